Background: an optimization exercise with open tools, aiming at small area, a short achievable clock period and few clock cycles per item. Do not read the settings as production practice.
RTL that was checked went through simulation tests only; none was proved equivalent to the original.
Order is by start time. A run may have started before the one above it ended, and the first run may already hold edits.
Not every run is shown, and edits may drop behaviour that the tests do not exercise.
Function not checked in runs 2 to 6 and 8 to 10: the RTL went through the layout flow alone.

===== design/flow/config.mk =====
export PLATFORM = sky130hd
export DESIGN_NAME = ascon128_top
export DESIGN_NICKNAME = ascon128_top
export VERILOG_FILES = /design/flow/design.v
export SDC_FILE = /design/flow/constraint.sdc
export NUM_CORES = 8
export LEC_CHECK = 0
export CAP_MARGIN = 20
export CORE_MARGIN = 2
export CORE_UTILIZATION = 40
export SLEW_MARGIN = 20

===== design/flow/constraint.sdc =====
create_clock -name core_clock -period 8.0 [get_ports {CLK}]
set_input_delay 1.6000 -clock core_clock [delete_from_list [all_inputs] [get_ports {CLK}]]
set_output_delay 1.6000 -clock core_clock [all_outputs]
set_load 0.01 [all_outputs]

===== design/flow/design.v =====
module ascon_round (
    input  [63:0] x0, x1, x2, x3, x4,
    input  [63:0] m0, m1, m2, m3, m4,
    output [63:0] y0, y1, y2, y3, y4
);
    wire [63:0] a0 = x0 ^ x4;
    wire [63:0] a4 = x4 ^ x3;
    wire [63:0] a2 = x2 ^ x1;
    wire [63:0] b0 = a0 ^ (~x1 & a2);
    wire [63:0] b1 = x1 ^ (~a2 & x3);
    wire [63:0] b2 = a2 ^ (~x3 & a4);
    wire [63:0] b3 = x3 ^ (~a4 & a0);
    wire [63:0] b4 = a4 ^ (~a0 & x1);
    wire [63:0] s0 = b0 ^ b4;
    wire [63:0] s1 = b1 ^ b0;
    wire [63:0] s2 = ~b2;
    wire [63:0] s3 = b3 ^ b2;
    wire [63:0] s4 = b4;
    assign y0 = s0 ^ {s0[18:0], s0[63:19]} ^ {s0[27:0], s0[63:28]} ^ m0;
    assign y1 = s1 ^ {s1[60:0], s1[63:61]} ^ {s1[38:0], s1[63:39]} ^ m1;
    assign y2 = s2 ^ {s2[0],    s2[63:1]}  ^ {s2[5:0],  s2[63:6]}  ^ m2;
    assign y3 = s3 ^ {s3[9:0],  s3[63:10]} ^ {s3[16:0], s3[63:17]} ^ m3;
    assign y4 = s4 ^ {s4[6:0],  s4[63:7]}  ^ {s4[40:0], s4[63:41]} ^ m4;
endmodule
module ascon128_top(CLK, RST, START, SK, N, A, P, DONE, C, T);
    input CLK;
    input RST;
    input START;
    input [127:0] SK, N;
    input [63:0] A;
    input [63:0] P;
    output reg DONE;
    output [63:0] C;
    output [127:0] T;
    reg [63:0] x0, x1, x2, x3, x4;
    reg [127:0] k;
    reg [63:0] a_r, c_r;
    reg busy;
    reg [1:0] ph;      
    reg [3:0] rd;      
    wire last_rd = (rd == 4'd11);
    wire e_a = last_rd & (ph == 2'd0);
    wire e_p = last_rd & (ph == 2'd1);
    wire e_k = last_rd & (ph == 2'd2);
    wire e_t = last_rd & (ph == 2'd3);
    wire [3:0] rd_n = last_rd ? ((ph == 2'd2) ? 4'd0 : 4'd6) : rd + 4'd1;
    wire [7:0] rc_n = e_t ? 8'h00 : {~rd_n, rd_n};
    wire [63:0] m0 = ({64{e_a}} & a_r) | ({64{e_p}} & c_r);
    wire [63:0] m1 = {64{e_k}} & k[127:64];
    wire [63:0] m2 = ({64{e_k}} & k[63:0]) ^ {56'd0, rc_n};
    wire [63:0] m3 = {64{e_a | e_t}} & k[127:64];
    wire [63:0] m4 = ({64{e_a | e_t}} & k[63:0]) ^ {63'd0, e_p};
    wire [63:0] y0, y1, y2, y3, y4;
    ascon_round u_round (
        .x0(x0), .x1(x1), .x2(x2), .x3(x3), .x4(x4),
        .m0(m0), .m1(m1), .m2(m2), .m3(m3), .m4(m4),
        .y0(y0), .y1(y1), .y2(y2), .y3(y3), .y4(y4));
    always @(posedge CLK) begin
        if (!busy) begin
            x0  <= 64'h80400c0600000000;
            x1  <= SK[127:64];
            x2  <= SK[63:0] ^ 64'hf0;
            x3  <= N[127:64];
            x4  <= N[63:0];
            k   <= SK;
            a_r <= A;
            c_r <= P;
        end else begin
            x0 <= y0;
            x1 <= y1;
            x2 <= y2;
            x3 <= y3;
            x4 <= y4;
            if (e_p) c_r <= y0;
        end
    end
    always @(posedge CLK) begin
        if (RST) begin
            busy <= 1'b0;
            DONE <= 1'b0;
            ph   <= 2'd0;
            rd   <= 4'd0;
        end else begin
            DONE <= busy & e_t;
            if (!busy) begin
                busy <= START;
                ph   <= 2'd0;
                rd   <= 4'd0;
            end else begin
                busy <= ~e_t;
                rd   <= rd_n;
                if (last_rd) ph <= ph + 2'd1;
            end
        end
    end
    assign C = c_r;
    assign T = {x3, x4};
endmodule

===== design/flow/run.sh =====
#!/bin/bash
# synth_recipe.tcl (not shown) runs the flow's synth.tcl, then flattens the netlist and writes it again
# the make line also repeats each setting of config.mk as NAME=value (left out here)
make -C /OpenROAD-flow-scripts/flow DESIGN_CONFIG=/design/flow/config.mk WORK_HOME=/design/flow/orfs CLKGATE_MAP_FILE= SYNTH_SCRIPT=/design/flow/synth_recipe.tcl finish

==> results of run 1 <==
Yosys cell counts (all sizes together):
library cell    n  area share (%)
a211o           1           0.020
a211oi          2           0.035
a21boi          3           0.052
a21oi         146             1.7
a22oi          64             1.1
a311oi          1           0.020
a31oi           1           0.015
and2          101             1.5
and3            2           0.029
and3b           2           0.041
and4b           1           0.023
buf            56            0.72
clkbuf         90            0.78
clkinv          1          0.0087
dfxtp         328              15
edfxtp        256              18
ha            133             3.9
inv           159             1.4
maj3           22            0.51
mux2          196             5.1
mux2i           4           0.093
nand2         331             2.9
nand2b          2           0.029
nand3           3           0.035
nand3b          2           0.035
nor2          228             2.0
nor2b           3           0.044
nor3            3           0.035
nor3b         127             2.5
o211a           2           0.046
o211ai          1           0.017
o21ai          95             1.1
o31ai           1           0.017
or2             5           0.073
or3             1           0.015
xnor2         513              11
xnor3         392              20
xor2          175             3.6
xor3          118             6.5
worst max-delay path: stages, from the launching register on:
cell	delay (ns)
dfxtp_1	0.41
inv_1	0.09
ha_2	0.21
buf_12	0.17
nor2_4	0.57
buf_4	0.55
buf_4	0.64
nor3b_2	0.13
xnor3_1	0.37
xnor3_1	0.18
mux2_2	0.26
per-layer routing:
metal	up-vias	track usage (%)	part of all wire [%]	wire length, um
met5	-	0	0.028	57
met4	8	20.9	6.7	13600
met3	394	9.40	11	22600
met2	1999	54.1	44	88400
met1	15700	45.9	38	77000
li1	13400	-	-	-
sequential cells by signal, indices dropped and copies added, names as in the netlist:
signal  count
busy        1
x4         64
c_r        64
a_r        64
x1         64
DONE        1
ph          2
x3         64
x0         64
k         128
x2         64
rd          4
stage by stage:
step                utilization, %  instances
floorplan                        -       3571
finish                        50.1       5649
global route                  50.1       5638
CTS                           50.1       5638
detailed placement            47.7       5500
global placement              47.7       5500
how the worst max path moves through the flow:
stage	startpoint	endpoint	slack (ns)
after floorplan	busy	a_r[0]	1.45
after global placement	ph[0]	x4[33]	4.24
after detailed placement	ph[0]	x4[33]	4.18
after CTS	ph[0]	x4[33]	4.17
after global routing	ph[0]	x3[59]	4.05
final	ph[0]	x4[33]	4.12
final cells by class:
type | instances | area (um^2)
Sequential cell | 584 | 14300
Multi-Input combinational cell | 2681 | 27800
Clock inverter | 39 | 383
Fill cell | 9756 | 53300
Timing Repair Buffer | 672 | 6570
Antenna cell | 11 | 27.5
Tap cell | 1403 | 1760
Clock buffer | 99 | 2170
Inverter | 160 | 608
cell families (layout without fill, tap and decap cells):
kind of cell    Yosys count  after routing
xor+xnor               1198           1198
simple gates            811            811
flops                   584            584
compound gates          317            317
buf+inv                 306            970
mux                     200            200
fa+ha+maj               155            155
other cells               0             11
==> reports/metrics.yaml, run 1 <==
crit_path_end_kind: "flip-flop"
gp_congestion: 1.05
worst_pin_slew_ns: 1.38
clock_skew_ns: 0.0315
setup_ws_ns: 4.12
die_w_um: 332
synth_area_per_cell_um2: 12.1
layout-drive-gt1-share_pct: 11.4
rr_startpoint: "ph[0]"
r2r_slack_ns: 4.12
cts_buffers: 75
status: "no timing/DRC/antenna violations"
rr_worst_depth: 10
rsz0062_at_grt: "false"
cts_tree: "built"
crit_arrival_ns: 4.42
drc: 0
muxShareOfSynthArea_pct: 5.21
hold_viol: 0
root_buffer: "clkbuf_16"
grt_pass1_vias: 30100
num_vias: 31500
grt-ovfl-total: 0
place_worst_setup_slack_ns: 4.18
dr.first_iter.drc_count: 4191
htree_levels: 3
drv_slew: 0
hold_depth: 2
grt_max_degree: 148
synthAdderAreaFrac_pct: 4.37
die_area_um2: 110000
hp-start: "ph[1]"
dp_hpwl_um: 166000
crit_required_ns: 8.54
worstSkewPairLatency_ns: 0.67
synth-compound-area-share_pct: 4.14
hold_path_end: "ph[1]"
relSlewSlack_pct: 6.94
die_y_um: 332
synth-seq-area-share_pct: 33.1
dr.pass1.iters: 6
r2r_end: "x4[33]"
synth_nets: 4091
hold_class: "flip-flop to flip-flop"
post-route-period-util_pct: 48.5
core_um2: 107000
maxCapViolCount: 0
synth_xor_area_share_pct: 41.1
whs_ns: 0.506
post_cts_buffers: 0
ant_nets: 0
synth-seq-cells: 584
grt_pass1_wl_um: 263000
viasPerCell: 5.58
syn_inst: 3571
pin_count: 580
synth_simple_gate_area_share_pct: 9.20
nNetsFinal: 4694
path_clk_slew_ns: 0.06
wl_per_cell_um: 35.7
startpoint_type: "flip-flop"
synthToLayoutAreaGrowth_pct: 24.4
cts-resized-gates: 0
drt-total-wl_um: 202000
tns_ns: 0
cts_buffer_depth: 3
port_buffers: 579
initial_utilization_pct: 40.3
fmax_ghz: 0.258
clock-sinks: 584
synth_area_um2: 43100
grtUsageTotal_pct: 35.7
postCtsHoldBufs: 0
critPathKind: "flip-flop to flip-flop"
final_area_um2: 53600
dpl_cell_area_um2: 51000
synth_cell_type_count: 47
antenna_found_initial: 26
yosys_warnings: 1
crit_fanout: 66
fin_crit_ns: 3.88
final_cell_mix: "clkdlybuf4s50_1, xnor2_1, xnor3_1"
setup_viol: 0
synth_top_family_by_area: "XOR/XNOR gates"
layout_commonest_cell: "clkdlybuf4s50_1"
rows: 120
Testbench counts, summed over its fixed seeds: cycles 29,608, items 800.
Power of run 1 is not shown: default switching activity piles up to over one toggle a cycle in this logic, so the estimate is an artifact.
==> run 2: changes to the inputs <==
--- a/design/flow/design.v
+++ b/design/flow/design.v
@@ -39,14 +39,14 @@
     reg [1:0] ph;      
     reg [3:0] rd;      
-    wire last_rd = (rd == 4'd11);
-    wire e_a = last_rd & (ph == 2'd0);
-    wire e_p = last_rd & (ph == 2'd1);
-    wire e_k = last_rd & (ph == 2'd2);
-    wire e_t = last_rd & (ph == 2'd3);
+    reg e_a, e_p, e_k, e_t;
+    reg [7:0] rc;      
+    wire last_rd = e_a | e_p | e_k | e_t;
     wire [3:0] rd_n = last_rd ? ((ph == 2'd2) ? 4'd0 : 4'd6) : rd + 4'd1;
-    wire [7:0] rc_n = e_t ? 8'h00 : {~rd_n, rd_n};
+    wire [1:0] ph_n = last_rd ? ph + 2'd1 : ph;
+    wire [3:0] rd_nn = (rd_n == 4'd11) ? ((ph_n == 2'd2) ? 4'd0 : 4'd6) : rd_n + 4'd1;
+    wire last_n = (rd_n == 4'd11);
     wire [63:0] m0 = ({64{e_a}} & a_r) | ({64{e_p}} & c_r);
     wire [63:0] m1 = {64{e_k}} & k[127:64];
-    wire [63:0] m2 = ({64{e_k}} & k[63:0]) ^ {56'd0, rc_n};
+    wire [63:0] m2 = ({64{e_k}} & k[63:0]) ^ {56'd0, rc};
     wire [63:0] m3 = {64{e_a | e_t}} & k[127:64];
     wire [63:0] m4 = ({64{e_a | e_t}} & k[63:0]) ^ {63'd0, e_p};
@@ -81,14 +81,29 @@
             ph   <= 2'd0;
             rd   <= 4'd0;
+            rc   <= 8'he1;
+            e_a  <= 1'b0;
+            e_p  <= 1'b0;
+            e_k  <= 1'b0;
+            e_t  <= 1'b0;
         end else begin
-            DONE <= busy & e_t;
+            DONE <= e_t;
             if (!busy) begin
                 busy <= START;
                 ph   <= 2'd0;
                 rd   <= 4'd0;
+                rc   <= 8'he1;
+                e_a  <= 1'b0;
+                e_p  <= 1'b0;
+                e_k  <= 1'b0;
+                e_t  <= 1'b0;
             end else begin
                 busy <= ~e_t;
                 rd   <= rd_n;
-                if (last_rd) ph <= ph + 2'd1;
+                ph   <= ph_n;
+                rc   <= {~rd_nn, rd_nn};
+                e_a  <= last_n & (ph_n == 2'd0);
+                e_p  <= last_n & (ph_n == 2'd1);
+                e_k  <= last_n & (ph_n == 2'd2);
+                e_t  <= last_n & (ph_n == 2'd3);
             end
         end
--- a/design/flow/config.mk
+++ b/design/flow/config.mk
@@ -6,6 +6,8 @@
 export NUM_CORES = 8
 export LEC_CHECK = 0
+export ABC_CLOCK_PERIOD_IN_PS = 2800
 export CAP_MARGIN = 20
 export CORE_MARGIN = 2
 export CORE_UTILIZATION = 40
+export SETUP_SLACK_MARGIN = 5
 export SLEW_MARGIN = 20
==> reports/metrics.yaml, run 2 <==
critPathKind: "flip-flop to flip-flop"
crit_path_end_kind: "flip-flop"
synth-seq-cells: 596  # +2.1%
dp_cells: 5426  # -1.3%
fin_crit_ns: 3.16  # -0.717 ns
die_area_um2: 111000  # +0.12%
grt_pass1_vias: 29700  # -1.6%
crit_fanout: 3  # -95%
async_flop_share_pct: 0  # unchanged
hold_viol: 0  # unchanged
grt-ovfl-total: 0  # unchanged
synth_common_cells: "nand2_1, xnor2_1, xnor3_1, dfxtp_1, edfxtp_1"
viasPerCell: 5.52  # -1.1%
core_um2: 107000  # +0.14%
tns_ns: 0  # unchanged
largest_register_ffs: 128  # unchanged
layout-drive-gt1-share_pct: 16.7  # +5.3 points
synth_cell_type_count: 41  # -13%
synthTopCellsByArea: "xnor3_1, edfxtp_1, dfxtp_1"
clock-sinks: 596  # +2.1%
gp_congestion: 1.05  # unchanged
drt-total-wl_um: 199000  # -1.1%
grtUsageTotal_pct: 35.4  # -0.25 points
yosysMostFrequentCell: "nand2_1"
crit_arrival_ns: 3.63  # -0.79 ns
pin_count: 580  # unchanged
rsz0062_at_grt: "false"
largest_register: "k"
root_buffer: "clkbuf_16"
antenna_found_initial: 23  # -12%
dpl_cell_area_um2: 50900  # -0.27%
layout_commonest_cell: "nand2_1"
maxCapViolCount: 0  # unchanged
ant_nets: 0  # unchanged
grt_pass1_wl_um: 261000  # -1.1%
dr.pass1.iters: 5  # -1
drv_slew: 0  # unchanged
setup_viol: 0  # unchanged
relSlewSlack_pct: 8.21  # +1.3 points
synth_area_per_cell_um2: 12.3  # +1.8%
postCtsHoldBufs: 0  # unchanged
htree_levels: 3  # unchanged
crit_required_ns: 8.47  # -0.07 ns
finish.utilization_pct: 50.0  # -0.17 points
worstSkewPairLatency_ns: 0.68  # about the same
synth_nets: 4030  # -1.5%
port_buffers: 579  # unchanged
die_y_um: 332  # about the same
grt_max_degree: 132  # -11%
stdcell_count: 5582  # -1.2%
cts_buffers: 75  # unchanged
hold_class: "flip-flop to flip-flop"
drc: 0  # unchanged
startpoint_type: "flip-flop"
worst_pin_slew_ns: 1.37  # -0.00912 ns
synth_top_area_cell: "xnor3_1"
synth-seq-area-share_pct: 33.6  # +0.52 points
ys.flop_type: "dfxtp_1"
fmax_ghz: 0.316  # +23%
synthToLayoutAreaGrowth_pct: 24.0
initial_utilization_pct: 40.3  # about the same
synth_edf_count: 256  # unchanged
post-route-period-util_pct: 39.5  # -9.0 points
synth_area_um2: 43200  # +0.12%
path_clk_slew_ns: 0.06  # about the same
nNetsFinal: 4624  # -1.5%
rows: 120  # unchanged
num_vias: 30800  # -2.3%
cts_buffer_depth: 3  # unchanged
dr.first_iter.drc_count: 4114  # -1.8%
cts_tree: "built"
syn_inst: 3512  # -1.7%
final_area_um2: 53500  # -0.20%
netlist.area_leader.share_pct: 18.8  # -1.6 points
yosys_warnings: 1  # unchanged
wl_per_cell_um: 35.7  # +0.14%
clock_skew_ns: 0.0333  # +0.00182 ns
dp_hpwl_um: 164000  # -1.5%
status: "no timing/DRC/antenna violations"
final_cell_mix: "nand2_1, xnor2_1, clkdlybuf4s50_1"
die_w_um: 332  # about the same
-- run 2: changes by cell type after synthesis, moves of 18 or more --
cell | previous run | this run
xor3_1 | 118 | 151
nor3b_1 | 103 | 1
xor2_1 | 175 | 132
nand2_1 | 331 | 502
a21oi_1 | 146 | 83
mux2_2 | 196 | 178
nor2_1 | 227 | 180
and2_1 | 95 | 70
o21ai_1 | 3 | 27
xnor3_1 | 392 | 361
xnor2_2 | 8 | 109
o21ai_0 | 92 | 146
xnor2_1 | 505 | 433
nor3b_2 | 24 | 0
-- run 2: cell families (layout without fill, tap and decap cells) --
logic type | Yosys count | in the layout | share of synthesized area [%]
and+or+nand+nor | 777 | 777 | 7.34
xor gates and xnor gates | 1203 | 1203 | 43.4
adders and majority gates | 148 | 148 | 4.20
muxes | 184 | 184 | 4.80
DFF | 596 | 596 | 33.6
AOI/OAI and AO/OA | 324 | 324 | 4.16
buffers and inverters | 280 | 937 | 2.55
other | 0 | 10 | 0
-- run 2: path summary, 6_finish.rpt --
check / cells after the start / endpoint / from / slack, ns
max: 6 / x0[10] / x4[29] / 4.84
min: 2 / e_t / ph[0] / 0.48
max reg2reg: 6 / x0[10] / x4[29] / 4.84
min reg2reg: 2 / e_t / ph[0] / 0.48
-- run 2: cell type report --
cell class	instances	area (um^2)
Multi-Input combinational cell	2636	27800
Sequential cell	596	14700
Fill cell	9625	53600
Tap cell	1403	1760
Clock buffer	121	2300
Inverter	150	571
Antenna cell	10	25.0
Timing Repair Buffer	647	6190
Clock inverter	19	130
-- run 2: per-layer routing --
metal | up-vias | global-route usage (%) | wire length (um)
met2 | 1920 | 53.5 | 87500
met4 | 16 | 18.9 | 12300
met1 | 15400 | 45.3 | 75800
met5 | - | 0 | 103
li1 | 13100 | - | -
met3 | 361 | 11.3 | 23800
-- run 2: repair_timing --
action,in CTS,in global routing
pin swaps,0,0
hold endpoints to repair,0,0
setup endpoints to repair,214,61
resized for setup,480,62
buffers inserted,2,3
-- run 2: worst max-delay path, stage by stage (launching register included) --
cell	delay, ns
dfxtp_4	0.39
buf_12	0.15
ha_1	0.35
xor2_1	0.64
xnor3_1	0.54
xnor3_1	0.26
nor2_1	0.64
-- run 2: stage by stage --
| step | hold slack [ns] | setup WS [ns] |
|---|---|---|
| 4_1_cts | 0.481 | 4.96 |
| 2_1_floorplan | 0.443 | 5.04 |
| 5_1_grt | 0.525 | 5.00 |
| 6_report | 0.477 | 4.84 |
| 3_5_place_dp | 0.474 | 4.57 |
| 3_3_place_gp | 0.475 | 4.56 |
Power of run 2 is left out for the same reason.
==> run 3: changes to the inputs <==
--- a/design/flow/design.v
+++ b/design/flow/design.v
@@ -40,18 +40,25 @@
     reg [3:0] rd;      
     reg e_a, e_p, e_k, e_t;
-    reg [7:0] rc;      
+    reg [7:0] rc2;     
+    reg [7:0] rc3;     
     wire last_rd = e_a | e_p | e_k | e_t;
-    wire [3:0] rd_n = last_rd ? ((ph == 2'd2) ? 4'd0 : 4'd6) : rd + 4'd1;
+    wire [3:0] rd_n = last_rd ? ((ph == 2'd2) ? 4'd0 : 4'd6) : rd + 4'd2;
     wire [1:0] ph_n = last_rd ? ph + 2'd1 : ph;
-    wire [3:0] rd_nn = (rd_n == 4'd11) ? ((ph_n == 2'd2) ? 4'd0 : 4'd6) : rd_n + 4'd1;
-    wire last_n = (rd_n == 4'd11);
+    wire last_n = (rd_n == 4'd10);
+    wire [3:0] rd_nn = last_n ? ((ph_n == 2'd2) ? 4'd0 : 4'd6) : rd_n + 4'd2;
+    wire [3:0] rd_n1 = rd_n + 4'd1;
     wire [63:0] m0 = ({64{e_a}} & a_r) | ({64{e_p}} & c_r);
     wire [63:0] m1 = {64{e_k}} & k[127:64];
-    wire [63:0] m2 = ({64{e_k}} & k[63:0]) ^ {56'd0, rc};
+    wire [63:0] m2 = ({64{e_k}} & k[63:0]) ^ {56'd0, rc3};
     wire [63:0] m3 = {64{e_a | e_t}} & k[127:64];
     wire [63:0] m4 = ({64{e_a | e_t}} & k[63:0]) ^ {63'd0, e_p};
+    wire [63:0] h0, h1, h2, h3, h4;
     wire [63:0] y0, y1, y2, y3, y4;
-    ascon_round u_round (
+    ascon_round u_round1 (
         .x0(x0), .x1(x1), .x2(x2), .x3(x3), .x4(x4),
+        .m0(64'd0), .m1(64'd0), .m2({56'd0, rc2}), .m3(64'd0), .m4(64'd0),
+        .y0(h0), .y1(h1), .y2(h2), .y3(h3), .y4(h4));
+    ascon_round u_round2 (
+        .x0(h0), .x1(h1), .x2(h2), .x3(h3), .x4(h4),
         .m0(m0), .m1(m1), .m2(m2), .m3(m3), .m4(m4),
         .y0(y0), .y1(y1), .y2(y2), .y3(y3), .y4(y4));
@@ -81,5 +88,6 @@
             ph   <= 2'd0;
             rd   <= 4'd0;
-            rc   <= 8'he1;
+            rc2  <= 8'he1;
+            rc3  <= 8'hd2;
             e_a  <= 1'b0;
             e_p  <= 1'b0;
@@ -92,5 +100,6 @@
                 ph   <= 2'd0;
                 rd   <= 4'd0;
-                rc   <= 8'he1;
+                rc2  <= 8'he1;
+                rc3  <= 8'hd2;
                 e_a  <= 1'b0;
                 e_p  <= 1'b0;
@@ -101,5 +110,6 @@
                 rd   <= rd_n;
                 ph   <= ph_n;
-                rc   <= {~rd_nn, rd_nn};
+                rc2  <= {~rd_n1, rd_n1};
+                rc3  <= {~rd_nn, rd_nn};
                 e_a  <= last_n & (ph_n == 2'd0);
                 e_p  <= last_n & (ph_n == 2'd1);
--- a/design/flow/config.mk
+++ b/design/flow/config.mk
@@ -6,5 +6,5 @@
 export NUM_CORES = 8
 export LEC_CHECK = 0
-export ABC_CLOCK_PERIOD_IN_PS = 2800
+export ABC_CLOCK_PERIOD_IN_PS = 3000
 export CAP_MARGIN = 20
 export CORE_MARGIN = 2
==> reports/metrics.yaml, run 3 <==
crit_arrival_ns: 5.10  # +1.47 ns
crit_path_end_kind: "flip-flop"
pin_count: 580  # unchanged
netlist.area_leader.share_pct: 19.6  # +0.72 points
tns_ns: 0  # unchanged
yosysMostFrequentCell: "xnor2_1"
initial_utilization_pct: 40.4  # +0.049 points
check.faults: "capacitance limit, slew limit"
grt-ovfl-total: 0  # unchanged
largest_register_ffs: 128  # unchanged
path_clk_slew_ns: 0.06  # about the same
rows: 138  # +15%
fin_crit_ns: 4.60  # +1.44 ns
grt_pass1_vias: 54200  # +83%
cts_buffers: 77  # +2.7%
fmax_ghz: 0.217  # -31%
layout-drive-gt1-share_pct: 68.5  # +52 points
core_um2: 142000  # +32%
wl_per_cell_um: 46.1  # +29%
synthTopCellsByArea: "xnor3_1, xnor2_1, edfxtp_1"
drv_slew: 2  # +2
synth_area_per_cell_um2: 11.2  # -8.6%
dpl_cell_area_um2: 70900  # +39%
place_worst_setup_slack_ns: 2.33  # -2.24 ns
clock-sinks: 601  # +0.84%
port_buffers: 579  # unchanged
synth_top_area_cell: "xnor3_1"
synth_nets: 5741  # +42%
synth_edf_count: 256  # unchanged
hold_depth: 1  # -1
die_w_um: 382  # +15%
yosys_warnings: 1  # unchanged
htree_levels: 3  # unchanged
async_flop_share_pct: 0  # unchanged
viasPerCell: 6.26  # +13%
synth_common_cells: "xnor2_1, xnor3_1, nand2_1, xor2_1, dfxtp_1"
hold_viol: 0  # unchanged
grt_pass1_wl_um: 514000  # +97%
worstSkewPairLatency_ns: 0.76  # +0.08 ns
nNetsFinal: 8181  # +77%
final_area_um2: 114000  # +110%
synth-seq-cells: 601  # +0.84%
postCtsHoldBufs: 0  # unchanged
crit_required_ns: 8.50  # +0.03 ns
die_area_um2: 146000  # +32%
synth-seq-area-share_pct: 25.5  # -8.1 points
nFillCells: 6811  # -29%
cts_tree: "built"
die_y_um: 382  # +15%
startpoint_type: "flip-flop"
relSlewSlack_pct: -65.0  # -73 points
clock_skew_ns: 0.0393  # +0.00600 ns
syn_inst: 5093  # +45%
hp-start: "e_t"
dr.first_iter.drc_count: 8963  # +120%
crit_fanout: 53  # +50
rr_startpoint: "e_a"
gp_congestion: 1.17  # +11%
synth_area_um2: 57200  # +33%
startpoint: "e_a"
ant_nets: 0  # unchanged
synthToLayoutAreaGrowth_pct: 99.3
dr.pass1.iters: 8  # +3
status: "failed layout checks"
root_buffer: "clkbuf_16"
grt_max_degree: 168  # +27%
drc: 0  # unchanged
final_cell_mix: "buf_4, xnor2_4, buf_6"
ys.flop_type: "dfxtp_1"
synth_cell_type_count: 45  # +9.8%
grtUsageTotal_pct: 54.1  # +19 points
worst_pin_slew_ns: 2.47  # +1.10 ns
largest_register: "k"
hold_class: "flip-flop to flip-flop"
num_vias: 59700  # +94%
setup_ws_ns: 3.40  # -1.44 ns
setup_viol: 0  # unchanged
cts_buffer_depth: 3  # unchanged
antenna_found_initial: 46  # +100%
post-route-period-util_pct: 57.5  # +18 points
dp_hpwl_um: 307000  # +87%
layout_commonest_cell: "buf_4"
drt-total-wl_um: 440000  # +120%
critPathKind: "flip-flop to flip-flop"
rr_worst_depth: 5  # -1
maxCapViolCount: 1  # +1
rsz0062_at_grt: "true"
==> run 3: cell types whose count changed after synthesis, moves of 110 or more <==
cell | previous run | this run
xnor2_1 | 433 | 1012
xor2_1 | 132 | 449
inv_1 | 150 | 319
nor2_1 | 180 | 340
xnor3_1 | 361 | 497
ha_1 | 131 | 261
a21oi_1 | 83 | 193
==> run 3: cell type report <==
| class | count | area [um^2] | area share (%) |
|---|---|---|---|
| flip-flops and latches | 601 | 15400 | 13.5 |
| diodes | 46 | 115 | 0.101 |
| clock buffers | 113 | 2290 | 2.01 |
| multi-input cells | 4051 | 64700 | 56.8 |
| repair buffers | 2478 | 27600 | 24.2 |
| inverters | 324 | 1310 | 1.15 |
| well taps | 1890 | 2360 | 2.07 |
| clock inverters | 29 | 279 | 0.245 |
==> run 3: logic make-up (layout without fill, tap and decap cells) <==
| kind of cell | Yosys count | after routing | synth area share [%] |
|---|---|---|---|
| AOI/OAI and AO/OA | 341 | 341 | 3.29 |
| xor gates and xnor gates | 2214 | 2214 | 50.3 |
| adders and majority gates | 344 | 344 | 7.20 |
| buffers and inverters | 441 | 2944 | 2.90 |
| DFF | 601 | 601 | 25.5 |
| muxes | 222 | 222 | 4.21 |
| other | 0 | 46 | 0 |
| and+or+nand+nor | 930 | 930 | 6.59 |
==> run 3: metrics by stage <==
stage | util, % | instances | hold slack, ns
after global routing | 80.4 | 9492 | 0.565
after CTS | 74.0 | 9022 | 0.499
final | 80.4 | 9532 | 0.560
after global placement | 49.9 | 7565 | 0.485
after floorplan | - | 5093 | 0.452
after detailed placement | 50.0 | 7569 | 0.506
==> run 3: worst max-delay path: stages, from the launching register on <==
cell and delay (ns):
dfxtp_2 0.47, buf_4 0.39, a22oi_1 1.94, xnor3_2 0.82, xnor3_2 0.36, mux2_2 0.31
==> run 3: worst paths after layout <==
| path | end | slack (ns) |
|---|---|---|
| worst max-delay path | c_r[58] | 3.40 |
| worst min-delay path | DONE | 0.56 |
| worst max register to register | c_r[58] | 3.40 |
| worst min register to register | DONE | 0.56 |
==> run 3: routing by layer <==
layer | global-route usage (%) | part of all wire (%) | vias to the layer above
met5 | 0 | 0.33 | -
met4 | 51.4 | 14 | 34
met3 | 22.6 | 16 | 2435
met2 | 75.3 | 39 | 6196
met1 | 62.3 | 31 | 29400
li1 | - | - | 21600
==> run 3: timing repair <==
action | in CTS | in global routing
pin swaps | 1401 | 921
endpoints found under the setup margin | 652 | 425
setup buffers | 1311 | 464
resized for setup | 3708 | 975
gates cloned | 0 | 0
Power of run 3 is left out for the same reason.
==> run 4: changes to the inputs <==
--- a/design/flow/design.v
+++ b/design/flow/design.v
@@ -40,25 +40,18 @@
     reg [3:0] rd;      
     reg e_a, e_p, e_k, e_t;
-    reg [7:0] rc2;     
-    reg [7:0] rc3;     
+    reg [7:0] rc;      
     wire last_rd = e_a | e_p | e_k | e_t;
-    wire [3:0] rd_n = last_rd ? ((ph == 2'd2) ? 4'd0 : 4'd6) : rd + 4'd2;
+    wire [3:0] rd_n = last_rd ? ((ph == 2'd2) ? 4'd0 : 4'd6) : rd + 4'd1;
     wire [1:0] ph_n = last_rd ? ph + 2'd1 : ph;
-    wire last_n = (rd_n == 4'd10);
-    wire [3:0] rd_nn = last_n ? ((ph_n == 2'd2) ? 4'd0 : 4'd6) : rd_n + 4'd2;
-    wire [3:0] rd_n1 = rd_n + 4'd1;
+    wire [3:0] rd_nn = (rd_n == 4'd11) ? ((ph_n == 2'd2) ? 4'd0 : 4'd6) : rd_n + 4'd1;
+    wire last_n = (rd_n == 4'd11);
     wire [63:0] m0 = ({64{e_a}} & a_r) | ({64{e_p}} & c_r);
     wire [63:0] m1 = {64{e_k}} & k[127:64];
-    wire [63:0] m2 = ({64{e_k}} & k[63:0]) ^ {56'd0, rc3};
+    wire [63:0] m2 = ({64{e_k}} & k[63:0]) ^ {56'd0, rc};
     wire [63:0] m3 = {64{e_a | e_t}} & k[127:64];
     wire [63:0] m4 = ({64{e_a | e_t}} & k[63:0]) ^ {63'd0, e_p};
-    wire [63:0] h0, h1, h2, h3, h4;
     wire [63:0] y0, y1, y2, y3, y4;
-    ascon_round u_round1 (
+    ascon_round u_round (
         .x0(x0), .x1(x1), .x2(x2), .x3(x3), .x4(x4),
-        .m0(64'd0), .m1(64'd0), .m2({56'd0, rc2}), .m3(64'd0), .m4(64'd0),
-        .y0(h0), .y1(h1), .y2(h2), .y3(h3), .y4(h4));
-    ascon_round u_round2 (
-        .x0(h0), .x1(h1), .x2(h2), .x3(h3), .x4(h4),
         .m0(m0), .m1(m1), .m2(m2), .m3(m3), .m4(m4),
         .y0(y0), .y1(y1), .y2(y2), .y3(y3), .y4(y4));
@@ -88,6 +81,5 @@
             ph   <= 2'd0;
             rd   <= 4'd0;
-            rc2  <= 8'he1;
-            rc3  <= 8'hd2;
+            rc   <= 8'he1;
             e_a  <= 1'b0;
             e_p  <= 1'b0;
@@ -100,6 +92,5 @@
                 ph   <= 2'd0;
                 rd   <= 4'd0;
-                rc2  <= 8'he1;
-                rc3  <= 8'hd2;
+                rc   <= 8'he1;
                 e_a  <= 1'b0;
                 e_p  <= 1'b0;
@@ -110,6 +101,5 @@
                 rd   <= rd_n;
                 ph   <= ph_n;
-                rc2  <= {~rd_n1, rd_n1};
-                rc3  <= {~rd_nn, rd_nn};
+                rc   <= {~rd_nn, rd_nn};
                 e_a  <= last_n & (ph_n == 2'd0);
                 e_p  <= last_n & (ph_n == 2'd1);
==> design/flow/flow/run.sh (new file) <==
#!/bin/bash
# Layout flow: the standard synthesis unchanged, then the standard ORFS
# steps with a tighter timing-repair target, plain buffers on the ports and a
# clock tree built from smaller buffers. Each tool's output goes to its own log.
set -euo pipefail
here=$(cd "$(dirname "$0")" && pwd)
source "$here/params.sh"
bash standard.sh synth > synth.log 2>&1
bash standard.sh \
  SETUP_SLACK_MARGIN="$SETUP_MARGIN" \
  TNS_END_PERCENT="$TNS_END" \
  BUFFER_PORTS_ARGS="-buffer_cell $PORT_BUF" \
  CTS_ARGS="$CTS_ARGS" \
  finish > layout.log 2>&1
==> design/flow/flow/params.sh (new file) <==
SETUP_MARGIN=5.6
TNS_END=100
PORT_BUF=sky130_fd_sc_hd__buf_2
CTS_ARGS="-sink_clustering_enable -repair_clock_nets -dont_use_dummy_load"
==> design/flow/standard.sh (new file) <==
#!/bin/bash
# synth_recipe.tcl (not shown) runs the flow's synth.tcl, then flattens the netlist and writes it again
# the make line also repeats each setting of config.mk as NAME=value (left out here)
make -C /OpenROAD-flow-scripts/flow DESIGN_CONFIG=/design/flow/config.mk WORK_HOME=/design/flow/orfs CLKGATE_MAP_FILE= SYNTH_SCRIPT=/design/flow/synth_recipe.tcl "${@:-finish}"
--- a/design/flow/config.mk
+++ b/design/flow/config.mk
@@ -6,8 +6,7 @@
 export NUM_CORES = 8
 export LEC_CHECK = 0
-export ABC_CLOCK_PERIOD_IN_PS = 3000
+export ABC_CLOCK_PERIOD_IN_PS = 2500
 export CAP_MARGIN = 20
 export CORE_MARGIN = 2
 export CORE_UTILIZATION = 40
-export SETUP_SLACK_MARGIN = 5
 export SLEW_MARGIN = 20
removed: design/flow/run.sh
==> reports/metrics.yaml, run 4 <==
status: "no timing/DRC/antenna violations"
fin_crit_ns: 2.92  # -1.68 ns
path_clk_slew_ns: 0.05  # about the same
path_depth: 1  # -4
crit_path_end_kind: "output pin"
cp_slowest_cell: "edfxtp_1"
async_flop_share_pct: 0  # unchanged
grt_max_degree: 98  # -42%
wl_per_cell_um: 36.1  # -22%
synth_edf_count: 256  # unchanged
tns_ns: 0  # unchanged
drt-total-wl_um: 212000  # -52%
stdcell_count: 5882  # -38%
hold_class: "flip-flop to flip-flop"
layout-drive-gt1-share_pct: 42.7  # -26 points
cts_buffer_depth: 3  # unchanged
netlist.area_leader.share_pct: 18.8  # -0.72 points
port_buffers: 579  # unchanged
synth_nets: 4030  # -30%
crit_required_ns: 6.40  # -2.10 ns
hold_viol: 0  # unchanged
rr_worst_depth: 6  # +1
clock-sinks: 596  # -0.83%
cts_buffers: 78  # +1.3%
grtUsageTotal_pct: 37.2  # -17 points
grt_pass1_vias: 31400  # -42%
startpoint_type: "flip-flop"
critPathMaxStageDelay_ns: 0.48  # -1.46 ns
hold_depth: 2  # +1
synthTopCellsByArea: "xnor3_1, edfxtp_1, dfxtp_1"
grt_pass1_wl_um: 274000  # -47%
critPathTopFamily: "flip-flops"
final_cell_mix: "nand2_1, buf_2, buf_4"
synth_area_per_cell_um2: 12.3  # +9.4%
synth_area_um2: 43200  # -25%
setup_viol: 0  # unchanged
syn_inst: 3512  # -31%
dr.first_iter.drc_count: 4491  # -50%
crit_fanout: 2  # -96%
crit_arrival_ns: 1.32  # -3.78 ns
met1_usage_pct: 47.9  # -14 points
initial_utilization_pct: 40.3  # -0.049 points
synth_common_cells: "nand2_1, xnor2_1, xnor3_1, dfxtp_1, edfxtp_1"
largest_register_ffs: 128  # unchanged
fmax_ghz: 0.342  # +57%
postCtsHoldBufs: 0  # unchanged
relSlewSlack_pct: 40.1  # +110 points
yosys_warnings: 1  # unchanged
nNetsFinal: 4991  # -39%
clock_skew_ns: 0.0698  # +0.0305 ns
largest_register: "k"
worstPathCellList: "buf_2"
ys.flop_type: "dfxtp_1"
ant_nets: 0  # unchanged
synth-seq-area-share_pct: 33.6  # +8.1 points
synth-seq-cells: 596  # -0.83%
drc: 0  # unchanged
drv_slew: 0  # -2
layout_commonest_cell: "nand2_1"
pin_count: 580  # unchanged
path_buf_inv: 1  # unchanged
synthToLayoutAreaGrowth_pct: 36.2
viasPerCell: 5.67  # -9.5%
die_w_um: 332  # -13%
critPathKind: "flip-flop to output pin"
dr.pass1.iters: 5  # -3
grt-ovfl-total: 0  # unchanged
synth_cell_type_count: 41  # -8.9%
use_met3_pct: 10.6  # -12 points
cts_tree: "built"
dp_hpwl_um: 166000  # -46%
post-route-period-util_pct: 36.5  # -21 points
htree_levels: 3  # unchanged
gp_congestion: 1.04  # -11%
worst_pin_slew_ns: 0.889  # -1.59 ns
num_vias: 33300  # -44%
yosysMostFrequentCell: "nand2_1"
rsz0062_at_grt: "true"
antenna_found_initial: 24  # -48%
die_y_um: 332  # -13%
die_area_um2: 111000  # -24%
busiest_layer: "met2"
grt_use_met2_pct: 56.7  # -19 points
synth_top_area_cell: "xnor3_1"
rows: 120  # -13%
core_um2: 107000  # -24%
dp_cells: 5429  # -28%
maxCapViolCount: 0  # -1
worstSkewPairLatency_ns: 0.68  # -0.08 ns
root_buffer: "clkbuf_16"
==> run 4: logic make-up (layout without fill, tap and decap cells) <==
kind of cell | after synthesis | in the layout | synth area share [%]
muxes | 184 | 184 | 4.80
other | 0 | 8 | 0
AOI/OAI and AO/OA | 324 | 324 | 4.16
xor gates and xnor gates | 1203 | 1203 | 43.4
adders and majority gates | 148 | 148 | 4.20
buffers and inverters | 280 | 1237 | 2.55
DFF | 596 | 596 | 33.6
and+or+nand+nor | 777 | 779 | 7.34
==> run 4: cell type report <==
cell class	instances	area, um^2
flip-flops and latches	596	15000
clock buffers	78	1950
inverters	150	573
repair buffers	1009	8000
multi-input cells	2638	31500
diodes	8	20.0
fillers	8952	48300
well taps	1403	1760
==> run 4: stage by stage <==
step                hold slack [ns]  utilization, %  area (um^2)  setup WS, ns
floorplan                     0.443               -        43200          5.62
global placement              0.459            44.8        47900          4.45
detailed placement            0.463            44.8        48000          4.47
CTS                           0.447            52.4        56100          5.05
global route                  0.482            54.9        58800          5.06
finish                        0.444            54.9        58800          5.08
==> run 4: timing repair <==
action                                  4_1_cts  5_1_grt
endpoints found under the setup margin      536      342
cloned                                        8        2
pin swaps                                    69      101
setup buffers                               208      149
endpoints found under the hold margin         0        0
resized for setup                           850      226
==> run 4: layer usage <==
metal	routed length (um)	up-vias
met1	78600	16800
li1	-	13800
met2	92500	2271
met4	15100	22
met3	25900	481
met5	132	-
==> run 4: final timing paths <==
check,startpoint,to,slack (ns)
worst max register to register,c_r[61],c_r[61],5.48
worst min register to register,ph[0],e_t,0.44
worst min-delay path,ph[0],e_t,0.44
worst max-delay path,c_r[54],C[54],5.08
Power of run 4 is left out for the same reason.
==> run 5: changes to the inputs <==
--- a/design/flow/design.v
+++ b/design/flow/design.v
@@ -40,4 +40,5 @@
     reg [3:0] rd;      
     reg e_a, e_p, e_k, e_t;
+    reg e_c;           
     reg [7:0] rc;      
     wire last_rd = e_a | e_p | e_k | e_t;
@@ -72,5 +73,5 @@
             x3 <= y3;
             x4 <= y4;
-            if (e_p) c_r <= y0;
+            if (e_c) c_r <= x0;
         end
     end
@@ -79,4 +80,5 @@
             busy <= 1'b0;
             DONE <= 1'b0;
+            e_c  <= 1'b0;
             ph   <= 2'd0;
             rd   <= 4'd0;
@@ -88,4 +90,5 @@
         end else begin
             DONE <= e_t;
+            e_c  <= e_p & busy;
             if (!busy) begin
                 busy <= START;
==> design/flow/flow/params.sh (replaced) <==
SETUP_MARGIN=5.0
TNS_END=100
PORT_BUF=sky130_fd_sc_hd__buf_2
CTS_ARGS="-sink_clustering_enable -repair_clock_nets -dont_use_dummy_load -buf_list {sky130_fd_sc_hd__clkbuf_16} -sink_clustering_size 20 -sink_clustering_max_diameter 80"
--- a/design/flow/config.mk
+++ b/design/flow/config.mk
@@ -6,5 +6,5 @@
 export NUM_CORES = 8
 export LEC_CHECK = 0
-export ABC_CLOCK_PERIOD_IN_PS = 2500
+export ABC_AREA = 1
 export CAP_MARGIN = 20
 export CORE_MARGIN = 2
==> reports/metrics.yaml, run 5 <==
layout-drive-gt1-share_pct: 10.0  # -33 points
crit_required_ns: 8.59  # +2.19 ns
initial_utilization_pct: 40.2  # -0.060 points
whs_ns: 0.566  # +0.122 ns
crit_arrival_ns: 3.79  # +2.47 ns
worst_pin_slew_ns: 1.32  # +0.434 ns
grt_pass1_vias: 46400  # +48%
synth-seq-area-share_pct: 31.1  # -2.5 points
path_clk_slew_ns: 0.09  # +0.04 ns
clock_skew_ns: 0.0812  # +0.0114 ns
syn_inst: 7632  # +120%
dr.pass1.iters: 9  # +4
crit_fanout: 7  # +5
dr.first_iter.drc_count: 8805  # +96%
num_vias: 55400  # +66%
cts_buffer_depth: 3  # unchanged
largest_register_ffs: 128  # unchanged
critPathMaxStageDelay_ns: 0.54  # +0.06 ns
netlist.area_leader.share_pct: 31.9  # +13 points
rows: 125  # +4.2%
synth_top_area_cell: "nand2_1"
htree_levels: 2  # -1
antenna_found_initial: 32  # +33%
synth-seq-cells: 597  # +0.17%
synth_nets: 8150  # +100%
crit_top_cell: "nand2_1"
setup_viol: 0  # unchanged
grt-ovfl-total: 0  # unchanged
cts_buffers: 50  # -36%
grt_max_degree: 195  # +99%
dp_hpwl_um: 253000  # +53%
path_buf_inv: 1  # unchanged
async_flop_share_pct: 0  # unchanged
worstSkewPairLatency_ns: 0.72  # +0.04 ns
clock-sinks: 597  # +0.17%
final_cell_mix: "nand2_1, inv_1, nand3_1"
startpoint_type: "flip-flop"
tns_ns: 0  # unchanged
die_w_um: 345  # +3.9%
yosysMostFrequentCell: "nand2_1"
final_area_um2: 52900  # -10%
synth_area_um2: 46600  # +8.1%
drc: 0  # unchanged
port_buffers: 579  # unchanged
layout_commonest_cell: "nand2_1"
grt_pass1_wl_um: 389000  # +42%
largest_register: "k"
synth_edf_count: 256  # unchanged
post-route-period-util_pct: 40.0  # +3.5 points
dpl_cell_area_um2: 51400  # +7.0%
synthTopCellsByArea: "nand2_1, edfxtp_1, dfxtp_1"
critPathTopFamily: "simple AND/OR/NAND/NOR gates"
status: "no timing/DRC/antenna violations"
viasPerCell: 5.69  # +0.44%
wl_per_cell_um: 30.8  # -15%
grtUsageTotal_pct: 48.0  # +11 points
crit_path_end_kind: "flip-flop"
rsz0062_at_grt: "false"
root_buffer: "clkbuf_16"
setup_ws_ns: 4.80  # -0.280 ns
maxCapViolCount: 0  # unchanged
synth_common_cells: "nand2_1, inv_1, nand3_1, dfxtp_1, edfxtp_1"
ys.flop_type: "dfxtp_1"
ant_nets: 0  # unchanged
synth_area_per_cell_um2: 6.11  # -50%
hold_class: "flip-flop to flip-flop"
cts_tree: "built"
gp_congestion: 1.14  # +8.9%
die_y_um: 345  # +3.9%
cp_slowest_cell: "dfxtp_1"
fmax_ghz: 0.312  # -8.7%
drv_slew: 0  # unchanged
drt-total-wl_um: 300000  # +41%
pin_count: 580  # unchanged
nNetsFinal: 8715  # +75%
core_um2: 116000  # +8.3%
hold_viol: 0  # unchanged
fin_crit_ns: 3.20  # +0.280 ns
place_worst_setup_slack_ns: 4.52  # +0.0442 ns
synth_cell_type_count: 41  # unchanged
synthToLayoutAreaGrowth_pct: 13.4
post_cts_buffers: 0  # -100%
die_area_um2: 119000  # +8.0%
relSlewSlack_pct: 11.5  # -29 points
yosys_warnings: 1  # unchanged
critPathKind: "flip-flop to flip-flop"
worstPathCellList: "inv_1 > nand2_1 > nand3_1 > nand2_1 > nand2_1 > nand2_1 > nand2_1 > nand2_1 > nand2_1 > nand2_1 > nand2_1 > nor2_1"
## run 5: cell types whose count changed in the layout (fill, tap and decap cells not counted), sizes merged, moves of 156 or more
cell and delta:
xnor2 -366, buf -370, nand3 +683, nand2 +3475, xnor3 -361, mux2 -179, nand4 +156, inv +810
## run 5: what timing repair did
| action | 4_1_cts | 5_1_grt |
|---|---|---|
| endpoints found under the setup margin | 89 | 33 |
| hold buffers | 0 | 0 |
| cloned | 1 | 1 |
| gates resized for setup | 46 | 23 |
## run 5: worst paths after layout
| kind | startpoint | to | slack [ns] | depth (start not counted) |
|---|---|---|---|---|
| max | x0[59] | x0[59] | 4.80 | 12 |
| min | e_t | DONE | 0.57 | 2 |
| max reg2reg | x0[59] | x0[59] | 4.80 | 12 |
| min reg2reg | e_t | DONE | 0.57 | 2 |
## run 5: layout make-up
type | instances | area (um^2)
diodes | 13 | 32.5
clock buffers | 50 | 1250
fillers | 12300 | 63000
inverters | 960 | 3620
multi-input cells | 5952 | 28100
flip-flops and latches | 597 | 14600
well taps | 1524 | 1910
repair buffers | 636 | 3450
## run 5: per-layer routing
layer / part of all wire [%] / track usage, %
met5: 0.014 / 0
met4: 9.2 / 36.3
met3: 14 / 14.8
met2: 39 / 66.0
met1: 38 / 62.6
## run 5: cells by family after synthesis
kind of cell | share of synthesized area, %
flip-flops | 31.1
multiplexers | 0.0858
XOR/XNOR | 7.77
adder cells (fa/ha/maj) | 3.51
buffers and inverters | 9.04
AO/OA/AOI/OAI | 3.97
AND/OR/NAND/NOR | 44.5
## run 5: worst min-delay path: stages, from the launching register on
cell     delay, ns
dfxtp_1       0.39
inv_1         0.09
nor2_1        0.05
## run 5: through the flow
step	std cells	utilization [%]
after global placement	9665	44.3
final	9732	45.6
after detailed placement	9667	44.3
after global routing	9720	45.6
after floorplan	7632	-
after CTS	9718	45.5
Power of run 5 is left out for the same reason.
==> run 6: changes to the inputs <==
--- a/design/flow/config.mk
+++ b/design/flow/config.mk
@@ -6,5 +6,4 @@
 export NUM_CORES = 8
 export LEC_CHECK = 0
-export ABC_AREA = 1
 export CAP_MARGIN = 20
 export CORE_MARGIN = 2
==> reports/metrics.yaml, run 6 <==
ant_nets: 0  # unchanged
synthTopCellsByArea: "edfxtp_1, xnor3_1, dfxtp_1"
synth_area_um2: 42100  # -9.8%
dpl_cell_area_um2: 46800  # -8.8%
netlist.area_leader.share_pct: 18.3  # -14 points
met3WireLength_um: 22300  # -46%
cts-resized-gates: 10  # -78%
cts_buffer_depth: 3  # unchanged
grt_pass1_wl_um: 246000  # -37%
postCtsHoldBufs: 0  # unchanged
fin_crit_ns: 3.05  # -0.149 ns
initial_utilization_pct: 40.5  # +0.23 points
drv_slew: 0  # unchanged
rsz0062_at_grt: "false"
r2r_end: "x3[26]"
largest_register_ffs: 128  # unchanged
dr.pass1.iters: 6  # -3
clock_skew_ns: 0.0396  # -0.0417 ns
post_cts_buffers: 0  # unchanged
root_buffer: "clkbuf_16"
synth-seq-cells: 597  # unchanged
nNetsFinal: 4477  # -49%
synth_common_cells: "xnor2_1, dfxtp_1, nand2_1, xnor3_1, edfxtp_1"
num_vias: 30000  # -46%
synth_top_area_cell: "edfxtp_1"
synth_cell_type_count: 43  # +4.9%
cp_slowest_cell: "o21ai_0"
rows: 118  # -5.6%
final_area_um2: 48000  # -9.2%
critPathKind: "flip-flop to flip-flop"
hold_class: "flip-flop to flip-flop"
startpoint_type: "flip-flop"
synth_nets: 3918  # -52%
largest_register: "k"
dp_hpwl_um: 156000  # -38%
synth-seq-area-share_pct: 34.5  # +3.4 points
crit_fanout: 6  # -1
worstSkewPairLatency_ns: 0.66  # -0.06 ns
dr.first_iter.drc_count: 3881  # -56%
die_area_um2: 108000  # -9.7%
rr_worst_depth: 5  # -7
synth_area_per_cell_um2: 12.4  # +100%
top_layer: "met5"
grt_pass1_vias: 28400  # -39%
pin_count: 580  # unchanged
crit_arrival_ns: 3.59  # -0.20 ns
async_flop_share_pct: 0  # unchanged
hp-start: "ph[0]"
met1_length_um: 71100  # -38%
viasPerCell: 5.62  # -1.3%
setup_viol: 0  # unchanged
rr_startpoint: "x3[36]"
hold_viol: 0  # unchanged
tns_ns: 0  # unchanged
crit_path_end_kind: "flip-flop"
hold_path_end: "e_t"
whs_ns: 0.537  # -0.0292 ns
dp_cells: 5294  # -45%
r2r_slack_ns: 4.95  # +0.15 ns
path_clk_slew_ns: 0.09  # about the same
core_um2: 104000  # -10%
post-route-period-util_pct: 38.2  # -1.9 points
die_w_um: 328  # -5.0%
die_y_um: 328  # -5.0%
port_buffers: 579  # unchanged
maxCapViolCount: 0  # unchanged
drc: 0  # unchanged
grt_max_degree: 144  # -26%
synthToLayoutAreaGrowth_pct: 14.1
yosys_warnings: 1  # unchanged
drt-total-wl_um: 189000  # -37%
crit_required_ns: 8.54  # -0.05 ns
layout_commonest_cell: "buf_2"
antenna_found_initial: 21  # -34%
yosysMostFrequentCell: "xnor2_1"
grtUsageTotal_pct: 34.3  # -14 points
cts_buffers: 43  # -14%
met2_length_um: 83400  # -28%
synth_edf_count: 256  # unchanged
worst_pin_slew_ns: 1.34  # +0.0215 ns
critPathMaxStageDelay_ns: 1.03  # +0.49 ns
layout-drive-gt1-share_pct: 25.2  # +15 points
nFillCells: 9715  # -21%
fmax_ghz: 0.327  # +4.9%
gp_congestion: 1.08  # -4.6%
hold_depth: 2  # unchanged
grt-ovfl-total: 0  # unchanged
worstPathCellList: "nor2_1 > o21ai_0 > xnor2_1 > xnor3_1 > mux2_2"
ys.flop_type: "dfxtp_1"
cts_tree: "built"
relSlewSlack_pct: 9.46  # -2.1 points
syn_inst: 3400  # -55%
clock-sinks: 597  # unchanged
wl_per_cell_um: 35.4  # +15%
stdcell_count: 5343  # -45%
status: "no timing/DRC/antenna violations"
final_cell_mix: "buf_2, xnor2_1, dfxtp_1"
htree_levels: 2  # unchanged
-- run 6: worst max path at each step --
stage	startpoint	to	slack, ns	depth (start not counted)
after floorplan	busy	a_r[0]	5.07	5
after global placement	x4[15]	x3[5]	4.93	5
after detailed placement	x3[63]	x3[46]	4.87	6
after CTS	x4[3]	T[3]	5.00	1
after global routing	x3[37]	T[101]	5.01	1
final	x3[36]	x3[26]	4.95	5
-- run 6: layout make-up --
class / count / area, um^2 / share of cell area (%)
tap: 1380 / 1730 / 3.60
timing repair buffer: 642 / 3420 / 7.11
multi-input combinational: 2524 / 26700 / 55.5
antenna: 6 / 15.0 / 0.0313
sequential: 597 / 14500 / 30.3
clock buffer: 43 / 1080 / 2.24
inverter: 151 / 574 / 1.20
-- run 6: critical path: cells and delay by family (launching register included) --
family	cells	cell delay, ns
XOR/XNOR	2	1.08
AO/OA/AOI/OAI	1	1.03
flip-flops	1	0.47
multiplexers	1	0.28
AND/OR/NAND/NOR	1	0.06
-- run 6: cells by family (layout without fill, tap and decap cells) --
kind of cell	count (synthesis)	in the layout	share of synthesized area, %
multiplexers	290	290	7.61
adder cells (fa/ha/maj)	148	148	4.30
XOR/XNOR	1132	1132	40.4
other	0	6	0
flip-flops	597	597	34.5
AO/OA/AOI/OAI	399	399	5.22
buffers and inverters	279	836	2.52
AND/OR/NAND/NOR	555	555	5.46
-- run 6: stage by stage --
stage | utilization [%] | setup WS (ns)
after CTS | 46.1 | 5.00
after global routing | 46.2 | 5.01
after global placement | 45.0 | 4.93
final | 46.2 | 4.95
after floorplan | - | 5.07
after detailed placement | 45.1 | 4.87
-- run 6: layer usage --
metal  up-vias  GRT usage (%)
met5         -              0
met3       351           10.1
met4        12           18.0
met1     15000           43.8
li1      12800              -
met2      1816           52.5
Power of run 6 is left out for the same reason.
==> run 7: changes to the inputs <==
--- a/design/flow/design.v
+++ b/design/flow/design.v
@@ -4,17 +4,9 @@
     output [63:0] y0, y1, y2, y3, y4
 );
-    wire [63:0] a0 = x0 ^ x4;
-    wire [63:0] a4 = x4 ^ x3;
-    wire [63:0] a2 = x2 ^ x1;
-    wire [63:0] b0 = a0 ^ (~x1 & a2);
-    wire [63:0] b1 = x1 ^ (~a2 & x3);
-    wire [63:0] b2 = a2 ^ (~x3 & a4);
-    wire [63:0] b3 = x3 ^ (~a4 & a0);
-    wire [63:0] b4 = a4 ^ (~a0 & x1);
-    wire [63:0] s0 = b0 ^ b4;
-    wire [63:0] s1 = b1 ^ b0;
-    wire [63:0] s2 = ~b2;
-    wire [63:0] s3 = b3 ^ b2;
-    wire [63:0] s4 = b4;
+    wire [63:0] s0 = (x1 & ~(x4 ^ x2 ^ x0)) ^ (x3 ^ x2 ^ x0);
+    wire [63:0] s1 = ((x1 & x2) | (x3 & (x1 | x2))) ^ (x0 ^ x1 ^ x2 ^ x3 ^ x4);
+    wire [63:0] s2 = ~((x4 & ~x3) ^ x1 ^ x2);
+    wire [63:0] s3 = (x0 | (x3 ^ x4)) ^ x1 ^ x2;
+    wire [63:0] s4 = (x1 & ~(x0 ^ x4)) ^ x3 ^ x4;
     assign y0 = s0 ^ {s0[18:0], s0[63:19]} ^ {s0[27:0], s0[63:28]} ^ m0;
     assign y1 = s1 ^ {s1[60:0], s1[63:61]} ^ {s1[38:0], s1[63:39]} ^ m1;
==> reports/metrics.yaml, run 7 <==
status: "no timing/DRC/antenna violations"
clock-sinks: 597  # unchanged
num_vias: 29500  # -1.8%
yosysMostFrequentCell: "xnor2_1"
rows: 111  # -5.9%
worst_pin_slew_ns: 1.30  # -0.0461 ns
crit_path_end_kind: "output pin"
use_met3_pct: 6.82  # -3.3 points
post-route-period-util_pct: 37.3  # -0.84 points
synth-seq-cells: 597  # unchanged
ant_nets: 0  # unchanged
tns_ns: 0  # unchanged
nNetsFinal: 4775  # +6.7%
synthTopCellsByArea: "xnor2_1, edfxtp_1, dfxtp_1"
dr.pass1.iters: 5  # -1
cp_slowest_cell: "dfxtp_1"
antenna_found_initial: 24  # +14%
grt_pass1_wl_um: 222000  # -9.7%
cts_buffer_depth: 3  # unchanged
synth_edf_count: 256  # unchanged
postCtsHoldBufs: 0  # unchanged
synth_area_per_cell_um2: 9.98  # -19%
worstSkewPairLatency_ns: 0.64  # -0.02 ns
synth_common_cells: "xnor2_1, nand2_1, dfxtp_1, xor2_1, edfxtp_1"
critPathMaxStageDelay_ns: 0.54  # -0.49 ns
yosys_warnings: 1  # unchanged
relSlewSlack_pct: 12.9  # +3.4 points
port_buffers: 579  # unchanged
root_buffer: "clkbuf_16"
drc: 0  # unchanged
fin_crit_ns: 2.99  # -0.0669 ns
hold_class: "flip-flop to flip-flop"
die_w_um: 308  # -6.1%
drv_slew: 0  # unchanged
crit_required_ns: 6.40  # -2.14 ns
die_y_um: 308  # -6.1%
synthToLayoutAreaGrowth_pct: 16.1
startpoint_type: "flip-flop"
ys.flop_type: "dfxtp_1"
viasPerCell: 5.35  # -4.8%
cts_tree: "built"
drt-total-wl_um: 166000  # -12%
dr.first_iter.drc_count: 3428  # -12%
syn_inst: 3711  # +9.1%
synth_nets: 4165  # +6.3%
final_cell_mix: "xnor2_1, buf_2, nand2_1"
critPathKind: "flip-flop to output pin"
path_buf_inv: 1  # +1
crit_arrival_ns: 1.39  # -2.20 ns
clock_skew_ns: 0.0542  # +0.0146 ns
grt_max_degree: 159  # +10%
pin_count: 580  # unchanged
layout-drive-gt1-share_pct: 21.4  # -3.8 points
netlist.area_leader.share_pct: 28.3  # +10 points
layout_commonest_cell: "xnor2_1"
critPathTopFamily: "flip-flops"
synth_cell_type_count: 32  # -26%
maxCapViolCount: 0  # unchanged
fmax_ghz: 0.335  # +2.2%
grtUsageTotal_pct: 34.0  # -0.31 points
worstPathCellList: "buf_2"
grt_use_met2_pct: 54.3  # +1.8 points
path_clk_slew_ns: 0.09  # about the same
async_flop_share_pct: 0  # unchanged
synth_area_um2: 37000  # -12%
post_cts_buffers: 0  # unchanged
grt-ovfl-total: 0  # unchanged
crit_fanout: 6  # unchanged
rsz0062_at_grt: "false"
grt_pass1_vias: 27800  # -1.9%
die_area_um2: 95000  # -12%
synth-seq-area-share_pct: 39.2  # +4.7 points
largest_register: "k"
met1_usage_pct: 43.5  # -0.30 points
dp_hpwl_um: 135000  # -14%
setup_viol: 0  # unchanged
core_um2: 91700  # -12%
initial_utilization_pct: 40.4  # -0.096 points
cts_buffers: 45  # +4.7%
htree_levels: 2  # unchanged
busiest_layer: "met2"
synth_top_area_cell: "xnor2_1"
gp_congestion: 1.02  # -6.0%
largest_register_ffs: 128  # unchanged
hold_viol: 0  # unchanged
wl_per_cell_um: 30.0  # -15%
[run 7: changes by cell type after synthesis, sizes merged, moves of 92 or more]
cell   previous run  this run
nor2            152       244
o21ai           266        66
xnor2           454      1195
xnor3           308         0
xor2            185       295
xor3            185         0
[run 7: final timing paths]
kind / startpoint / endpoint / slack, ns / cells after the start
max: x3[10] / T[74] / 5.01 / 1
min: ph[0] / e_a / 0.51 / 1
max reg2reg: e_a / x3[26] / 5.08 / 6
min reg2reg: ph[0] / e_a / 0.51 / 1
[run 7: stage by stage]
| stage | instance area (um^2) | instances | setup slack, ns | util (%) | hold slack (ns) |
|---|---|---|---|---|---|
| global placement | 41700 | 5457 | 4.99 | 45.5 | 0.503 |
| CTS | 42900 | 5505 | 5.00 | 46.8 | 0.507 |
| finish | 43000 | 5512 | 5.01 | 46.9 | 0.513 |
| global route | 43000 | 5508 | 5.00 | 46.9 | 0.543 |
| floorplan | 37000 | 3711 | 5.02 | - | 0.459 |
| detailed placement | 41800 | 5460 | 4.97 | 45.6 | 0.490 |
[run 7: cells by family (layout without fill, tap and decap cells)]
kind of cell	after synthesis	in the layout	share of synthesized area, %
AOI/OAI and AO/OA	267	267	4.06
xor gates and xnor gates	1490	1490	35.3
adders and majority gates	67	67	2.26
buffers and inverters	232	840	2.38
DFF	597	597	39.2
muxes	254	254	7.49
other	0	7	0
and+or+nand+nor	804	804	9.35
[run 7: repair_timing]
item	in CTS	in global routing
gates resized for setup	8	6
setup endpoints to repair	8	14
pin swaps	0	0
[run 7: area by class of cell]
class / count / area, um^2
flip-flops and latches: 597 / 14500
diodes: 7 / 17.5
well taps: 1186 / 1480
repair buffers: 663 / 3560
clock buffers: 45 / 1130
inverters: 132 / 503
fillers: 8853 / 48700
multi-input cells: 2882 / 21700
[run 7: per-layer routing]
metal,vias to the layer above,routed length [um]
li1,13300,-
met1,14400,65700
met2,1451,74700
met3,326,15300
met4,32,9650
met5,-,201
Testbench counts for the RTL of run 7, summed over its fixed seeds: cycles 29,608, items 800.
Power of run 7 is left out for the same reason.
==> run 8: changes to the inputs <==
--- a/design/flow/design.v
+++ b/design/flow/design.v
@@ -32,4 +32,5 @@
     reg [3:0] rd;      
     reg e_a, e_p, e_k, e_t;
+    reg e_at;          
     reg e_c;           
     reg [7:0] rc;      
@@ -42,6 +43,6 @@
     wire [63:0] m1 = {64{e_k}} & k[127:64];
     wire [63:0] m2 = ({64{e_k}} & k[63:0]) ^ {56'd0, rc};
-    wire [63:0] m3 = {64{e_a | e_t}} & k[127:64];
-    wire [63:0] m4 = ({64{e_a | e_t}} & k[63:0]) ^ {63'd0, e_p};
+    wire [63:0] m3 = {64{e_at}} & k[127:64];
+    wire [63:0] m4 = ({64{e_at}} & k[63:0]) ^ {63'd0, e_p};
     wire [63:0] y0, y1, y2, y3, y4;
     ascon_round u_round (
@@ -80,4 +81,5 @@
             e_k  <= 1'b0;
             e_t  <= 1'b0;
+            e_at <= 1'b0;
         end else begin
             DONE <= e_t;
@@ -92,4 +94,5 @@
                 e_k  <= 1'b0;
                 e_t  <= 1'b0;
+                e_at <= 1'b0;
             end else begin
                 busy <= ~e_t;
@@ -101,4 +104,5 @@
                 e_k  <= last_n & (ph_n == 2'd2);
                 e_t  <= last_n & (ph_n == 2'd3);
+                e_at <= last_n & ((ph_n == 2'd0) | (ph_n == 2'd3));
             end
         end
--- a/design/flow/flow/params.sh
+++ b/design/flow/flow/params.sh
@@ -1,3 +1,3 @@
-SETUP_MARGIN=5.0
+SETUP_MARGIN=5.2
 TNS_END=100
 PORT_BUF=sky130_fd_sc_hd__buf_2
==> reports/metrics.yaml, run 8 <==
viasPerCell: 5.34  # -0.17%
critPathKind: "flip-flop to flip-flop"
die_area_um2: 95100  # +0.14%
maxCapViolCount: 0  # unchanged
pin_count: 580  # unchanged
synth_common_cells: "xnor2_1, nand2_1, dfxtp_1, xor2_1, edfxtp_1"
worstSkewPairLatency_ns: 0.65  # about the same
critPathTopFamily: "XOR/XNOR gates"
crit_required_ns: 8.50  # +2.10 ns
yosys_warnings: 1  # unchanged
grt_pass1_vias: 28200  # +1.4%
synth_cell_type_count: 32  # unchanged
clock_skew_ns: 0.0706  # +0.0164 ns
syn_inst: 3719  # +0.22%
status: "no timing/DRC/antenna violations"
fin_crit_ns: 2.87  # -0.119 ns
dr.first_iter.drc_count: 3684  # +7.5%
synth_top_area_cell: "xnor2_1"
ant_nets: 0  # unchanged
cp_slowest_cell: "xnor2_1"
startpoint: "x4[62]"
yosysMostFrequentCell: "xnor2_1"
die_y_um: 308  # about the same
die_w_um: 308  # about the same
rr_startpoint: "x4[62]"
synth_edf_count: 256  # unchanged
cts_tree: "built"
dr.pass1.iters: 6  # +1
synthTopCellsByArea: "xnor2_1, edfxtp_1, dfxtp_1"
gp_congestion: 1.06  # +4.5%
synth_nets: 4177  # +0.29%
cts_buffers: 44  # -2.2%
rsz0062_at_grt: "true"
path_buf_inv: 1  # unchanged
num_vias: 30000  # +1.9%
synth_area_per_cell_um2: 9.97  # about the same
synth_area_um2: 37100  # +0.14%
grtUsageTotal_pct: 33.9  # about the same
crit_top_cell: "xnor2_1"
htree_levels: 2  # unchanged
synth-seq-cells: 598  # +0.17%
grt_max_degree: 155  # -2.5%
wl_per_cell_um: 29.7  # -1.2%
post-route-period-util_pct: 35.9  # -1.5 points
path_clk_slew_ns: 0.08  # about the same
root_buffer: "clkbuf_16"
nFillCells: 8890  # +0.42%
multiInputGateArea_um2: 21800  # +0.27%
largest_register_ffs: 128  # unchanged
port_buffers: 579  # unchanged
layout-drive-gt1-share_pct: 25.0  # +3.6 points
antenna_found_initial: 40  # +67%
drv_slew: 0  # unchanged
finish.utilization_pct: 47.9  # +1.0 points
async_flop_share_pct: 0  # unchanged
worst_pin_slew_ns: 1.31  # +0.00744 ns
grt-ovfl-total: 0  # unchanged
final_cell_mix: "xnor2_1, buf_2, nand2_1"
initial_utilization_pct: 40.4  # about the same
setup_viol: 0  # unchanged
drt-total-wl_um: 167000  # +0.89%
layout_commonest_cell: "xnor2_1"
ys.flop_type: "dfxtp_1"
tns_ns: 0  # unchanged
netlist.area_leader.share_pct: 28.4  # +0.15 points
drc: 0  # unchanged
critPathMaxStageDelay_ns: 1.00  # +0.46 ns
hold_class: "flip-flop to flip-flop"
cts_buffer_depth: 3  # unchanged
hp-start: "e_t"
startpoint_type: "flip-flop"
whs_ns: 0.524  # +0.0105 ns
crit_arrival_ns: 3.37  # +1.98 ns
fmax_ghz: 0.349  # +4.1%
crit_fanout: 4  # -2
grt_pass1_wl_um: 222000  # +0.11%
synthToLayoutAreaGrowth_pct: 18.6
regArea_um2: 14900  # +2.8%
relSlewSlack_pct: 12.4  # -0.50 points
dp_hpwl_um: 136000  # +0.47%
hold_viol: 0  # unchanged
nNetsFinal: 4829  # +1.1%
crit_path_end_kind: "flip-flop"
clock-sinks: 598  # +0.17%
core_um2: 91800  # +0.15%
rows: 111  # unchanged
postCtsHoldBufs: 0  # unchanged
largest_register: "k"
worstPathCellList: "buf_4 > ha_1 > nor2b_1 > xnor2_1 > xnor2_1 > xnor2_1 > mux2_2"
synth-seq-area-share_pct: 39.2  # about the same
-- run 8: routing by layer --
metal  part of all wire, %  vias up  track usage [%]
met5                  0.16        -                0
met3                    10      357             8.13
met4                   5.6       42             16.4
met2                    46     1547             54.8
li1                      -    13400                -
met1                    38    14700             42.5
-- run 8: final cells by class --
class	instances	area share [%]
timing repair buffer	707	9.13
tap	1243	3.54
multi-input combinational	2882	49.6
clock buffer	44	2.50
antenna	16	0.0910
sequential	598	34.0
inverter	138	1.19
-- run 8: final timing paths --
kind | slack [ns] | cells past startpoint | end
worst min-delay path | 0.52 | 1 | DONE
worst max register to register | 5.13 | 7 | x3[62]
worst min register to register | 0.52 | 1 | DONE
worst max-delay path | 5.13 | 7 | x3[62]
-- run 8: through the flow --
stage                     area (um^2)  setup WS [ns]  instances
after global placement          41800           5.10       5510
after global routing            44000           5.13       5618
final                           44000           5.13       5628
after CTS                       43700           5.11       5592
after detailed placement        41800           5.07       5511
after floorplan                 37100           5.33       3719
-- run 8: kinds of logic (layout without fill, tap and decap cells) --
group | count (synthesis) | after routing | synth area share (%)
flip-flops | 598 | 598 | 39.2
AO/OA/AOI/OAI | 265 | 265 | 4.02
multiplexers | 253 | 253 | 7.46
buffers and inverters | 239 | 889 | 2.43
other | 0 | 16 | 0
adder cells (fa/ha/maj) | 71 | 71 | 2.40
AND/OR/NAND/NOR | 802 | 802 | 9.27
XOR/XNOR | 1491 | 1491 | 35.2
-- run 8: worst reg2reg max path, stage by stage (launching register included) --
cell and delay [ns]:
dfxtp_4 0.35, buf_4 0.15, ha_1 0.28, nor2b_1 0.14, xnor2_1 1.00, xnor2_1 0.33, xnor2_1 0.21, mux2_2 0.27
-- run 8: what timing repair did --
item | in CTS | in global routing
gates resized for setup | 239 | 24
buffers inserted | 37 | 20
setup endpoints to repair | 232 | 109
Power of run 8 is left out for the same reason.
==> run 9: changes to the inputs <==
--- a/design/flow/flow/params.sh
+++ b/design/flow/flow/params.sh
@@ -1,3 +1,3 @@
-SETUP_MARGIN=5.2
+SETUP_MARGIN=5.5
 TNS_END=100
 PORT_BUF=sky130_fd_sc_hd__buf_2
==> reports/metrics.yaml, run 9 <==
synth_top_area_cell: "xnor2_1"
yosys_warnings: 1  # unchanged
synth_cell_type_count: 32  # unchanged
worstPathCellList: "buf_2"
synth_edf_count: 256  # unchanged
clock_skew_ns: 0.0741  # +0.00346 ns
critPathKind: "flip-flop to output pin"
dr.pass1.iters: 6  # unchanged
crit_arrival_ns: 1.23  # -2.14 ns
grt_max_degree: 155  # unchanged
dp_cells: 5517  # +0.11%
synthToLayoutAreaGrowth_pct: 24.1
layout_commonest_cell: "xnor2_1"
stdcell_count: 5737  # +1.9%
drc: 0  # unchanged
crit_fanout: 2  # -2
largest_register: "k"
ant_nets: 0  # unchanged
grt-ovfl-total: 0  # unchanged
relSlewSlack_pct: 15.3  # +3.0 points
critPathMaxStageDelay_ns: 0.42  # -0.58 ns
initial_utilization_pct: 40.4  # unchanged
nFillCells: 8756  # -1.5%
setup_ws_ns: 5.17  # +0.0393 ns
yosysMostFrequentCell: "xnor2_1"
hold_viol: 0  # unchanged
fmax_ghz: 0.353  # +1.4%
rows: 111  # unchanged
port_buffers: 579  # unchanged
finish.utilization_pct: 50.1  # +2.2 points
clock-sinks: 598  # unchanged
gp_congestion: 1.07  # +0.58%
grtUsageTotal_pct: 34.0  # about the same
root_buffer: "clkbuf_16"
cp_slowest_cell: "edfxtp_1"
async_flop_share_pct: 0  # unchanged
final_cell_mix: "xnor2_1, buf_2, nand2_1"
startpoint_type: "flip-flop"
syn_inst: 3719  # unchanged
die_y_um: 308  # unchanged
die_w_um: 308  # unchanged
synth_xor_area_share_pct: 35.2  # unchanged
maxCapViolCount: 0  # unchanged
ys.flop_type: "dfxtp_1"
synth_area_per_cell_um2: 9.97  # unchanged
antenna_found_initial: 40  # unchanged
path_buf_inv: 1  # unchanged
synth_top_family_by_area: "XOR/XNOR gates"
synth-compound-area-share_pct: 4.02  # unchanged
fin_crit_ns: 2.83  # -0.0393 ns
viasPerCell: 5.28  # -1.1%
synth-seq-area-share_pct: 39.2  # unchanged
drv_slew: 0  # unchanged
setup_viol: 0  # unchanged
drt-total-wl_um: 166000  # -0.68%
muxShareOfSynthArea_pct: 7.46  # unchanged
synth_nets: 4177  # unchanged
status: "no timing/DRC/antenna violations"
path_clk_slew_ns: 0.09  # about the same
cts_buffers: 43  # -2.3%
post-route-period-util_pct: 35.4  # -0.49 points
synthAdderAreaFrac_pct: 2.40  # unchanged
synthTopCellsByArea: "xnor2_1, edfxtp_1, dfxtp_1"
hold_class: "flip-flop to flip-flop"
synth_simple_gate_area_share_pct: 9.27  # unchanged
cts_buffer_depth: 3  # unchanged
dp_hpwl_um: 134000  # -1.0%
core_um2: 91800  # unchanged
dr.first_iter.drc_count: 3253  # -12%
worstSkewPairLatency_ns: 0.64  # about the same
wl_per_cell_um: 28.9  # -2.6%
crit_required_ns: 6.40  # -2.10 ns
worst_pin_slew_ns: 1.26  # -0.0441 ns
multiInputGateArea_um2: 22200  # +1.8%
cts_tree: "built"
grt_pass1_wl_um: 223000  # +0.51%
synth-seq-cells: 598  # unchanged
pin_count: 580  # unchanged
place_worst_setup_slack_ns: 5.07  # +0.00299 ns
layout-drive-gt1-share_pct: 28.0  # +2.9 points
netlist.area_leader.share_pct: 28.4  # unchanged
synth_area_um2: 37100  # unchanged
rsz0062_at_grt: "true"
htree_levels: 2  # unchanged
critPathTopFamily: "flip-flops"
num_vias: 30300  # +0.81%
largest_register_ffs: 128  # unchanged
tns_ns: 0  # unchanged
synth_common_cells: "xnor2_1, nand2_1, dfxtp_1, xor2_1, edfxtp_1"
nNetsFinal: 4937  # +2.2%
crit_path_end_kind: "output pin"
regArea_um2: 15000  # +0.54%
grt_pass1_vias: 29000  # +2.7%
die_area_um2: 95100  # unchanged
[run 9: cell counts after synthesis]
No cell type changed its count.
[run 9: cell families (layout without fill, tap and decap cells)]
| group | after synthesis | after routing |
|---|---|---|
| buf+inv | 239 | 997 |
| simple gates | 802 | 802 |
| compound gates | 265 | 265 |
| flops | 598 | 598 |
| xor+xnor | 1491 | 1491 |
| other cells | 0 | 17 |
| fa+ha+maj | 71 | 71 |
| mux | 253 | 253 |
[run 9: stage by stage]
stage / hold WS (ns) / instance area (um^2)
final: 0.515 / 46000
after global routing: 0.533 / 46000
after CTS: 0.507 / 45600
after detailed placement: 0.484 / 41800
after global placement: 0.488 / 41800
after floorplan: 0.451 / 37100
[run 9: cell type report]
type                    count  share of cell area (%)
diodes                     17                  0.0925
clock buffers              43                    2.34
inverters                 138                    1.14
multi-input cells        2882                    48.2
flip-flops and latches    598                    32.7
well taps                1243                    3.38
repair buffers            816                    12.1
[run 9: per-layer routing]
metal | up-vias | track usage [%] | part of all wire, % | wire length (um)
li1 | 13600 | - | - | -
met1 | 14800 | 42.0 | 38 | 62800
met2 | 1475 | 54.3 | 45 | 75300
met3 | 366 | 8.55 | 10 | 17300
met4 | 42 | 18.1 | 6.2 | 10300
met5 | - | 0 | 0.15 | 248
[run 9: path summary, 6_finish.rpt]
kind,from,end,slack (ns),depth (start not counted)
worst min register to register,rd[0],rc[4],0.51,1
worst max-delay path,c_r[9],C[9],5.17,1
worst min-delay path,rd[0],rc[4],0.51,1
worst max register to register,x1[17],x4[10],5.41,5
[run 9: what timing repair did]
action / 4_1_cts / 5_1_grt
resized for setup: 481 / 34
hold buffers: 0 / 0
setup buffers: 143 / 16
pin swaps: 0 / 0
setup endpoints to repair: 369 / 256
Power of run 9 is left out for the same reason.
==> run 10: changes to the inputs <==
--- a/design/flow/flow/params.sh
+++ b/design/flow/flow/params.sh
@@ -1,3 +1,3 @@
-SETUP_MARGIN=5.5
+SETUP_MARGIN=5.2
 TNS_END=100
 PORT_BUF=sky130_fd_sc_hd__buf_2
--- a/design/flow/config.mk
+++ b/design/flow/config.mk
@@ -8,4 +8,4 @@
 export CAP_MARGIN = 20
 export CORE_MARGIN = 2
-export CORE_UTILIZATION = 40
+export CORE_UTILIZATION = 60
 export SLEW_MARGIN = 20
==> reports/metrics.yaml, run 10 <==
synthToLayoutAreaGrowth_pct: 14.6
crit_required_ns: 6.40  # about the same
synth_edf_count: 256  # unchanged
place_worst_setup_slack_ns: 5.12  # +0.0438 ns
synth_area_per_cell_um2: 9.97  # unchanged
die_y_um: 253  # -18%
worst_pin_slew_ns: 1.34  # +0.0755 ns
drv_slew: 0  # unchanged
synth_area_um2: 37100  # unchanged
post-route-period-util_pct: 35.4  # +0.060 points
postCtsHoldBufs: 0  # unchanged
relSlewSlack_pct: 10.3  # -5.1 points
syn_inst: 3719  # unchanged
path_clk_slew_ns: 0.09  # about the same
dr.first_iter.drc_count: 4037  # +24%
synth_cell_type_count: 32  # unchanged
path_buf_inv: 1  # unchanged
wl_per_cell_um: 29.3  # +1.3%
synth-seq-area-share_pct: 39.2  # unchanged
port_buffers: 579  # unchanged
nNetsFinal: 4758  # -3.6%
startpoint_type: "flip-flop"
ant_nets: 0  # unchanged
yosysMostFrequentCell: "xnor2_1"
dpl_cell_area_um2: 41100  # -1.8%
critPathTopFamily: "flip-flops"
status: "no timing/DRC/antenna violations"
yosys_warnings: 1  # unchanged
drt-total-wl_um: 149000  # -10%
async_flop_share_pct: 0  # unchanged
final_cell_mix: "xnor2_1, buf_2, nand2_1"
critPathMaxStageDelay_ns: 0.45  # +0.03 ns
cts_buffer_depth: 3  # unchanged
rows: 91  # -18%
grt-ovfl-total: 0  # unchanged
hold_viol: 0  # unchanged
die_area_um2: 63800  # -33%
dp_hpwl_um: 119000  # -11%
layout-drive-gt1-share_pct: 23.5  # -4.5 points
clock_skew_ns: 0.0375  # -0.0365 ns
grt_pass1_wl_um: 203000  # -9.2%
gp_congestion: 1.08  # +1.3%
critPathKind: "flip-flop to output pin"
initial_utilization_pct: 60.4  # +20 points
crit_fanout: 2  # unchanged
htree_levels: 2  # unchanged
cp_slowest_cell: "edfxtp_1"
maxCapViolCount: 0  # unchanged
root_buffer: "clkbuf_16"
rsz0062_at_grt: "true"
ys.flop_type: "dfxtp_1"
setup_viol: 0  # unchanged
crit_arrival_ns: 1.23  # about the same
setup_ws_ns: 5.17  # -0.00483 ns
final_area_um2: 42500  # -7.6%
synth_nets: 4177  # unchanged
cts_tree: "built"
nFillCells: 5079  # -42%
grt_max_degree: 179  # +15%
fin_crit_ns: 2.83  # +0.00483 ns
cts_buffers: 40  # -7.0%
die_w_um: 253  # -18%
largest_register: "k"
synth-seq-cells: 598  # unchanged
finish.utilization_pct: 69.2  # +19 points
synth_common_cells: "xnor2_1, nand2_1, dfxtp_1, xor2_1, edfxtp_1"
worstPathCellList: "buf_2"
fmax_ghz: 0.353  # -0.17%
grtUsageTotal_pct: 45.5  # +12 points
pin_count: 580  # unchanged
largest_register_ffs: 128  # unchanged
clock-sinks: 598  # unchanged
viasPerCell: 5.91  # +12%
worstSkewPairLatency_ns: 0.61  # -0.03 ns
drc: 0  # unchanged
grt_pass1_vias: 27700  # -4.4%
core_um2: 61400  # -33%
netlist.area_leader.share_pct: 28.4  # unchanged
tns_ns: 0  # unchanged
crit_path_end_kind: "output pin"
layout_commonest_cell: "xnor2_1"
synth_top_area_cell: "xnor2_1"
antenna_found_initial: 10  # -75%
hold_class: "flip-flop to flip-flop"
num_vias: 30100  # -0.62%
synthTopCellsByArea: "xnor2_1, edfxtp_1, dfxtp_1"
dr.pass1.iters: 5  # -1
[run 10: cell counts after synthesis]
Identical to the previous run, type by type.
[run 10: cell families after synthesis]
group           Yosys count  synth area share [%]
compound gates          265                  4.02
xor+xnor               1491                  35.2
fa+ha+maj                71                  2.40
buf+inv                 239                  2.43
flops                   598                  39.2
mux                     253                  7.46
simple gates            802                  9.27
[run 10: stage by stage]
| stage | std cells | hold WS [ns] |
|---|---|---|
| after floorplan | 3719 | 0.451 |
| after global placement | 5042 | 0.495 |
| after detailed placement | 5043 | 0.498 |
| after CTS | 5085 | 0.501 |
| after global routing | 5089 | 0.532 |
| final | 5093 | 0.491 |
[run 10: final timing paths]
kind,endpoint,cells past startpoint,from,slack (ns)
setup / recovery,C[6],1,c_r[6],5.17
hold / removal,DONE,1,e_t,0.49
setup reg to reg,x3[10],7,x3[20],5.25
hold reg to reg,DONE,1,e_t,0.49
[run 10: what timing repair did]
| action | CTS | global route |
|---|---|---|
| cloned | 0 | 0 |
| setup endpoints to repair | 132 | 80 |
| hold endpoints to repair | 0 | 0 |
| pin swaps | 0 | 0 |
| gates resized for setup | 143 | 27 |
| buffers inserted | 2 | 2 |
[run 10: layout make-up]
type                    instances  area (um^2)  share of cell area (%)
multi-input cells            2882        21700                    51.2
flip-flops and latches        598        14800                    34.8
repair buffers                640         3430                    8.08
clock buffers                  40         1000                    2.36
well taps                     790          988                    2.33
inverters                     138          526                    1.24
diodes                          5         12.5                  0.0294
[run 10: routing by layer]
metal / track usage, % / wire [um] / vias up
met5: 0 / 72 / -
met4: 31.3 / 12500 / 12
met3: 10.7 / 17300 / 453
met2: 68.3 / 64200 / 1941
met1: 58.2 / 55200 / 14500
li1: - / - / 13200
Power of run 10 is left out for the same reason.

afterwards: timing with drivers on the ports:
No port has a modelled driver above. Below, the same layouts with a new extraction and two added sets of constraints. Step 1 sets driving cells, clkbuf_16 on the clock port and buf_2 on the other inputs (assumed; they add their load-dependent delay and slew). Step 2 moves the port delays by t, midway between the first and last clock arrival at a register: inputs arrive t later, outputs are due t later. That takes back most of the time a late clock gives input paths. Three values: no drivers, after step 1, after step 2; two values: the first two.
| run | shift t [ns] | slack for setup (ns) | slew at the worst register clock pin (ns) |
|---|---|---|---|
| run 1 | 0.723 | 4.121 / 4.121 / 4.121 | 0.07 / 0.07 |
| run 2 | 0.736 | 4.837 / 4.837 / 4.812 | 0.06 / 0.06 |
| run 3 | 0.828 | 3.397 / 3.397 / 3.397 | 0.08 / 0.08 |
| run 4 | 0.726 | 5.076 / 5.000 / 5.327 | 0.06 / 0.06 |
| run 5 | 0.764 | 4.796 / 4.796 / 4.796 | 0.10 / 0.10 |
| run 6 | 0.718 | 4.946 / 4.931 / 4.946 | 0.09 / 0.09 |
| run 7 | 0.685 | 5.013 / 4.937 / 5.077 | 0.09 / 0.09 |
| run 8 | 0.688 | 5.131 / 5.091 / 5.131 | 0.09 / 0.09 |
| run 9 | 0.674 | 5.170 / 5.098 / 5.347 | 0.09 / 0.09 |
| run 10 | 0.664 | 5.166 / 5.097 / 5.151 | 0.09 / 0.09 |
The setup slack of run 2, which loses most, moves by 0.000 ns with the drivers and by -0.025 ns with both steps.
